This design comes from an exercise in tuning for small area on the open sky130 flow, not from production work. RTL that was checked went through simulation tests only; none was proved equivalent to the original. Order is by start time. A run may have started before the one above it ended, and the first run may already hold edits. The series may have gaps, and a smaller design here may also do less where the tests do not look. Only the layout flow was run in runs 2 to 6 and 8; the RTL was not checked for function there. No activity file was given, so power comes from the tool's default toggle rates.

### config.mk
export PLATFORM = sky130hd
export DESIGN_NAME = Sobel
export DESIGN_NICKNAME = Sobel
export VERILOG_FILES = /design/flow/design.v
export SDC_FILE = /design/flow/constraint.sdc
export NUM_CORES = 4
export LEC_CHECK = 0
export CAP_MARGIN = 20
export CORE_MARGIN = 2
export CORE_UTILIZATION = 40
export SLEW_MARGIN = 20
### constraint.sdc
create_clock -name core_clock -period 7.0 [get_ports {clk}]
set_input_delay 1.4000 -clock core_clock [delete_from_list [all_inputs] [get_ports {clk}]]
set_output_delay 1.4000 -clock core_clock [all_outputs]
set_load 0.01 [all_outputs]
### design.v
`timescale 1ns / 1ps
module Sobel(
	clk, rst,
	valid_in,
	data_in,
	valid_sob,
	mor,
	the
    );
parameter  WIDE = 64,
					  HIGN = 64,
					  DW = 8,
					  CNT_DW = 16;
input clk, rst;
input valid_in;
input [DW-1:0] data_in;
output reg valid_sob;
output reg [DW-1:0] mor;
output reg [3:0] the;
reg valid_row[0:5];
reg [DW-1:0] data_row[0:5];
wire valid_cal[0:1];
wire [DW-1:0] data_cal[0:1];
reg [CNT_DW-1:0] cnt_w, cnt_h;
wire valid_xy;
reg valid_mor;
reg signed [DW-1:0] data_x, data_y;
Line_buff #(.NUM(WIDE), .DW(DW)) buff1(
 .clk(clk) ,
 .rst(rst),
 .valid_in(valid_in),
 .data_in(data_in),
 .valid_out(valid_cal[0]),
 .data_out(data_cal[0])
			 );
Line_buff #(.NUM(WIDE), .DW(DW)) buff2(
 .clk(clk) ,
 .rst(rst),
 .valid_in(valid_cal[0]),
 .data_in(data_cal[0]),
 .valid_out(valid_cal[1]),
 .data_out(data_cal[1])
			 );
generate
genvar j;
  for(j=0;j<6;j=j+1)
	  	begin
		  always@(posedge clk or negedge rst)
			if(!rst)
				begin
				data_row[j]<={DW{1'b0}};
				valid_row[j]<=1'b0;
				end
			else if(j==0)
				begin
				data_row[j]<=data_in;
				valid_row[j]<=valid_in;
				end		
			else if(j==2)
				begin
				data_row[j]<=data_cal[0];
				valid_row[j]<=valid_cal[0];
				end	
			else if(j==4)
				begin
				data_row[j]<=data_cal[1];
				valid_row[j]<=valid_cal[1];
				end			
			else 
				begin
				data_row[j]<=data_row[j-1];
				valid_row[j]<=valid_row[j-1];
				end									
			end
	endgenerate
	always @(posedge clk or negedge rst)
		if(!rst)
			begin
			cnt_h<={CNT_DW{1'b0}};
			cnt_w<={CNT_DW{1'b0}};
			end
		else if(!valid_row[2])
			begin
			cnt_h<={CNT_DW{1'b0}};
			cnt_w<={CNT_DW{1'b0}};
			end
		else if(cnt_h==(HIGN-1)&&cnt_w==(WIDE-1))
			begin
			cnt_h<={CNT_DW{1'b0}};
			cnt_w<={CNT_DW{1'b0}};
			end
		else if(cnt_w==(WIDE-1))
			begin
			cnt_h<=cnt_h+1'd1;
			cnt_w<={CNT_DW{1'b0}};
			end
		else 
			begin
			cnt_h<=cnt_h;
			cnt_w<=cnt_w+1;
			end
	assign valid_xy = (valid_row[2]&&(cnt_w>0)&&(cnt_h>0)&&(cnt_w<WIDE-1)&&(cnt_h<HIGN-1))?1:0;
	always@(posedge clk or negedge rst)
		if(!rst)
			valid_mor<=1'b0;
		else
			valid_mor<=valid_row[2];
	always@(posedge clk or negedge rst)
		if(!rst)
			begin
			data_x<=0;
			data_y<=0;
			end
		else if(valid_xy)
			begin
			data_x<=data_cal[0]-data_row[3];
			data_y<=data_row[4]-data_row[0];
			end
		else
			begin
			data_x<=0;
			data_y<=0;
			end
	wire signed [19:0] cor_the;
	wire signed [DW-1:0] cor_mor;
	wire valid_cor;
	Cordic_top #(.DW(DW)) cor(
		   .rst(rst), 
		   .clk(clk),
		   .in_x(data_x), 
		   .in_y(data_y), 
		   .in_z(20'b0),
		   .in_valid(valid_mor),
		   .out_x(cor_mor), 
		   .out_z(cor_the),
		   .out_valid(valid_cor)
			);	
	always@(posedge clk or negedge rst)
		if(!rst)
			begin
			mor<=20'b0;
			valid_sob<=1'b0;
			end
		else
			begin
			mor<=	cor_mor;
			valid_sob<=valid_cor;
			end
	always@(posedge clk or negedge rst)
		if(!rst)
			the<=4'd0;
		else if(cor_the>=20'h0&&cor_the<20'h8000)
			the<=4'd0;
		else if(cor_the>=20'h8000&&cor_the<20'h18000)
			the<=4'd1;			
		else if(cor_the>=20'h18000&&cor_the<20'h28000)
			the<=4'd2;    
		else if(cor_the>=20'h28000&&cor_the<20'h38000)	
			the<=4'd3;     
		else if(cor_the>=20'h38000&&cor_the<20'h48000)	
			the<=4'd4;     
		else if(cor_the>=20'h48000&&cor_the<20'h58000)	
			the<=4'd5;    
		else if(cor_the>=20'h58000&&cor_the<20'h68000)	
			the<=4'd6;     
		else if(cor_the>=20'h68000&&cor_the<20'h78000)	
			the<=4'd7;	
		else if(cor_the>=20'h78000&&cor_the<20'h88000)	
			the<=4'd8;     
		else if(cor_the>=20'h88000&&cor_the<20'h98000)	
			the<=4'd9;		
		else if(cor_the>=20'h98000&&cor_the<20'ha8000)	
			the<=4'd10;     
		else if(cor_the>=20'ha8000&&cor_the<20'hb8000)	
			the<=4'd11;		
		else if(cor_the>=20'hb8000&&cor_the<20'hc8000)	
			the<=4'd12;			
		else if(cor_the>=20'hc8000&&cor_the<20'hd8000)
			the<=4'd13;    
		else if(cor_the>=20'hd8000&&cor_the<20'he8000)	
			the<=4'd14;    
		else if(cor_the>=20'he8000&&cor_the<20'hf8000)	
			the<=4'd15;      
		else if(cor_the>=20'hf8000&&cor_the<=20'hfffff)	
			the<=4'd0; 			
		else
			the<=4'd0;		
endmodule
`timescale 1ns / 1ps
module Line_buff(
	clk ,rst,
	valid_in,
	data_in,
	valid_out,
	data_out
    );
    parameter NUM = 160,
                        DW = 16;
    input clk, rst;
    input valid_in;
    input [DW-1:0] data_in;
    output reg valid_out;
    output reg [DW-1:0] data_out;    
    reg [DW-1:0] data_tem[0:NUM-1];       
    reg valid_tem[0:NUM-1]; 
    generate
    genvar i;
    for(i=0;i<NUM-1;i=i+1)
    	begin
    	always@(posedge clk or negedge rst)
    		if(!rst)
    			begin
    			valid_tem[i]<=1'b0;
    			data_tem[i]<= {DW{1'b0}};
    			end
		   else if(i==0)
    			begin
				valid_tem[i]<=valid_in;
				data_tem[i]<=data_in;
			    end	
		   else 
    			begin
				valid_tem[i]<=valid_tem[i-1];
				data_tem[i]<=data_tem[i-1];
			    end	
		end
   endgenerate
   always@(posedge clk or negedge rst)
		if(!rst)
			begin
			valid_out<=1'b0;
			data_out<={DW{1'b0}};
			end
	   else 
			begin
			valid_out<=valid_tem[NUM-2];
			data_out<=data_tem[NUM-2];
			end	
endmodule
`timescale 1ns / 1ps
module Cordic_top(
   rst, clk,
   in_x, in_y, in_z,
   in_valid,
   out_x, out_z,
   out_valid
    );
    parameter DW = 16,
                         NORM = 20;
    input clk, rst;
    input signed [DW-1:0] in_x, in_y;
    input signed [NORM-1:0] in_z;
    input in_valid;
    output [DW-1:0] out_x;
    output [NORM-1:0] out_z;
    output out_valid;
    wire pre_out_valid;
    wire [DW-1:0] pre_out_x, pre_out_y;
    wire [NORM-1:0] core_out_x, core_out_z;
    wire [NORM-1:0] post_out_x, post_out_z;
    wire core_out_valid;
    wire [2:0] inf;
		   Coridc_pre #(.DW(DW)) pre(
		    .rst(rst), 
		    .clk(clk),
		    .in_valid(in_valid),
		    .in_x(in_x), 
		    .in_y(in_y),
		    .out_x(pre_out_x), 
		    .out_y(pre_out_y),
		    .inf(inf),
		    .out_valid(pre_out_valid)
		     );   
		    Cordic_core #(.DW(DW)) core(
		         .rst(rst),
		         .clk(clk),
		         .in_x(pre_out_x), 
		         .in_y(pre_out_y), 
		         .in_z(in_z),
		         .in_valid(pre_out_valid),
		         .out_x(core_out_x),
		         .out_z(core_out_z),
		         .out_valid(core_out_valid)
		         );
		 Cordic_post #(.DW(DW)) post(
				  .rst(rst), 
				  .clk(clk),
				  .in_x(core_out_x), 
				  .in_z(core_out_z),
				  .in_valid(core_out_valid),
				  .inf(inf),
				  .out_x(post_out_x), 
				  .out_z(post_out_z),
				  .out_valid(out_valid)
				 );      
		 assign out_z = post_out_z;
		 assign out_x = post_out_x[NORM-1:NORM-DW];
endmodule
`timescale 1ns / 1ps
module Coridc_pre(
    rst, clk,
    in_valid,
    in_x, in_y,
    out_x, out_y,
    inf,
    out_valid
    );
    parameter DW = 16;
    input rst, clk;
    input in_valid;
    input signed [DW-1:0] in_x, in_y;
    output signed [DW-1:0] out_x, out_y;
    output [2:0] inf;
    output reg out_valid;
    reg signed [DW-1:0] out_x_r, out_y_r;
    reg sign_x, sign_y;
    wire flag;
always @(posedge clk or negedge rst)
	if(!rst)
		 begin
		 sign_x<=0;
		 sign_y<=0;
		 end
	else if(!in_valid)
		 begin
		 sign_x<=0;
		 sign_y<=0;
		 end
	 else 
		 begin
		 sign_x<=in_x[DW-1]; 
		 sign_y<=in_y[DW-1];
		 end
always @(posedge clk or negedge rst)
	if(!rst)
		out_x_r<={DW{1'B0}};
	else if(!in_valid)
		out_x_r<={DW{1'B0}};
	else if(in_x[DW-1])
         out_x_r<=~in_x+1;
    else
    	 out_x_r<= in_x;
always @(posedge clk or negedge rst)
	if(!rst)
		out_y_r<={DW{1'B0}};
	else if(!in_valid)
		out_y_r<={DW{1'B0}};
	else if(in_y[DW-1])
         out_y_r<=~in_y+1;
    else
    	 out_y_r<= in_y;    	 
    always @(posedge clk or negedge rst)
       if(!rst)   
          out_valid<=1'b0;
       else
          out_valid<=in_valid;      
    assign out_x=(out_x_r>=out_y_r)?out_x_r:out_y_r;
    assign out_y=(out_x_r>=out_y_r)?out_y_r:out_x_r;  
    assign flag= (out_x_r>=out_y_r)?0:1;        
    assign inf={sign_x,sign_y,flag};      
endmodule
`timescale 1ns / 1ps
module Cordic_core(
    rst,clk,
    in_x, in_y, in_z,
    in_valid,
    out_x,
    out_z,
    out_valid
    );
     parameter    PIPELINE = 15, 
                            NORM = 20, 
                            DW = 16,
                            SUB = NORM - DW; 
     input rst, clk;
     input [DW-1:0] in_x, in_y;
     input [NORM-1:0] in_z;
     input in_valid;
     output reg signed [NORM-1:0] out_x, out_z;
     output reg out_valid;
     wire signed [NORM-1:0] in_x_r[PIPELINE:0], in_y_r[PIPELINE:0], in_z_r[PIPELINE:0];  
     wire in_valid_r[PIPELINE:1];
     wire out_valid_r;
     integer i;
     assign in_x_r[0] =(SUB>0)?{in_x, {SUB{1'b0}}}:in_x;    
     assign in_y_r[0] =(SUB>0)?{in_y, {SUB{1'b0}}}:in_y;
     assign in_z_r[0]=in_z; 
     assign in_x_r[1] =in_x_r[0]+in_y_r[0];    
     assign in_y_r[1] =in_y_r[0]-in_x_r[0];       
     assign in_z_r[1] = (in_y||in_x)?(in_z_r[0]+20'h20000):0;
     assign in_valid_r[1]=in_valid;
     assign out_valid_r=in_valid_r[PIPELINE];  
     always@(posedge clk or negedge rst)
        if(!rst)
           begin
           out_valid<=0;
		   out_x<=20'b0;
		   out_z<=20'b0;           
           end
        else if(!out_valid_r)
           begin
           out_valid<=0;
		   out_x<=20'b0;
		   out_z<=20'b0;           
           end
        else
           begin
		   out_valid<=out_valid_r;
           out_x<=in_x_r[PIPELINE];
           out_z<=in_z_r[PIPELINE];
			end       
        generate
        genvar n;
           begin
			   for(n=1;n<PIPELINE;n=n+1)
			   begin
				Cordic_ir_unit #(.DW(DW), .PIPENOW(n)) unit(
				  .rst(rst), 
				  .clk(clk),
				  .in_x(in_x_r[n]), 
				  .in_y(in_y_r[n]), 
				  .in_z(in_z_r[n]),
				  .in_valid(in_valid_r[n]),
				  .out_x(in_x_r[n+1]), 
				  .out_y(in_y_r[n+1]), 
				  .out_z(in_z_r[n+1]),
				  .out_valid(in_valid_r[n+1])
					 );
			 end 
		 end  
     endgenerate                                    
endmodule
`timescale 1ns / 1ps
module Cordic_ir_unit(
    rst, clk,
    in_x, in_y, in_z,
    in_valid,
    out_x, out_y, out_z,
    out_valid
    );
    parameter PIPELINE = 15, 
                         PIPENOW=1,
                         NORM = 20,
                         DW = 16, 
                         SUB = NORM - DW; 
   input clk, rst;
   input signed [NORM-1:0] in_z;
   input signed [NORM-1:0] in_x, in_y;
   input in_valid;
   output reg signed [NORM-1:0] out_x, out_y, out_z;
   output reg out_valid;
   reg signed [NORM-1:0] disp_x, disp_y, disp_z;
   always @(*)
 	   if(!rst)
 	   	    disp_x = {NORM{1'b0}};
 	   else if(in_x[NORM-1])
 	   	    disp_x = {{PIPENOW{1'b1}},in_x[NORM-1:PIPENOW]};
 	   else
 	   	    disp_x = {{PIPENOW{1'b0}},in_x[NORM-1:PIPENOW]};
   always @(*)
 	   if(!rst)
 	   	    disp_y = {NORM{1'b0}};
 	   else if(in_y[NORM-1])
 	   	    disp_y = {{PIPENOW{1'b1}},in_y[NORM-1:PIPENOW]};
 	   else
 	   	    disp_y = {{PIPENOW{1'b0}},in_y[NORM-1:PIPENOW]};
   always @(*)
 	   if(!rst)
 	   	    disp_z = {NORM{1'b0}};
 	   else if(in_y||in_x)
 	   	    disp_z = z_atan(PIPENOW);
 	   else
 	   	    disp_z = {NORM{1'b0}};
   function [NORM-1:0] z_atan;
   input [3:0] i;
   begin
      case(i)
      0: z_atan=20'h20000;
      1: z_atan=20'h12e40;
      2: z_atan=20'h9fb4;
      3: z_atan=20'h5111;
      4: z_atan=20'h28b1;
      5: z_atan=20'h145d;
      6: z_atan=20'ha2f;
      7: z_atan=20'h518;
      8: z_atan=20'h28c;
      9: z_atan=20'h146;
      10: z_atan=20'ha3;
      11: z_atan=20'h51;
      12: z_atan=20'h29;
      13: z_atan=20'h14;
      14: z_atan=20'ha;
      15: z_atan=20'h5;
      16: z_atan=20'h3;
      17: z_atan=20'h1;
      default:z_atan=0;
      endcase
   end
   endfunction
 always @(posedge clk or negedge rst)
    if(!rst)
         begin
         out_x<={NORM{1'b0}};
         out_y<={NORM{1'b0}};
         out_z<={NORM{1'b0}};
         out_valid<=1'b0;
         end
     else if(in_y[NORM-1])
         begin
         out_x<=(in_x-disp_y);
         out_y<=(in_y+disp_x);
         out_z<=(in_z-disp_z);
         out_valid<=in_valid;
         end
     else
         begin
         out_x<=(in_x+disp_y);
         out_y<=(in_y-disp_x);
         out_z<=(in_z+disp_z);
         out_valid<=in_valid;
         end     
endmodule
`timescale 1ns / 1ps
module Cordic_post(
     rst, clk,
     in_x, in_z,
     in_valid,
     inf,
     out_x, out_z,
     out_valid
    );
    parameter    PIPELINE = 15, 
                            NORM = 20,
                            DW = 16, 
                            SUB = NORM - DW; 
   parameter    NUM_90 = 20'h40000, 
                          NUM_180 = 20'h80000, 
                          NUM_360=20'h0;                      
   input rst, clk;
   input signed [NORM-1:0] in_x, in_z;
   input in_valid;
   input [2:0] inf;
   output reg signed [NORM-1:0] out_x;
   output reg signed [NORM-1:0] out_z;
   output reg out_valid;
   reg [2:0] inf_r[0:PIPELINE-1];
   wire signed [NORM-1:0] in_x1, in_x2, in_x3, in_x4;
   reg signed [NORM-1:0] out_x_r;
   wire signed [NORM-1:0] in_z1, in_z2, in_z3;
   assign in_x1 = (in_x[NORM-1]==0)?({1'b0,{in_x[NORM-1:1]}}+{3'b0,{in_x[NORM-1:3]}}):({1'b1,{in_x[NORM-1:1]}}+{3'b1,{in_x[NORM-1:3]}});
   assign in_x2 = (in_x[NORM-1]==0)?({6'b0,{in_x[NORM-1:6]}}+{9'b0,{in_x[NORM-1:9]}}):({6'b1,{in_x[NORM-1:6]}}+{9'b1,{in_x[NORM-1:9]}}); 
   assign in_x3 = in_x1-in_x2;
   assign in_x4 = (in_x3[NORM-1]==0)?{12'b0,{in_x3[NORM-1:12]}}:{12'b1,{in_x3[NORM-1:12]}};
   assign in_z1 = (inf_r[PIPELINE-1][0])?(NUM_90-in_z):in_z;             
   assign in_z2 = (inf_r[PIPELINE-1][2])?(NUM_180-in_z1):in_z1; 
   assign in_z3 = (inf_r[PIPELINE-1][1])?(NUM_360-in_z2):in_z2;  
   always @(posedge clk or negedge rst)
      if(!rst)
         begin
         out_x<=0; 
		 out_z<=0;  
		 out_valid<=0;        
         end     
      else if(!in_valid)
         begin
         out_x<=0; 
		 out_z<=0;  
		 out_valid<=0;        
         end     
      else
         begin
		 out_x<=(in_x3-in_x4); 
         out_z<=in_z3;  
         out_valid<=in_valid; 
         end
   generate
   genvar i;
   	  for(i=0;i<PIPELINE;i=i+1)  
   	  	  begin
   	  	  always @(posedge clk or negedge rst)  
			  if(!rst)   
				  inf_r[i]<=0;  
			  else if(i==0)
				  inf_r[i]<=inf;   
			  else
			  	  inf_r[i]<=inf_r[i-1];   
		  end
	endgenerate
      endmodule
### run.sh
#!/bin/bash
# synth_recipe.tcl (not shown) runs the flow's synth.tcl, then flattens the netlist and writes it again
# the make line also repeats each setting of config.mk as NAME=value (left out here)
make -C /OpenROAD-flow-scripts/flow DESIGN_CONFIG=/design/flow/config.mk WORK_HOME=/design/flow/orfs CLKGATE_MAP_FILE= SYNTH_SCRIPT=/design/flow/synth_recipe.tcl finish
==> run_results.csv, run 1 <==
group,metric,value,unit
routing,drtIter0Drc,3987,
synth,avgSynthCellArea,11.0,µm²
critical_path,r2r_slack,0.58,ns
cts,cts_htree_levels,4,
layout,fin_nets,9550,
synth,async_flop_share,1.00,
layout,regArea,51000,µm²
timing,finalClockSkew,0.0884,ns
timing,max_slew.worst_pin.slew,0.953,ns
synth,netlist-cell-type-count,88,
synth,yosysWarnings,26,
cts,cts.sinks,2038,
critical_path,cp_max_fo,5,
critical_path,crit_path_max_incr_delay,0.49,ns
synth,synth_seq_area_share,0.540,
critical_path,ff2ff_path_depth,30,
layout,fillers,21460,
floorplanning,rows,178,
critical_path,crit_path_start_kind,"register",
floorplanning,die_area,240000,µm²
global_routing,grt_pass1_vias,61915,
global_routing,grt_use_total,0.164,
outcome,outcome,"no timing/DRC/antenna violations",
timing,max_freq,156,MHz
layout,drive_gt1_frac,0.0585,
timing,setup_tns,0,ns
floorplanning,fp.dieW,490,µm
synth,syn-cell-area,94500,µm²
global_routing,grt.overflow.total,0,
critical_path,r2r-end,"cor.post.out_x[14]",
timing,setup_viol,0,
critical_path,crit_path_end,"cor.post.out_x[14]",
cts,ctsHoldBuffers,0,
hold_path,min_from,"buff1.data_tem[17][2]",
floorplanning,io_pins,24,
synth,synth_fp_nets,9400,
synth,synth_ff_type,"dfrtp_1",
run,maxCapViolCount,0,
cts,cts-root-buf,"clkbuf_16",
synth,synthCells,8554,
critical_path,end_kind,"register",
global_routing,antenna_found_initial,6,
layout,area_growth,12.1,%
timing,slew_headroom,0.364,
layout,design_area,106000,µm²
timing,hold_viol_final,0,
place,post-place-ws,0.305,ns
cts,clk_latency,0.87,ns
layout,fin_cells,12030,
cts,clock_path_buffers,3,
critical_path,crit_start,"cor.core.out_x[6]",
power,cellLeakagePower,51.9,nW
routing,vias,61692,
synth,synth_edf_count,0,
critical_path,required,7.72,ns
global_routing,grt_pass1_wl,325000,µm
critical_path,worstReg2RegStart,"cor.core.out_x[6]",
timing,rsz0062_at_grt,"no",
global_routing,grt_max_degree,143,
hold_path,hp-class,"reg -> reg",
power,total_power,23.6,mW
timing,period_share,0.917,
place,place_area,98700,µm²
place,placed_cells,11645,
synth,post-synth-top-count-cell,"dfrtp_1",
critical_path,critPathKind,"reg -> reg",
cts,cts_setup_buffers,0,
layout,multi_input_area,41400,µm²
power,power.density,223,nW/µm²
critical_path,slowest_stage,"or4_1",
power,vdd_drop_max,0.238,mV
synth,synth_seq_cells,2038,
timing,slew_viol_final,0,
routing,vias_per_cell,5.13,
place,place_congestion,0.915,
cts,clkTransAtPathRegs,0.06,ns
routing,wirelength,197000,µm
synth,yosys.area.top_type,"dfrtp_1",
routing,ant_nets,0,
cts,cts_resized,0,
synth,ys_top_cells_by_area,"dfrtp_1, ha_1, xnor2_1",
synth,synth_common_cells,"dfrtp_1, ha_1, nor2_1, a21oi_1, nand2_1",
routing,firstDrtPassIters,6,
cts,cts_made_buffers,207,
floorplanning,start_util,0.402,
routing,wl_per_cell,16.4,µm
critical_path,worst_ep_arrival_time,7.14,ns
cts,cts_tree,"yes",
place,portBuffers,23,
floorplanning,die_y,490,µm
timing,period_needed,6.42,ns
routing,drc,0,
place,dpl.hpwl,143000,µm
timing,setup_slack,0.584,ns
synth,synth_top_area_frac,0.540,
floorplanning,core,235000,µm²
==> cell type report <==
type | count | area share
Sequential cell | 2038 | 0.481
Multi-Input combinational cell | 5959 | 0.391
Clock buffer | 296 | 0.0559
Tap cell | 3150 | 0.0372
Inverter | 397 | 0.0141
Clock inverter | 87 | 0.0124
Timing Repair Buffer | 101 | 0.00836
Antenna cell | 2 | 0.0000472
==> worst min path at each step <==
stage / end / slack (ns) / depth (start not counted)
2_1_floorplan: buff1.data_out[0] / 0.33 / 0
3_3_place_gp: buff1.data_tem[13][3] / 0.33 / 0
3_5_place_dp: buff1.data_tem[11][3] / 0.33 / 0
4_1_cts: buff1.data_tem[18][2] / 0.28 / 0
5_1_grt: buff1.data_tem[18][2] / 0.29 / 0
6_report: buff1.data_tem[18][2] / 0.28 / 0
==> cell families after synthesis <==
| group | count (synthesis) | synth area share |
|---|---|---|
| flip-flops | 2038 | 0.540 |
| AO/OA/AOI/OAI | 1872 | 0.127 |
| multiplexers | 30 | 0.00321 |
| XOR/XNOR | 798 | 0.0743 |
| buffers and inverters | 557 | 0.0224 |
| AND/OR/NAND/NOR | 2422 | 0.120 |
| adder cells (fa/ha/maj) | 837 | 0.114 |
==> state kept, by name, indices dropped and copies added, names as in the netlist, 14 cells and up <==
| signal | flops |
|---|---|
| cor.core.out_x | 19 |
| cnt_h | 16 |
| cor.post.inf_r | 45 |
| buff2.data_tem | 504 |
| cor.core.out_z | 20 |
| cnt_w | 16 |
| cor.core.genblk0.genblk1.unit.out_valid | 14 |
| buff1.valid_tem | 63 |
| cor.core.genblk0.genblk1.unit.out_y | 232 |
| buff1.data_tem | 504 |
| cor.core.genblk0.genblk1.unit.out_z | 264 |
| cor.core.genblk0.genblk1.unit.out_x | 251 |
==> through the flow <==
stage | utilization | hold WS, ns
after floorplan | - | 0.331
after global placement | 0.420 | 0.331
after detailed placement | 0.420 | 0.335
after CTS | 0.451 | 0.281
after global routing | 0.451 | 0.287
final | 0.451 | 0.280
==> placed cells by master, fill, tap and decap left out, drive strengths merged, types with 268 or more instances in the layout <==
cell / synthesis / layout
nor3: 307 / 307
clkbuf: 134 / 296
a21oi: 591 / 591
xnor2: 528 / 528
xor2: 268 / 268
dfrtp: 2038 / 2038
o21ai: 377 / 377
nor2: 750 / 750
inv: 396 / 401
ha: 798 / 798
nand2: 577 / 577
==> worst max-delay path: cells and delay by family (launching register included) <==
kind	cells	cell delay, ns
and+or+nand+nor	4	0.97
buffers and inverters	2	0.20
AOI/OAI and AO/OA	17	2.73
DFF	1	0.40
adders and majority gates	6	1.89
xor gates and xnor gates	1	0.13
==> metal layers <==
layer / vias to the layer above / GRT usage / routed length [µm]
met4: 0 / 0.0529 / 6000
met3: 356 / 0.0226 / 6960
met2: 1136 / 0.274 / 93900
li1: 30101 / - / -
met5: - / 0 / 0
met1: 30099 / 0.220 / 89900
==> report_power, final <==
group | switching (mW) | internal, mW | leakage [nW]
logic | 0.281 | 0.0364 | 21.0
registers | 0.0385 | 11.9 | 27.4
clock network | 4.69 | 6.62 | 3.49
total | 5.01 | 18.6 | 51.9
==> run 2, diff against run 1 <==
==> design.v (replaced) <==
`timescale 1ns / 1ps
module Sobel(
	clk, rst,
	valid_in,
	data_in,
	valid_sob,
	mor,
	the
    );
parameter WIDE = 64,
          HIGN = 64,
          DW = 8;
input clk, rst;
input valid_in;
input [DW-1:0] data_in;
output reg valid_sob;
output [DW-1:0] mor;
output [3:0] the;
localparam [15:0] REGS = 16'h5554;
localparam integer NREG = 0 + REGS[0]+REGS[1]+REGS[2]+REGS[3]+REGS[4]+REGS[5]+REGS[6]+REGS[7]
                + REGS[8]+REGS[9]+REGS[10]+REGS[11]+REGS[12]+REGS[13]+REGS[14]+REGS[15];
localparam LAT = WIDE + NREG - 1;
wire [DW-1:0] tap_r1, tap_r1m, tap_r2;
Line_buff #(.NUM(2*WIDE), .DW(DW)) lb(
	.clk(clk),
	.data_in(data_in),
	.tap_a(tap_r1),     
	.tap_b(tap_r1m),    
	.tap_c(tap_r2)      
	);
reg [5:0] col, row;
always @(posedge clk or negedge rst)
	if(!rst) begin
		col <= 6'd0;
		row <= 6'd0;
	end else if(valid_in) begin
		col <= col + 1'b1;
		if(col == WIDE-1)
			row <= row + 1'b1;
	end
wire inner = valid_in && (row >= 2) && (col != 0) && (col != WIDE-1);
wire [DW-1:0] gx = inner ? tap_r1 - tap_r1m : {DW{1'b0}};
wire [DW-1:0] gy = inner ? tap_r2 - data_in : {DW{1'b0}};
Cordic_top #(.REGS(REGS)) cor(
	.clk(clk),
	.gx(gx),
	.gy(gy),
	.mag(mor),
	.bin(the)
	);
reg [6:0] since_end;
wire frame_end = valid_in && (row == HIGN-1) && (col == WIDE-1);
always @(posedge clk or negedge rst)
	if(!rst)
		since_end <= 7'h7f;
	else if(frame_end)
		since_end <= 7'd1;
	else if(since_end != 7'h7f)
		since_end <= since_end + 1'b1;
wire valid_lat = (valid_in && ({row, col} >= LAT)) || (since_end <= LAT);
always @(posedge clk or negedge rst)
	if(!rst)
		valid_sob <= 1'b0;
	else
		valid_sob <= valid_lat;
endmodule
`timescale 1ns / 1ps
module Line_buff(
	clk,
	data_in,
	tap_a,
	tap_b,
	tap_c
    );
parameter NUM = 128,
          DW = 8;
input clk;
input [DW-1:0] data_in;
output [DW-1:0] tap_a, tap_b, tap_c;
reg [DW-1:0] sr[1:NUM];
integer i;
always @(posedge clk) begin
	sr[1] <= data_in;
	for(i = 2; i <= NUM; i = i + 1)
		sr[i] <= sr[i-1];
end
assign tap_a = sr[NUM/2-1];
assign tap_b = sr[NUM/2+1];
assign tap_c = sr[NUM];
endmodule
`timescale 1ns / 1ps
module Cordic_top(
	clk,
	gx, gy,
	mag, bin
    );
parameter [15:0] REGS = 16'hffff;
input clk;
input [7:0] gx, gy;
output [7:0] mag;
output [3:0] bin;
wire sx = gx[7], sy = gy[7];
wire [7:0] ax = sx ? 8'd0 - gx : gx;
wire [7:0] ay = sy ? 8'd0 - gy : gy;
wire fl = ax < ay;
wire [7:0] ox = fl ? ay : ax;
wire [7:0] oy = fl ? ax : ay;
wire [7:0] x0 = ox + oy;
wire [7:0] y0 = oy - ox;
wire z00  = ~|{ax, ay};
wire b128 = ax[7] & ay[7];
wire [19:0] xw[0:14], yw[0:14];
wire [8:0]  sw[0:14];
wire [4:0]  fw[0:14];    
Cordic_pipe #(.W(54), .EN(REGS[0])) p0(.clk(clk),
	.d({{x0, 12'b0}, {y0, 12'b0}, 9'b0, fl, sx, sy, z00, b128}),
	.q({xw[0], yw[0], sw[0], fw[0]}));
genvar n;
generate
for(n = 1; n <= 14; n = n + 1) begin : step
	wire [19:0] xo, yo;
	wire [8:0] so;
	wire [4:0] fo;
	Cordic_ir_unit #(.N(n)) u(
		.in_x(xw[n-1]), .in_y(yw[n-1]),
		.out_x(xo), .out_y(yo));
	if(n <= 9)
		assign so = {sw[n-1][7:0], ~yw[n-1][19]};
	else
		assign so = sw[n-1];
	if(n == 9) begin : binning
		wire [3:0] b;
		Cordic_post bp(.sig(so), .flags(fw[n-1]), .bin(b));
		assign fo = {b, 1'b0};
	end else begin : keep
		assign fo = fw[n-1];
	end
	Cordic_pipe #(.W(54), .EN(REGS[n])) p(.clk(clk),
		.d({xo, yo, so, fo}), .q({xw[n], yw[n], sw[n], fw[n]}));
end
endgenerate
wire [7:0] m;
Coridc_pre sc(.x(xw[14]), .mag(m));
Cordic_pipe #(.W(12), .EN(REGS[15])) po(.clk(clk),
	.d({m, fw[14][4:1]}), .q({mag, bin}));
endmodule
module Cordic_pipe(clk, d, q);
parameter W = 1, EN = 1;
input clk;
input [W-1:0] d;
output [W-1:0] q;
generate
if(EN) begin : r
	reg [W-1:0] q_r;
	always @(posedge clk)
		q_r <= d;
	assign q = q_r;
end else begin : w
	assign q = d;
end
endgenerate
endmodule
`timescale 1ns / 1ps
module Coridc_pre(x, mag);
input [19:0] x;
output [7:0] mag;
wire s = x[19];
wire [19:0] x1 = {s, x[19:1]} + {2'b00, s, x[19:3]};
wire [19:0] x2 = {5'b0, s, x[19:6]} + {8'b0, s, x[19:9]};
wire [19:0] x3 = x1 - x2;
wire [19:0] x4 = {11'b0, x3[19], x3[19:12]};
wire [19:0] x5 = x3 - x4;
assign mag = x5[19:12];
endmodule
`timescale 1ns / 1ps
`timescale 1ns / 1ps
module Cordic_ir_unit(
	in_x, in_y,
	out_x, out_y
    );
parameter N = 1;
input [19:0] in_x, in_y;
output [19:0] out_x, out_y;
wire neg = in_y[19];
wire [19:0] dx = $signed(in_x) >>> N;
wire [19:0] dy = $signed(in_y) >>> N;
assign out_x = add_c(in_x, dy ^ {20{neg}}, neg);
assign out_y = add_c(in_y, dx ^ {20{~neg}}, ~neg);
function [19:0] add_c;
	input [19:0] a, b;
	input ci;
	integer i;
	reg c;
	begin
		c = ci;
		for(i = 0; i < 20; i = i + 1) begin
			add_c[i] = a[i] ^ b[i] ^ c;
			c = (a[i] & b[i]) | (a[i] & c) | (b[i] & c);
		end
	end
endfunction
endmodule
`timescale 1ns / 1ps
module Cordic_post(sig, flags, bin);
input [8:0] sig;
input [4:0] flags;       
output [3:0] bin;
wire fl = flags[4], sx = flags[3], sy = flags[2], z00 = flags[1], b128 = flags[0];
wire [2:0] base =
	z00          ? 3'd0 :
	b128         ? 3'd2 :
	(sig[8] & sig[7]) ? 3'd4 :
	(sig >= 9'b011000110) ? 3'd2 :
	(sig >= 9'b001011111) ? 3'd1 : 3'd0;
wire [3:0] v1 = fl ? 4'd4 - base : {1'b0, base};
wire [3:0] v2 = sx ? 4'd8 - v1 : v1;
assign bin = sy ? 4'd0 - v2 : v2;
endmodule
==> flow/run.sh (new file) <==
#!/bin/bash
# The standard layout (standard.sh), with one change: Yosys does not
# extract full adders (ADDER_MAP_FILE empty), so ABC maps the adders.
set -euo pipefail
bash standard.sh ADDER_MAP_FILE= finish > standard.log 2>&1
==> standard.sh (new file) <==
#!/bin/bash
# synth_recipe.tcl (not shown) runs the flow's synth.tcl, then flattens the netlist and writes it again
# the make line also repeats each setting of config.mk as NAME=value (left out here)
make -C /OpenROAD-flow-scripts/flow DESIGN_CONFIG=/design/flow/config.mk WORK_HOME=/design/flow/orfs CLKGATE_MAP_FILE= SYNTH_SCRIPT=/design/flow/synth_recipe.tcl "${@:-finish}"
--- a/config.mk
+++ b/config.mk
@@ -6,4 +6,5 @@
 export NUM_CORES = 4
 export LEC_CHECK = 0
+export ABC_AREA = 1
 export CAP_MARGIN = 20
 export CORE_MARGIN = 2
removed: run.sh
==> run_results.csv, run 2 <==
group,metric,value,unit
outcome,outcome,"finished with violations",
outcome,so.violations,"negative setup slack",
critical_path,critPathKind,"reg -> out",
global_routing,grt.overflow.total,0,
layout,layout_commonest_cell,"nand2_1",
routing,ant_nets,0,
global_routing,grt_max_degree,24,
synth,avgSynthCellArea,9.18,µm²
layout,num_antenna_cells,0,
layout,fillers,10681,
place,place_congestion,0.797,
timing,rsz0062_at_grt,"yes",
timing,slew_viol_final,0,
critical_path,worst_ep_arrival_time,5.78,ns
routing,wl_met3,2230,µm
critical_path,cp_top_family,"simple AND/OR/NAND/NOR gates",
hold_path,min_from,"lb.sr[123][6]",
timing,setup_slack,-0.181,ns
floorplanning,start_util,0.403,
cts,ctsHoldBuffers,0,
place,placed_cells,6720,
floorplanning,rows,124,
hold_path,hp-class,"reg -> reg",
layout,fin_nets,5407,
run,maxCapViolCount,0,
floorplanning,core,115000,µm²
timing,hold_viol_final,0,
synth,synth_ff_type,"dfxtp_1",
layout,reg.largest.list,"lb.sr (1024), cor.step.p.r.q_r (288), since_end (7)",
synth,synth_top_area_frac,0.569,
routing,wirelength,77200,µm
cts,clk_latency,0.73,ns
routing,top_layer,"met4",
synth,synth_fp_nets,5044,
floorplanning,die_area,118000,µm²
synth,syn-cell-area,46200,µm²
cts,cts_htree_levels,3,
cts,clkTransAtPathRegs,0.07,ns
layout,multi_input_area,17500,µm²
synth,synth_common_cells,"nand2_1, dfxtp_1, inv_1, xor2_1, nor2_1",
timing,finalClockSkew,0.0514,ns
routing,vias_per_cell,4.13,
timing,setup_viol,4,
synth,post-synth-top-count-cell,"nand2_1",
global_routing,grt_pass1_vias,27382,
synth,synth_edf_count,0,
routing,vias,28963,
cts,clock_path_buffers,3,
global_routing,antenna_found_initial,0,
synth,synth_seq_area_share,0.580,
floorplanning,io_pins,24,
routing,drt-met1-wl,37500,µm
cts,cts_made_buffers,119,
routing,firstDrtPassIters,7,
synth,yosys.area.top_type,"dfxtp_1",
critical_path,crit_start,"cor.step[14].p.r.q_r[43]",
floorplanning,die_y,344,µm
place,dpl.hpwl,55800,µm
critical_path,slowest_stage,"dfxtp_4",
layout,largest_register_ffs,1024,
place,portBuffers,23,
critical_path,required,5.60,ns
routing,wl_per_cell,11.0,µm
floorplanning,fp.dieW,344,µm
timing,period_needed,7.18,ns
global_routing,grt_use_total,0.132,
routing,drtIter0Drc,763,
timing,max_slew.worst_pin.slew,0.895,ns
layout,largest-register,"lb.sr",
layout,area_growth,18.3,%
synth,netlist-cell-type-count,64,
critical_path,crit_buf_inv,11,
routing,wl_met2,35300,µm
cts,cts-root-buf,"clkbuf_16",
synth,ys_top_cells_by_area,"dfxtp_1, nand2_1, xor2_1",
routing,drc,0,
layout,regArea,26800,µm²
layout,fin_cells,7007,
timing,max_freq,139,MHz
critical_path,crit_path_start_kind,"register",
cts,cts.sinks,1332,
timing,slew_headroom,0.402,
critical_path,worstReg2RegStart,"col[0]",
timing,holdWs,0.285,ns
synth,synth_seq_cells,1332,
cts,cts_tree,"yes",
timing,period_share,1.03,
critical_path,cp_max_fo,4,
timing,setup_tns,-0.444,ns
layout,final_cell_mix,"nand2_1, dfxtp_1, inv_1",
layout,drive_gt1_frac,0.198,
layout,final_util,0.477,
critical_path,end_kind,"output pin",
global_routing,grt_pass1_wl,128000,µm
critical_path,crit_path_max_incr_delay,0.38,ns
synth,async_flop_share,0.0150,
synth,yosysWarnings,18,
synth,synthCells,5033,
## run 2: changes by cell type in the layout (fill, tap and decap cells not counted), moves of 138 or more
cell     change
buf_4      +183
a21o_1     -138
a21oi_1    -524
dfrtp_1   -2025
nor3_1     -294
dfxtp_1   +1302
or2_2      +176
xnor2_1    -279
o21ai_0    -297
ha_1       -798
nand2_1    +760
nor2_1     -499
nand2_2    +188
## run 2: repair_timing
item	4_1_cts	5_1_grt
buffers inserted	26	42
setup endpoints to repair	7	51
cloned	0	1
hold endpoints to repair	0	0
gates resized for setup	67	116
pin swaps	31	66
## run 2: cell families (layout without fill, tap and decap cells)
logic type | Yosys count | after routing | share of synthesized area
adders and majority gates | 3 | 3 | 0.000650
buffers and inverters | 593 | 1054 | 0.0519
AOI/OAI and AO/OA | 221 | 221 | 0.0272
xor gates and xnor gates | 654 | 654 | 0.126
and+or+nand+nor | 2230 | 2231 | 0.215
DFF | 1332 | 1332 | 0.580
## run 2: final timing paths
path / cells past startpoint / slack, ns / end
worst max-delay path: 38 / -0.18 / mor[4]
worst min-delay path: 0 / 0.29 / lb.sr[124][6]
worst max register to register: 55 / 0.71 / cor.step[2].p.r.q_r[52]
worst min register to register: 0 / 0.29 / lb.sr[124][6]
max in group asynchronous: 1 / 5.23 / row[5]
min in group asynchronous: 1 / 1.21 / valid_sob
## run 2: layer usage
layer | global-route usage | up-vias
li1 | - | 15893
met1 | 0.170 | 12713
met2 | 0.224 | 213
met3 | 0.0231 | 144
met4 | 0.0465 | 0
met5 | 0 | -
## run 2: layout make-up
class	count	share of cell area
Clock buffer	171	0.0627
Tap cell	1512	0.0346
Timing Repair Buffer	286	0.0413
Multi-Input combinational cell	3109	0.321
Inverter	548	0.0380
Sequential cell	1332	0.491
Clock inverter	49	0.0123
## run 2: through the flow
stage	setup WS, ns	area (µm²)
3_3_place_gp	-0.648	49500
3_5_place_dp	-0.738	49500
4_1_cts	-0.413	53900
5_1_grt	-0.591	54600
2_1_floorplan	0.399	46200
6_report	-0.181	54600
Power of run 2 is left out: the tool's default activity adds up to more than one toggle a clock period on the data nets, which glitch-free logic cannot reach.
==> run 3, diff against run 2 <==
--- a/design.v
+++ b/design.v
@@ -95,5 +95,6 @@
 	mag, bin
     );
-parameter [15:0] REGS = 16'hffff;
+parameter [15:0] REGS = 16'h5554;
+parameter KW = 5;
 input clk;
 input [7:0] gx, gy;
@@ -101,18 +102,16 @@
 output [3:0] bin;
 wire sx = gx[7], sy = gy[7];
-wire [7:0] ax = sx ? 8'd0 - gx : gx;
-wire [7:0] ay = sy ? 8'd0 - gy : gy;
-wire fl = ax < ay;
-wire [7:0] ox = fl ? ay : ax;
-wire [7:0] oy = fl ? ax : ay;
-wire [7:0] x0 = ox + oy;
-wire [7:0] y0 = oy - ox;
-wire z00  = ~|{ax, ay};
-wire b128 = ax[7] & ay[7];
+wire [7:0] ax = add8(gx ^ {8{sx}}, 8'd0, sx);
+wire [7:0] ay = add8(gy ^ {8{sy}}, 8'd0, sy);
+wire [8:0] dd = add9({1'b0, ax}, {1'b0, ~ay}, 1'b1);
+wire fl = ~dd[8];                      
+wire [7:0] x0 = add8(ax, ay, 1'b0);    
+wire [7:0] y0 = add8(dd[7:0] ^ {8{~fl}}, 8'd0, ~fl);
+wire xy0 = ~|{ax, ay} | (ax[7] & ay[7]);
 wire [19:0] xw[0:14], yw[0:14];
 wire [8:0]  sw[0:14];
-wire [4:0]  fw[0:14];    
-Cordic_pipe #(.W(54), .EN(REGS[0])) p0(.clk(clk),
-	.d({{x0, 12'b0}, {y0, 12'b0}, 9'b0, fl, sx, sy, z00, b128}),
+wire [3:0]  fw[0:14];    
+Cordic_pipe #(.W(53), .EN(REGS[0])) p0(.clk(clk),
+	.d({{x0, 12'b0}, {y0, 12'b0}, 9'b0, fl, sx, sy, xy0}),
 	.q({xw[0], yw[0], sw[0], fw[0]}));
 genvar n;
@@ -121,20 +120,32 @@
 	wire [19:0] xo, yo;
 	wire [8:0] so;
-	wire [4:0] fo;
-	Cordic_ir_unit #(.N(n)) u(
-		.in_x(xw[n-1]), .in_y(yw[n-1]),
-		.out_x(xo), .out_y(yo));
+	wire [3:0] fo;
+	wire sgn;    
+	if(n < KW) begin : std
+		Cordic_ir_unit #(.N(n)) u(
+			.in_x(xw[n-1]), .in_y(yw[n-1]),
+			.out_x(xo), .out_y(yo));
+		assign sgn = yw[n-1][19];
+	end else begin : mag
+		wire [19:0] v;
+		if(n == KW)
+			assign v = {yw[n-1][19], yw[n-1][18:0] ^ {19{yw[n-1][19]}}};
+		else
+			assign v = yw[n-1];
+		Cordic_core #(.N(n)) u(
+			.in_x(xw[n-1]), .in_v(v),
+			.out_x(xo), .out_v(yo));
+		assign sgn = v[19];
+	end
 	if(n <= 9)
-		assign so = {sw[n-1][7:0], ~yw[n-1][19]};
+		assign so = {sw[n-1][7:0], ~sgn};
 	else
 		assign so = sw[n-1];
 	if(n == 9) begin : binning
-		wire [3:0] b;
-		Cordic_post bp(.sig(so), .flags(fw[n-1]), .bin(b));
-		assign fo = {b, 1'b0};
+		Cordic_post bp(.sig(so), .flags(fw[n-1]), .bin(fo));
 	end else begin : keep
 		assign fo = fw[n-1];
 	end
-	Cordic_pipe #(.W(54), .EN(REGS[n])) p(.clk(clk),
+	Cordic_pipe #(.W(53), .EN(REGS[n])) p(.clk(clk),
 		.d({xo, yo, so, fo}), .q({xw[n], yw[n], sw[n], fw[n]}));
 end
@@ -143,5 +154,31 @@
 Coridc_pre sc(.x(xw[14]), .mag(m));
 Cordic_pipe #(.W(12), .EN(REGS[15])) po(.clk(clk),
-	.d({m, fw[14][4:1]}), .q({mag, bin}));
+	.d({m, fw[14]}), .q({mag, bin}));
+function [7:0] add8;
+	input [7:0] a, b;
+	input ci;
+	integer i;
+	reg c;
+	begin
+		c = ci;
+		for(i = 0; i < 8; i = i + 1) begin
+			add8[i] = a[i] ^ b[i] ^ c;
+			c = (a[i] & b[i]) | (a[i] & c) | (b[i] & c);
+		end
+	end
+endfunction
+function [8:0] add9;
+	input [8:0] a, b;
+	input ci;
+	integer i;
+	reg c;
+	begin
+		c = ci;
+		for(i = 0; i < 9; i = i + 1) begin
+			add9[i] = a[i] ^ b[i] ^ c;
+			c = (a[i] & b[i]) | (a[i] & c) | (b[i] & c);
+		end
+	end
+endfunction
 endmodule
 module Cordic_pipe(clk, d, q);
@@ -166,12 +203,73 @@
 output [7:0] mag;
 wire s = x[19];
-wire [19:0] x1 = {s, x[19:1]} + {2'b00, s, x[19:3]};
-wire [19:0] x2 = {5'b0, s, x[19:6]} + {8'b0, s, x[19:9]};
-wire [19:0] x3 = x1 - x2;
-wire [19:0] x4 = {11'b0, x3[19], x3[19:12]};
-wire [19:0] x5 = x3 - x4;
-assign mag = x5[19:12];
-endmodule
-`timescale 1ns / 1ps
+wire [19:0] t1 = x >> 1;
+wire [19:0] t2 = x >> 3;
+wire [19:0] t3 = ~(x >> 6);
+wire [19:0] t4 = ~(x >> 9);
+wire [19:0] k = (s ? 20'h9b800 : 20'h0) + 20'd2;
+wire [19:0] u = t1 ^ t2 ^ t3;
+wire [19:0] v = {(t1[18:0] & t2[18:0]) | (t1[18:0] & t3[18:0]) | (t2[18:0] & t3[18:0]), 1'b0};
+wire [19:0] p = u ^ v ^ t4;
+wire [19:0] q = {(u[18:0] & v[18:0]) | (u[18:0] & t4[18:0]) | (v[18:0] & t4[18:0]), 1'b0};
+wire [19:0] r = p ^ q ^ k;
+wire [19:0] c = {(p[18:0] & q[18:0]) | (p[18:0] & k[18:0]) | (q[18:0] & k[18:0]), 1'b0};
+wire [19:0] x3 = add20(r, c);
+wire [7:0] h = x3[19:12];
+wire lt = x3[11:0] < {3'b0, x3[19], h};
+assign mag = lt ? add8(h, 8'hff, 1'b0) : h;
+function [19:0] add20;
+	input [19:0] a, b;
+	integer i;
+	reg c;
+	begin
+		c = 1'b0;
+		for(i = 0; i < 20; i = i + 1) begin
+			add20[i] = a[i] ^ b[i] ^ c;
+			c = (a[i] & b[i]) | (a[i] & c) | (b[i] & c);
+		end
+	end
+endfunction
+function [7:0] add8;
+	input [7:0] a, b;
+	input ci;
+	integer i;
+	reg c;
+	begin
+		c = ci;
+		for(i = 0; i < 8; i = i + 1) begin
+			add8[i] = a[i] ^ b[i] ^ c;
+			c = (a[i] & b[i]) | (a[i] & c) | (b[i] & c);
+		end
+	end
+endfunction
+endmodule
+`timescale 1ns / 1ps
+module Cordic_core(
+	in_x, in_v,
+	out_x, out_v
+    );
+parameter N = 5;
+input [19:0] in_x, in_v;
+output [19:0] out_x, out_v;
+wire s = in_v[19];
+wire [19:0] w = {1'b0, in_v[18:0]};
+wire [19:0] dx = $signed(in_x) >>> N;
+assign out_x = add_c(in_x, w >> N, s);
+wire [19:0] d = add_c(w, ~dx, 1'b1);
+assign out_v = {s ^ d[19], d[18:0] ^ {19{d[19]}}};
+function [19:0] add_c;
+	input [19:0] a, b;
+	input ci;
+	integer i;
+	reg c;
+	begin
+		c = ci;
+		for(i = 0; i < 20; i = i + 1) begin
+			add_c[i] = a[i] ^ b[i] ^ c;
+			c = (a[i] & b[i]) | (a[i] & c) | (b[i] & c);
+		end
+	end
+endfunction
+endmodule
 `timescale 1ns / 1ps
 module Cordic_ir_unit(
@@ -204,10 +302,9 @@
 module Cordic_post(sig, flags, bin);
 input [8:0] sig;
-input [4:0] flags;       
+input [3:0] flags;       
 output [3:0] bin;
-wire fl = flags[4], sx = flags[3], sy = flags[2], z00 = flags[1], b128 = flags[0];
+wire fl = flags[3], sx = flags[2], sy = flags[1], xy0 = flags[0];
 wire [2:0] base =
-	z00          ? 3'd0 :
-	b128         ? 3'd2 :
+	xy0               ? {1'b0, sx, 1'b0} :
 	(sig[8] & sig[7]) ? 3'd4 :
 	(sig >= 9'b011000110) ? 3'd2 :
==> run_results.csv, run 3 <==
group,metric,value,unit
synth,async_flop_share,0.0151,
floorplanning,die_area,119000,µm²
critical_path,crit_path_start_kind,"register",
routing,ant_nets,0,
synth,post-synth-top-count-cell,"nand2_1",
cts,clkTransAtPathRegs,0.06,ns
hold_path,hold_path_depth,0,
layout,largest_register_ffs,1024,
cts,cts_made_buffers,119,
synth,synthSimpleGateAreaFrac,0.223,
cts,cts_tree,"yes",
synth,synth_fa_ha_area_frac,0.00150,
critical_path,r2r-end,"cor.step[6].p.r.q_r[21]",
hold_path,hp-class,"reg -> reg",
floorplanning,fp.dieW,345,µm
synth,yosysWarnings,20,
cts,cts_htree_levels,3,
outcome,so.violations,"negative setup slack",
global_routing,grt.overflow.total,0,
timing,holdWs,0.309,ns
layout,area_growth,24.1,%
layout,fin_nets,5620,
place,portBuffers,23,
timing,period_needed,7.07,ns
routing,vias,30712,
floorplanning,rows,125,
critical_path,required,5.60,ns
critical_path,crit_path_max_incr_delay,0.42,ns
routing,wirelength,83000,µm
place,place_congestion,0.819,
critical_path,critPathMostFrequentCell,"nand2_1",
timing,hold_viol_final,0,
floorplanning,start_util,0.402,
timing,finalClockSkew,0.0379,ns
run,maxCapViolCount,0,
global_routing,grt_pass1_vias,28593,
global_routing,met1_usage,0.174,
timing,setup_slack,-0.0717,ns
timing,setup_viol,3,
critical_path,crit_path_end,"mor[6]",
floorplanning,die_y,345,µm
global_routing,grt_max_degree,21,
floorplanning,core,116000,µm²
synth,synthMuxAreaShare,0,
critical_path,critPathKind,"reg -> out",
synth,synth_seq_area_share,0.573,
synth,synth_top_area_frac,0.562,
critical_path,slowest_stage,"or3_4",
timing,slew_viol_final,0,
layout,layout_commonest_cell,"dfxtp_1",
global_routing,grt_util_met2,0.226,
global_routing,antenna_found_initial,2,
global_routing,grt_use_total,0.134,
synth,synth_compound_area_frac,0.0417,
synth,synth_edf_count,0,
critical_path,worst_ep_arrival_time,5.67,ns
critical_path,cp_max_fo,3,
cts,cts.sinks,1328,
routing,drtIter0Drc,994,
synth,synthCells,5069,
synth,yosys.area.top_type,"dfxtp_1",
global_routing,grt_util_met3,0.0198,
critical_path,worstReg2RegStart,"cor.step[4].p.r.q_r[32]",
synth,synth_ff_type,"dfxtp_1",
synth,avgSynthCellArea,9.19,µm²
routing,firstDrtPassIters,5,
layout,num_antenna_cells,0,
routing,vias_per_cell,4.25,
layout,reg.largest.list,"lb.sr (1024), cor.step.p.r.q_r (284), since_end (7)",
timing,slew_headroom,0.359,
synth,netlist-cell-type-count,80,
timing,period_share,1.01,
synth,ys_top_cells_by_area,"dfxtp_1, nand2_1, xor2_1",
cts,clock_path_buffers,3,
synth,synth_common_cells,"nand2_1, dfxtp_1, inv_1, xor2_1, nor2_1",
critical_path,r2r_slack,0.10,ns
layout,final_cell_mix,"dfxtp_1, nand2_1, inv_1",
cts,cts-root-buf,"clkbuf_16",
global_routing,grt_pass1_wl,134000,µm
layout,largest-register,"lb.sr",
synth,synth_seq_cells,1328,
synth,synth_fp_nets,5080,
synth,synth_top_family_by_area,"simple AND/OR/NAND/NOR gates",
critical_path,ff2ff_path_depth,68,
timing,max_freq,141,MHz
timing,rsz0062_at_grt,"yes",
critical_path,crit_start,"cor.step[14].p.r.q_r[36]",
place,dpl.hpwl,58200,µm
layout,drive_gt1_frac,0.255,
cts,ctsHoldBuffers,0,
cts,clk_latency,0.71,ns
routing,drc,0,
floorplanning,io_pins,24,
synth,syn-cell-area,46600,µm²
global_routing,grt_busiest_layer,"met2",
routing,wl_per_cell,11.5,µm
outcome,outcome,"finished with violations",
synth,synth_xor_xnor_area_share,0.105,
critical_path,end_kind,"output pin",
timing,max_slew.worst_pin.slew,0.951,ns
run 3: changes by cell type after synthesis, sizes merged, moves of 17 or more:
| cell | before | now |
|---|---|---|
| nand4 | 10 | 27 |
| or2 | 256 | 162 |
| nand3b | 4 | 21 |
| inv | 543 | 570 |
| xor2 | 397 | 380 |
| a21oi | 84 | 111 |
| nand3 | 96 | 179 |
| o21ai | 104 | 136 |
| nor2 | 300 | 322 |
| xnor2 | 257 | 166 |
| nand2 | 1541 | 1511 |
run 3: metrics by stage:
stage | area [µm²] | utilization | instances | setup TNS [ns] | worst slack, ns
after global routing | 57800 | 0.499 | 7231 | -22.85 | -0.615
after global placement | 50500 | 0.435 | 6840 | -10.06 | -0.818
after floorplan | 46600 | - | 5069 | 0 | 0.0182
after detailed placement | 50500 | 0.435 | 6840 | -12.99 | -0.995
final | 57800 | 0.499 | 7231 | -0.116 | -0.0717
after CTS | 55000 | 0.475 | 7093 | -1.42 | -0.296
run 3: final cells by class:
cell class	count	area (µm²)
Inverter	577	2210
Timing Repair inverter	1	11.3
Timing Repair Buffer	463	3740
Multi-Input combinational cell	3119	19100
Clock buffer	167	3430
Sequential cell	1328	26700
Fill cell	10542	58100
Clock inverter	52	713
Tap cell	1524	1910
run 3: kinds of logic after synthesis:
logic type                 count (synthesis)
DFF                                     1328
AOI/OAI and AO/OA                        307
adders and majority gates                  7
xor gates and xnor gates                 546
buffers and inverters                    626
and+or+nand+nor                         2255
run 3: metal layers:
layer / wire length (µm) / share of wire
met1: 39400 / 0.47
met2: 39200 / 0.47
met3: 2050 / 0.025
met4: 2360 / 0.028
met5: 0 / 0
run 3: timing repair:
item                       in CTS  in global routing
cloned                          0                  8
pin swaps                      48                238
gates resized for setup        81                402
setup endpoints to repair      24                126
setup buffers                  35                133
run 3: how the worst min path moves through the flow:
| stage | start | to |
|---|---|---|
| floorplan | cor.step[10].p.r.q_r[0] | cor.step[12].p.r.q_r[0] |
| global placement | lb.sr[14][4] | lb.sr[15][4] |
| detailed placement | lb.sr[101][2] | lb.sr[102][2] |
| CTS | lb.sr[33][2] | lb.sr[34][2] |
| global route | lb.sr[118][1] | lb.sr[119][1] |
| finish | lb.sr[33][2] | lb.sr[34][2] |
run 3: critical path: cells and delay by family, from the launching register on:
family,cells,cell delay (ns)
flops,1,0.37
buf+inv,2,0.20
simple gates,22,2.36
compound gates,13,1.44
fa+ha+maj,2,0.34
xor+xnor,2,0.27
Power of run 3 is left out for the same reason.
==> run 4, diff against run 3 <==
--- a/config.mk
+++ b/config.mk
@@ -10,3 +10,4 @@
 export CORE_MARGIN = 2
 export CORE_UTILIZATION = 40
+export CTS_BUF_LIST = sky130_fd_sc_hd__clkbuf_4
 export SLEW_MARGIN = 20
==> run_results.csv, run 4 <==
group,metric,value,unit
global_routing,grt_use_total,0.138,
synth,netlist-cell-type-count,80,
synth,ys_top_cells_by_area,"dfxtp_1, nand2_1, xor2_1",
place,place_area,50500,µm²
timing,slew_headroom,0.350,
floorplanning,start_util,0.402,
global_routing,grt_pass1_vias,30300,
cts,clock_path_buffers,4,
cts,cts_made_buffers,327,
critical_path,crit_buf_inv,4,
timing,max_slew.worst_pin.slew,0.964,ns
floorplanning,core,116000,µm²
synth,synth_ff_type,"dfxtp_1",
critical_path,required,5.60,ns
run,maxCapViolCount,0,
critical_path,cp_top_family,"simple AND/OR/NAND/NOR gates",
synth,synth_seq_cells,1328,
place,placed_cells,6840,
place,dpl.hpwl,58200,µm
outcome,outcome,"finished with violations",
global_routing,grt.overflow.total,0,
layout,layout_commonest_cell,"dfxtp_1",
critical_path,critPathMostFrequentCell,"nand2_1",
timing,max_freq,134,MHz
routing,drtIter0Drc,907,
timing,setup_viol,7,
global_routing,antenna_found_initial,4,
cts,cts_tree,"yes",
routing,wl_per_cell,11.1,µm
layout,fillers,10786,
synth,synth_seq_area_share,0.573,
layout,largest-register,"lb.sr",
synth,avgSynthCellArea,9.19,µm²
timing,period_needed,7.45,ns
synth,yosysWarnings,20,
synth,async_flop_share,0.0151,
synth,synth_top_area_frac,0.562,
timing,slew_viol_final,0,
cts,clkTransAtPathRegs,0.07,ns
timing,hold_viol_final,0,
hold_path,hold_path_depth,0,
synth,post-synth-top-count-cell,"nand2_1",
global_routing,grt_max_degree,21,
layout,drive_gt1_frac,0.288,
synth,yosys.area.top_type,"dfxtp_1",
synth,synth_fa_ha_area_frac,0.00150,
floorplanning,fp.dieW,345,µm
floorplanning,die_y,345,µm
critical_path,crit_start,"cor.step[14].p.r.q_r[37]",
synth,synth_common_cells,"nand2_1, dfxtp_1, inv_1, xor2_1, nor2_1",
synth,synth_compound_area_frac,0.0417,
layout,fin_nets,5820,
timing,setup_slack,-0.448,ns
routing,firstDrtPassIters,4,
cts,cts-root-buf,"clkbuf_4",
synth,synth_xor_xnor_area_share,0.105,
critical_path,slowest_stage,"or3_4",
outcome,so.violations,"negative setup slack",
cts,clk_latency,1.11,ns
timing,period_share,1.06,
cts,cts_htree_levels,5,
timing,rsz0062_at_grt,"yes",
critical_path,crit_path_start_kind,"register",
synth,synthCells,5069,
layout,final_cell_mix,"dfxtp_1, nand2_1, inv_1",
critical_path,crit_path_max_incr_delay,0.42,ns
synth,synthMuxAreaShare,0,
layout,largest_register_ffs,1024,
synth,syn-cell-area,46600,µm²
routing,vias,31718,
floorplanning,rows,125,
hold_path,hp-class,"reg -> reg",
routing,drc,0,
synth,synthSimpleGateAreaFrac,0.223,
timing,finalClockSkew,0.0881,ns
synth,synth_top_family_by_area,"simple AND/OR/NAND/NOR gates",
critical_path,crit_cells,42,
routing,wirelength,84000,µm
routing,vias_per_cell,4.20,
critical_path,ff2ff_path_depth,67,
layout,design_area,57400,µm²
global_routing,grt_pass1_wl,138000,µm
floorplanning,die_area,119000,µm²
critical_path,worst_ep_arrival_time,6.05,ns
layout,fin_cells,7544,
synth,synth_edf_count,0,
critical_path,end_kind,"output pin",
cts,cts.sinks,1328,
synth,synth_fp_nets,5080,
layout,reg.largest.list,"lb.sr (1024), cor.step.p.r.q_r (284), since_end (7)",
floorplanning,io_pins,24,
cts,ctsHoldBuffers,0,
layout,area_growth,23.4,%
critical_path,critPathKind,"reg -> out",
critical_path,cp_max_fo,3,
hold_path,min_from,"lb.sr[97][5]",
critical_path,worstReg2RegStart,"cor.step[4].p.r.q_r[32]",
place,portBuffers,23,
place,place_congestion,0.819,
routing,ant_nets,0,
==> run 4: what timing repair did <==
item | 4_1_cts | 5_1_grt
buffers inserted | 20 | 142
gates cloned | 0 | 5
pin swaps | 30 | 208
resized for setup | 69 | 415
endpoints found under the setup margin | 23 | 118
==> run 4: cell type report <==
| cell class | instances | area, µm² | area share |
|---|---|---|---|
| sequential | 1328 | 26700 | 0.465 |
| multi-input combinational | 3118 | 19000 | 0.331 |
| timing repair buffer | 457 | 3670 | 0.0640 |
| clock buffer | 461 | 3460 | 0.0602 |
| inverter | 577 | 2210 | 0.0384 |
| tap | 1524 | 1910 | 0.0332 |
| clock inverter | 74 | 427 | 0.00743 |
| antenna | 5 | 12.5 | 0.000218 |
==> run 4: worst reg2reg max path, delay by kind of cell (launching register included) <==
family                 cells  cell delay, ns
buffers and inverters      4            0.45
AO/OA/AOI/OAI              2            0.33
XOR/XNOR                   1            0.28
AND/OR/NAND/NOR           60            5.43
flip-flops                 1            0.35
==> run 4: final timing paths <==
path / to / slack [ns]
hold reg to reg: lb.sr[98][5] / 0.26
setup reg to reg: cor.step[6].p.r.q_r[15] / 0.06
setup / recovery: mor[6] / -0.45
min in group asynchronous: col[2] / 0.84
hold / removal: lb.sr[98][5] / 0.26
max in group asynchronous: col[0] / 5.57
==> run 4: cell families (layout without fill, tap and decap cells) <==
logic type / count (synthesis) / after routing
simple gates: 2255 / 2258
flops: 1328 / 1328
buf+inv: 626 / 1569
xor+xnor: 546 / 546
compound gates: 307 / 307
fa+ha+maj: 7 / 7
other cells: 0 / 5
==> run 4: per-layer routing <==
layer,vias to the layer above,wire length [µm],share of wire,track usage
met1,14156,39900,0.48,0.172
met4,0,1870,0.022,0.0648
li1,17140,-,-,-
met2,300,40200,0.48,0.227
met3,122,2060,0.024,0.0297
met5,-,0,0,0
==> run 4: metrics by stage <==
| stage | util | hold WS (ns) | TNS (ns) | setup slack [ns] |
|---|---|---|---|---|
| 2_1_floorplan | - | 0.310 | 0 | 0.0182 |
| 3_3_place_gp | 0.435 | 0.310 | -10.06 | -0.818 |
| 3_5_place_dp | 0.435 | 0.312 | -12.99 | -0.995 |
| 4_1_cts | 0.471 | 0.231 | -4.66 | -0.758 |
| 5_1_grt | 0.496 | 0.249 | -26.83 | -1.07 |
| 6_report | 0.496 | 0.255 | -2.34 | -0.448 |
Power of run 4 is left out for the same reason.
==> run 5, diff against run 4 <==
--- a/design.v
+++ b/design.v
@@ -17,5 +17,5 @@
 output [DW-1:0] mor;
 output [3:0] the;
-localparam [15:0] REGS = 16'h5554;
+localparam [15:0] REGS = 16'hd554;
 localparam integer NREG = 0 + REGS[0]+REGS[1]+REGS[2]+REGS[3]+REGS[4]+REGS[5]+REGS[6]+REGS[7]
                 + REGS[8]+REGS[9]+REGS[10]+REGS[11]+REGS[12]+REGS[13]+REGS[14]+REGS[15];
@@ -95,6 +95,6 @@
 	mag, bin
     );
-parameter [15:0] REGS = 16'h5554;
-parameter KW = 5;
+parameter [15:0] REGS = 16'hd554;
+parameter KW = 15;
 input clk;
 input [7:0] gx, gy;
--- a/config.mk
+++ b/config.mk
@@ -9,5 +9,4 @@
 export CAP_MARGIN = 20
 export CORE_MARGIN = 2
-export CORE_UTILIZATION = 40
-export CTS_BUF_LIST = sky130_fd_sc_hd__clkbuf_4
+export CORE_UTILIZATION = 70
 export SLEW_MARGIN = 20
==> run_results.csv, run 5 <==
group,metric,value,unit
layout,drive_gt1_frac,0.177,
synth,synth_seq_area_share,0.581,
synth,synth_seq_cells,1340,
place,place_congestion,0.864,
synth,yosys.area.top_type,"dfxtp_1",
timing,period_needed,7.35,ns
timing,setup_slack,-0.353,ns
synth,synth_edf_count,0,
timing,max_freq,136,MHz
timing,period_share,1.05,
critical_path,worst_ep_arrival_time,7.94,ns
layout,largest-register,"lb.sr",
floorplanning,core,65600,µm²
synth,avgSynthCellArea,9.30,µm²
layout,fin_nets,5230,
layout,final_util,0.807,
cts,cts_htree_levels,3,
timing,max_slew.worst_pin.slew,1.13,ns
synth,post-synth-top-count-cell,"nand2_1",
layout,fillers,3784,
layout,reg.largest.list,"lb.sr (1024), cor.step.p.r.q_r (284), cor.po.r.q_r (12)",
cts,cts_tree,"yes",
layout,layout_commonest_cell,"nand2_1",
global_routing,grt.overflow.total,0,
layout,final_cell_mix,"nand2_1, dfxtp_1, inv_1",
floorplanning,die_area,68300,µm²
routing,firstDrtPassIters,9,
routing,wl_per_cell,16.9,µm
synth,synth_fp_nets,4995,
layout,largest_register_ffs,1024,
layout,multi_input_area,17500,µm²
place,portBuffers,23,
synth,synth_top_area_frac,0.570,
floorplanning,rows,94,
hold_path,hp-class,"reg -> reg",
critical_path,crit_path_max_incr_delay,0.61,ns
layout,regArea,26900,µm²
cts,cts_made_buffers,118,
critical_path,cp_max_fo,13,
place,dpl.hpwl,60000,µm
global_routing,grt_pass1_vias,30650,
critical_path,crit_path_start_kind,"register",
cts,clk_latency,0.74,ns
critical_path,required,7.59,ns
run,maxCapViolCount,0,
cts,cts-root-buf,"clkbuf_16",
cts,clock_path_buffers,3,
layout,design_area,53000,µm²
synth,async_flop_share,0.0149,
routing,ant_nets,0,
cts,ctsHoldBuffers,0,
timing,slew_viol_final,0,
routing,drc,0,
global_routing,grt_pass1_wl,155000,µm
floorplanning,die_y,261,µm
synth,synth_ff_type,"dfxtp_1",
timing,finalClockSkew,0.121,ns
critical_path,critPathMostFrequentCell,"nand2_1",
timing,slew_headroom,0.240,
global_routing,antenna_found_initial,4,
timing,setup_viol,3,
cts,clkTransAtPathRegs,0.08,ns
synth,ys_top_cells_by_area,"dfxtp_1, nand2_1, xor2_1",
floorplanning,fp.dieW,261,µm
synth,synthCells,4984,
critical_path,critPathKind,"reg -> reg",
routing,vias,31488,
timing,hold_viol_final,0,
floorplanning,start_util,0.706,
global_routing,grt_max_degree,22,
routing,wirelength,105000,µm
synth,syn-cell-area,46300,µm²
synth,netlist-cell-type-count,75,
routing,drtIter0Drc,2471,
place,place_area,48100,µm²
critical_path,r2r_slack,-0.35,ns
floorplanning,io_pins,24,
cts,cts.sinks,1340,
synth,synth_common_cells,"nand2_1, dfxtp_1, inv_1, xor2_1, xnor2_1",
critical_path,slowest_stage,"dfxtp_1",
synth,yosysWarnings,21,
outcome,so.violations,"negative setup slack",
layout,area_growth,14.3,%
routing,vias_per_cell,5.09,
timing,setup_tns,-0.787,ns
global_routing,grt_use_total,0.288,
critical_path,end_kind,"register",
outcome,outcome,"finished with violations",
run 5: changes by cell type in the layout (fill, tap and decap cells not counted), sizes merged, moves of 52 or more:
cell	previous run	this run
clkbuf	464	153
nand2	1513	1565
buf	438	137
nor2	322	253
nand3	180	118
xnor2	166	272
inv	573	501
or2	162	238
run 5: cell families after synthesis:
group,Yosys count,synth area share
buffers and inverters,543,0.0481
and+or+nand+nor,2217,0.215
adders and majority gates,2,0.000432
DFF,1340,0.581
AOI/OAI and AO/OA,223,0.0292
xor gates and xnor gates,659,0.126
run 5: worst max-delay path, delay by kind of cell (launching register included):
kind	cells	cell delay, ns
buf+inv	5	0.96
xor+xnor	3	0.77
compound gates	5	1.36
simple gates	27	3.53
flops	1	0.61
run 5: timing repair:
action,4_1_cts,5_1_grt
gates resized for setup,7,91
endpoints found under the setup margin,7,41
setup buffers,5,23
pin swaps,2,19
run 5: layout make-up:
class                      instances  area share
sequential                      1340       0.509
tap                              864      0.0204
inverter                         498      0.0357
timing repair buffer             160      0.0250
clock buffer                     153      0.0618
antenna                            3    0.000142
clock inverter                    70      0.0180
multi-input combinational       3101       0.330
run 5: path summary, 6_finish.rpt:
check / start / to / cells past startpoint
worst max-delay path: cor.step[2].p.r.q_r[32] / cor.step[4].p.r.q_r[32] / 40
worst min-delay path: lb.sr[36][6] / lb.sr[37][6] / 0
worst max register to register: cor.step[2].p.r.q_r[32] / cor.step[4].p.r.q_r[32] / 40
worst min register to register: lb.sr[36][6] / lb.sr[37][6] / 0
max in group asynchronous: rst / col[4] / 1
min in group asynchronous: rst / valid_sob / 1
run 5: stage by stage:
step / hold WS (ns) / instances / setup slack [ns]
floorplan: 0.310 / 4984 / 0.543
global placement: 0.309 / 5935 / -0.164
detailed placement: 0.312 / 5935 / -0.415
CTS: 0.283 / 6163 / 0.00334
global route: 0.289 / 6186 / -0.448
finish: 0.282 / 6189 / -0.353
run 5: metal layers:
metal  wire length (µm)  GRT usage
met3               6820     0.0532
met2              51600      0.514
met1              40200      0.334
met4               6030      0.139
met5                 22          0
Power of run 5 is left out for the same reason.
==> run 6, diff against run 5 <==
--- a/config.mk
+++ b/config.mk
@@ -10,3 +10,7 @@
 export CORE_MARGIN = 2
 export CORE_UTILIZATION = 70
+export CTS_BUF_LIST = sky130_fd_sc_hd__clkbuf_8
+export CTS_CLUSTER_DIAMETER = 60
+export CTS_CLUSTER_SIZE = 18
+export GPL_TIMING_DRIVEN = 0
 export SLEW_MARGIN = 20
==> run_results.csv, run 6 <==
group,metric,value,unit
synth,netlist-cell-type-count,75,
critical_path,worstReg2RegStart,"cor.step[2].p.r.q_r[32]",
critical_path,end_kind,"register",
layout,reg.largest.list,"lb.sr (1024), cor.step.p.r.q_r (284), cor.po.r.q_r (12)",
floorplanning,rows,94,
critical_path,crit_start,"data_in[1]",
synth,post-synth-top-count-cell,"nand2_1",
floorplanning,die_area,68300,µm²
global_routing,grt.overflow.total,0,
synth,async_flop_share,0.0149,
cts,clk_latency,0.76,ns
cts,clkTransAtPathRegs,0.11,ns
timing,hold_viol_final,0,
cts,cts_htree_levels,3,
synth,yosysWarnings,21,
critical_path,worst_ep_arrival_time,7.28,ns
place,dpl.hpwl,58000,µm
synth,avgSynthCellArea,9.30,µm²
layout,layout_commonest_cell,"nand2_1",
floorplanning,start_util,0.706,
timing,setup_viol,0,
place,portBuffers,23,
hold_path,hold_path_depth,0,
synth,ys_top_cells_by_area,"dfxtp_1, nand2_1, xor2_1",
routing,wirelength,78900,µm
place,place_area,47700,µm²
global_routing,grt_pass1_wl,128000,µm
routing,ant_nets,0,
synth,syn-cell-area,46300,µm²
layout,largest-register,"lb.sr",
cts,cts.sinks,1340,
routing,vias,28885,
cts,clock_path_buffers,3,
timing,max_slew.worst_pin.slew,0.938,ns
synth,synth_fp_nets,4995,
critical_path,crit_path_start_kind,"input pin",
critical_path,cp_max_fo,6,
timing,finalClockSkew,0.0504,ns
critical_path,crit_path_max_incr_delay,0.28,ns
timing,period_needed,6.66,ns
timing,slew_headroom,0.373,
layout,area_growth,7.23,%
synth,synthCells,4984,
synth,synth_seq_cells,1340,
synth,yosys.area.top_type,"dfxtp_1",
critical_path,critPathMostFrequentCell,"nand2_2",
layout,design_area,49700,µm²
floorplanning,die_y,261,µm
synth,synth_seq_area_share,0.581,
floorplanning,core,65600,µm²
cts,cts-root-buf,"clkbuf_8",
place,place_congestion,0.837,
global_routing,grt_use_total,0.233,
critical_path,ff2ff_path_depth,35,
timing,period_share,0.951,
critical_path,critPathKind,"in -> reg",
synth,synth_common_cells,"nand2_1, dfxtp_1, inv_1, xor2_1, xnor2_1",
routing,firstDrtPassIters,5,
synth,synth_ff_type,"dfxtp_1",
layout,fin_nets,5139,
critical_path,required,7.62,ns
layout,final_cell_mix,"nand2_1, dfxtp_1, inv_1",
hold_path,hp-class,"reg -> reg",
global_routing,antenna_found_initial,4,
layout,largest_register_ffs,1024,
cts,ctsHoldBuffers,0,
routing,wl_per_cell,13.1,µm
floorplanning,fp.dieW,261,µm
floorplanning,io_pins,24,
run,maxCapViolCount,0,
routing,drtIter0Drc,1361,
timing,max_freq,150,MHz
global_routing,grt_max_degree,21,
hold_path,min_from,"lb.sr[61][6]",
layout,drive_gt1_frac,0.144,
cts,cts_tree,"yes",
routing,drc,0,
synth,synth_top_area_frac,0.570,
timing,slew_viol_final,0,
cts,cts_made_buffers,94,
synth,synth_edf_count,0,
routing,vias_per_cell,4.79,
outcome,outcome,"no timing/DRC/antenna violations",
global_routing,grt_pass1_vias,26942,
critical_path,slowest_stage,"or2_4",
-- run 6: routing by layer --
metal / up-vias / wire [µm] / GRT usage
li1: 15304 / - / -
met1: 13065 / 37000 / 0.305
met2: 387 / 37300 / 0.401
met3: 129 / 2690 / 0.0346
met4: 0 / 1900 / 0.0701
met5: - / 0 / 0
-- run 6: logic make-up after synthesis --
family          Yosys count  share of synthesized area
simple gates           2217                      0.215
flops                  1340                      0.581
xor+xnor                659                      0.126
buf+inv                 543                     0.0481
compound gates          223                     0.0292
fa+ha+maj                 2                   0.000432
-- run 6: timing repair --
action,4_1_cts,5_1_grt
gates resized for setup,2,47
buffers inserted,0,24
cloned,0,1
pin swaps,0,18
setup endpoints to repair,2,20
-- run 6: final timing paths --
kind                                                 to  slack (ns)
worst max-delay path            cor.step[2].p.r.q_r[51]        0.34
worst min-delay path                       lb.sr[62][6]        0.31
max in group asynchronous                        row[4]        5.25
worst min register to register             lb.sr[62][6]        0.31
min in group asynchronous                        col[1]        1.18
worst max register to register  cor.step[4].p.r.q_r[52]        0.59
-- run 6: critical path: cells and delay by family --
kind	cells	cell delay, ns
AND/OR/NAND/NOR	48	4.09
XOR/XNOR	2	0.36
buffers and inverters	5	0.56
AO/OA/AOI/OAI	5	0.81
-- run 6: through the flow --
stage | setup TNS [ns] | hold slack [ns] | util | instances | setup WS, ns
floorplan | 0 | 0.310 | - | 4984 | 0.543
global placement | -5.40 | 0.310 | 0.726 | 5871 | -0.648
detailed placement | -7.49 | 0.312 | 0.726 | 5871 | -0.802
CTS | 0 | 0.298 | 0.752 | 6000 | 0.112
global route | -0.294 | 0.303 | 0.757 | 6027 | -0.0944
finish | 0 | 0.306 | 0.757 | 6027 | 0.341
-- run 6: area by class of cell --
type	instances	area, µm²
repair buffers	47	410
fillers	4531	15900
diodes	2	5.00
flip-flops and latches	1340	26900
plain buffers	45	352
multi-input cells	3102	17300
clock inverters	34	372
well taps	864	1080
clock buffers	95	1310
inverters	498	1890
Power of run 6 is left out for the same reason.
==> run 7, diff against run 6 <==
--- a/design.v
+++ b/design.v
@@ -96,5 +96,4 @@
     );
 parameter [15:0] REGS = 16'hd554;
-parameter KW = 15;
 input clk;
 input [7:0] gx, gy;
@@ -121,21 +120,8 @@
 	wire [8:0] so;
 	wire [3:0] fo;
-	wire sgn;    
-	if(n < KW) begin : std
-		Cordic_ir_unit #(.N(n)) u(
-			.in_x(xw[n-1]), .in_y(yw[n-1]),
-			.out_x(xo), .out_y(yo));
-		assign sgn = yw[n-1][19];
-	end else begin : mag
-		wire [19:0] v;
-		if(n == KW)
-			assign v = {yw[n-1][19], yw[n-1][18:0] ^ {19{yw[n-1][19]}}};
-		else
-			assign v = yw[n-1];
-		Cordic_core #(.N(n)) u(
-			.in_x(xw[n-1]), .in_v(v),
-			.out_x(xo), .out_v(yo));
-		assign sgn = v[19];
-	end
+	Cordic_ir_unit #(.N(n)) u(
+		.in_x(xw[n-1]), .in_y(yw[n-1]),
+		.out_x(xo), .out_y(yo));
+	wire sgn = yw[n-1][19];    
 	if(n <= 9)
 		assign so = {sw[n-1][7:0], ~sgn};
@@ -245,31 +231,4 @@
 endmodule
 `timescale 1ns / 1ps
-module Cordic_core(
-	in_x, in_v,
-	out_x, out_v
-    );
-parameter N = 5;
-input [19:0] in_x, in_v;
-output [19:0] out_x, out_v;
-wire s = in_v[19];
-wire [19:0] w = {1'b0, in_v[18:0]};
-wire [19:0] dx = $signed(in_x) >>> N;
-assign out_x = add_c(in_x, w >> N, s);
-wire [19:0] d = add_c(w, ~dx, 1'b1);
-assign out_v = {s ^ d[19], d[18:0] ^ {19{d[19]}}};
-function [19:0] add_c;
-	input [19:0] a, b;
-	input ci;
-	integer i;
-	reg c;
-	begin
-		c = ci;
-		for(i = 0; i < 20; i = i + 1) begin
-			add_c[i] = a[i] ^ b[i] ^ c;
-			c = (a[i] & b[i]) | (a[i] & c) | (b[i] & c);
-		end
-	end
-endfunction
-endmodule
 `timescale 1ns / 1ps
 module Cordic_ir_unit(
@@ -281,6 +240,6 @@
 output [19:0] out_x, out_y;
 wire neg = in_y[19];
-wire [19:0] dx = $signed(in_x) >>> N;
-wire [19:0] dy = $signed(in_y) >>> N;
+wire [19:0] dx = {{N{in_x[19]}}, in_x[19:N]};
+wire [19:0] dy = {{N{in_y[19]}}, in_y[19:N]};
 assign out_x = add_c(in_x, dy ^ {20{neg}}, neg);
 assign out_y = add_c(in_y, dx ^ {20{~neg}}, ~neg);
==> run_results.csv, run 7 <==
group,metric,value,unit
outcome,outcome,"no timing/DRC/antenna violations",
place,dpl.hpwl,58300,µm
timing,period_share,0.933,
floorplanning,start_util,0.710,
place,post-place-ws,-0.711,ns
timing,slew_headroom,0.382,
synth,synth_common_cells,"dfxtp_1, nand2_1, inv_1, xor2_1, nand2_2",
synth,synth_top_family_by_area,"simple AND/OR/NAND/NOR gates",
routing,vias_per_cell,4.74,
critical_path,slowest_stage,"clkdlybuf4s50_1",
cts,cts.sinks,1340,
synth,synth_xor_xnor_area_share,0.122,
critical_path,cp_top_family,"simple AND/OR/NAND/NOR gates",
timing,setup_viol,0,
synth,synth_seq_cells,1340,
cts,cts_htree_levels,3,
layout,area_growth,6.45,%
critical_path,critPathKind,"in -> reg",
hold_path,min_from,"lb.sr[118][3]",
cts,cts-root-buf,"clkbuf_8",
routing,ant_nets,0,
synth,synthMuxAreaShare,0,
floorplanning,die_y,263,µm
layout,largest_register_ffs,1024,
critical_path,crit_buf_inv,4,
routing,vias,28602,
floorplanning,die_area,69100,µm²
layout,drive_gt1_frac,0.163,
critical_path,r2r_slack,0.55,ns
cts,cts_made_buffers,92,
synth,ys_top_cells_by_area,"dfxtp_1, nand2_1, xor2_1",
cts,clock_path_buffers,3,
global_routing,grt.overflow.total,0,
critical_path,critPathMostFrequentCell,"nand2_2",
floorplanning,core,66100,µm²
critical_path,cp_max_fo,10,
critical_path,worstReg2RegStart,"cor.step[2].p.r.q_r[32]",
synth,yosys.area.top_type,"dfxtp_1",
timing,period_needed,6.53,ns
layout,regArea,26900,µm²
timing,holdWs,0.305,ns
routing,wirelength,78500,µm
synth,async_flop_share,0.0149,
timing,finalClockSkew,0.0708,ns
critical_path,ff2ff_path_depth,38,
synth,synth_seq_area_share,0.574,
synth,synth_ff_type,"dfxtp_1",
global_routing,antenna_found_initial,2,
timing,slew_viol_final,0,
synth,syn-cell-area,46900,µm²
critical_path,required,7.62,ns
layout,multi_input_area,17700,µm²
global_routing,grt_max_degree,21,
hold_path,hold_path_depth,0,
layout,reg.largest.list,"lb.sr (1024), cor.step.p.r.q_r (284), cor.po.r.q_r (12)",
synth,synth_fp_nets,5028,
cts,clk_latency,0.76,ns
synth,synth_top_area_frac,0.563,
place,place_congestion,0.859,
layout,final_cell_mix,"dfxtp_1, nand2_1, inv_1",
routing,firstDrtPassIters,7,
synth,synth_edf_count,0,
synth,synthSimpleGateAreaFrac,0.224,
timing,hold_viol_final,0,
cts,clkTransAtPathRegs,0.11,ns
floorplanning,rows,94,
synth,netlist-cell-type-count,70,
place,portBuffers,23,
layout,fillers,4561,
routing,wl_per_cell,13.0,µm
synth,post-synth-top-count-cell,"dfxtp_1",
synth,avgSynthCellArea,9.35,µm²
critical_path,crit_path_start_kind,"input pin",
layout,fin_nets,5151,
routing,drtIter0Drc,1166,
critical_path,end_kind,"register",
layout,final_util,0.756,
hold_path,hold_end,"lb.sr[119][3]",
synth,synth_compound_area_frac,0.0267,
critical_path,r2r-end,"cor.step[4].p.r.q_r[32]",
routing,drc,0,
run,maxCapViolCount,0,
global_routing,grt_use_total,0.231,
critical_path,crit_path_max_incr_delay,0.58,ns
synth,yosysWarnings,21,
timing,max_freq,153,MHz
floorplanning,fp.dieW,263,µm
timing,setup_slack,0.467,ns
synth,synthCells,5017,
global_routing,grt_pass1_vias,27231,
synth,synth_fa_ha_area_frac,0.00224,
hold_path,hp-class,"reg -> reg",
layout,layout_commonest_cell,"dfxtp_1",
timing,max_slew.worst_pin.slew,0.924,ns
global_routing,grt_pass1_wl,130000,µm
cts,cts_tree,"yes",
layout,largest-register,"lb.sr",
critical_path,worst_ep_arrival_time,7.15,ns
floorplanning,io_pins,24,
[run 7: cell types whose count changed in the layout (fill, tap and decap cells not counted), sizes merged, moves of 6 or more]
cell / delta
xnor2: -23
clkbuf: -6
xor2: +15
buf: -15
or2: +7
maj3: +8
o21ai: -10
inv: +29
[run 7: cell families after synthesis]
group,Yosys count
and+or+nand+nor,2234
adders and majority gates,10
buffers and inverters,576
AOI/OAI and AO/OA,206
DFF,1340
xor gates and xnor gates,651
[run 7: worst reg2reg max path, delay by kind of cell, from the launching register on]
| family | cells | cell delay (ns) |
|---|---|---|
| simple gates | 28 | 3.33 |
| compound gates | 5 | 1.28 |
| buf+inv | 2 | 0.71 |
| xor+xnor | 3 | 0.63 |
| flops | 1 | 0.41 |
[run 7: cell type report]
cell class | count | area share
flip-flops and latches | 1340 | 0.539
plain buffers | 46 | 0.00744
clock buffers | 92 | 0.0253
multi-input cells | 3101 | 0.354
inverters | 530 | 0.0400
repair buffers | 29 | 0.00556
well taps | 864 | 0.0216
diodes | 2 | 0.000100
clock inverters | 31 | 0.00679
[run 7: how the worst max path moves through the flow]
stage	start	end	slack (ns)	cells after the start
floorplan	data_in[0]	cor.step[2].p.r.q_r[32]	0.67	53
global placement	data_in[0]	cor.step[2].p.r.q_r[32]	-0.64	54
detailed placement	data_in[0]	cor.step[2].p.r.q_r[31]	-0.71	56
CTS	data_in[0]	cor.step[2].p.r.q_r[31]	0.04	56
global route	data_in[1]	cor.step[2].p.r.q_r[31]	-0.08	57
finish	data_in[4]	cor.step[2].p.r.q_r[31]	0.47	54
[run 7: repair_timing]
action                                 in CTS  in global routing
setup endpoints to repair                   0                 13
resized for setup                           0                 17
setup buffers                               0                  6
hold buffers                                0                  0
endpoints found under the hold margin       0                  0
[run 7: metal layers]
metal | up-vias | wire length (µm) | GRT usage
met2 | 380 | 37200 | 0.402
li1 | 15304 | - | -
met5 | - | 0 | 0
met1 | 12772 | 37000 | 0.303
met3 | 146 | 2140 | 0.0279
met4 | 0 | 2090 | 0.0700
[run 7: metrics by stage]
step,std cells,cell area [µm²],setup TNS (ns)
global placement,5904,48200,-4.88
global route,6034,50000,-0.140
floorplan,5017,46900,0
finish,6035,50000,0
detailed placement,5904,48200,-5.45
CTS,6027,49800,0
Power of run 7 is left out for the same reason.
==> run 8, diff against run 7 <==
--- a/design.v
+++ b/design.v
@@ -20,12 +20,13 @@
 localparam integer NREG = 0 + REGS[0]+REGS[1]+REGS[2]+REGS[3]+REGS[4]+REGS[5]+REGS[6]+REGS[7]
                 + REGS[8]+REGS[9]+REGS[10]+REGS[11]+REGS[12]+REGS[13]+REGS[14]+REGS[15];
-localparam LAT = WIDE + NREG - 1;
-wire [DW-1:0] tap_r1, tap_r1m, tap_r2;
-Line_buff #(.NUM(2*WIDE), .DW(DW)) lb(
+localparam LAT = WIDE + NREG;
+wire [DW-1:0] tap_r1, tap_r1m, tap_r2, tap_r0;
+Line_buff #(.NUM(2*WIDE+1), .DW(DW)) lb(
 	.clk(clk),
 	.data_in(data_in),
 	.tap_a(tap_r1),     
 	.tap_b(tap_r1m),    
-	.tap_c(tap_r2)      
+	.tap_c(tap_r2),     
+	.tap_d(tap_r0)      
 	);
 reg [5:0] col, row;
@@ -39,7 +40,24 @@
 			row <= row + 1'b1;
 	end
-wire inner = valid_in && (row >= 2) && (col != 0) && (col != WIDE-1);
-wire [DW-1:0] gx = inner ? tap_r1 - tap_r1m : {DW{1'b0}};
-wire [DW-1:0] gy = inner ? tap_r2 - data_in : {DW{1'b0}};
+reg inner;
+always @(posedge clk or negedge rst)
+	if(!rst)
+		inner <= 1'b0;
+	else
+		inner <= valid_in && (row >= 2) && (col != 0) && (col != WIDE-1);
+wire [DW-1:0] gx = inner ? sub8(tap_r1, tap_r1m) : {DW{1'b0}};
+wire [DW-1:0] gy = inner ? sub8(tap_r2, tap_r0) : {DW{1'b0}};
+function [7:0] sub8;
+	input [7:0] a, b;
+	integer i;
+	reg c;
+	begin
+		c = 1'b1;
+		for(i = 0; i < 8; i = i + 1) begin
+			sub8[i] = a[i] ^ ~b[i] ^ c;
+			c = (a[i] & ~b[i]) | (a[i] & c) | (~b[i] & c);
+		end
+	end
+endfunction
 Cordic_top #(.REGS(REGS)) cor(
 	.clk(clk),
@@ -71,11 +89,12 @@
 	tap_a,
 	tap_b,
-	tap_c
+	tap_c,
+	tap_d
     );
-parameter NUM = 128,
+parameter NUM = 129,
           DW = 8;
 input clk;
 input [DW-1:0] data_in;
-output [DW-1:0] tap_a, tap_b, tap_c;
+output [DW-1:0] tap_a, tap_b, tap_c, tap_d;
 reg [DW-1:0] sr[1:NUM];
 integer i;
@@ -85,7 +104,8 @@
 		sr[i] <= sr[i-1];
 end
-assign tap_a = sr[NUM/2-1];
-assign tap_b = sr[NUM/2+1];
+assign tap_a = sr[(NUM+1)/2-1];
+assign tap_b = sr[(NUM+1)/2+1];
 assign tap_c = sr[NUM];
+assign tap_d = sr[1];
 endmodule
 `timescale 1ns / 1ps
@@ -109,8 +129,8 @@
 wire xy0 = ~|{ax, ay} | (ax[7] & ay[7]);
 wire [19:0] xw[0:14], yw[0:14];
-wire [8:0]  sw[0:14];
+wire [2:0]  sw[0:14];    
 wire [3:0]  fw[0:14];    
-Cordic_pipe #(.W(53), .EN(REGS[0])) p0(.clk(clk),
-	.d({{x0, 12'b0}, {y0, 12'b0}, 9'b0, fl, sx, sy, xy0}),
+Cordic_pipe #(.W(47), .EN(REGS[0])) p0(.clk(clk),
+	.d({{x0, 12'b0}, {y0, 12'b0}, 3'b0, fl, sx, sy, xy0}),
 	.q({xw[0], yw[0], sw[0], fw[0]}));
 genvar n;
@@ -118,20 +138,28 @@
 for(n = 1; n <= 14; n = n + 1) begin : step
 	wire [19:0] xo, yo;
-	wire [8:0] so;
+	wire [2:0] so;
 	wire [3:0] fo;
 	Cordic_ir_unit #(.N(n)) u(
 		.in_x(xw[n-1]), .in_y(yw[n-1]),
 		.out_x(xo), .out_y(yo));
-	wire sgn = yw[n-1][19];    
-	if(n <= 9)
-		assign so = {sw[n-1][7:0], ~sgn};
+	wire sgn;
+	if(n == 1 && !REGS[0])
+		assign sgn = ~(ax == ay);
+	else
+		assign sgn = yw[n-1][19];
+	if(n <= 3)
+		assign so = {sw[n-1][1:0], ~sgn};
+	else if(n == 4)
+		assign so = cls_init({sw[n-1], ~sgn});
+	else if(n <= 9)
+		assign so = cls_step(sw[n-1], ~sgn, T1[9-n], T2[9-n]);
 	else
 		assign so = sw[n-1];
 	if(n == 9) begin : binning
-		Cordic_post bp(.sig(so), .flags(fw[n-1]), .bin(fo));
+		Cordic_post bp(.cls(so), .flags(fw[n-1]), .bin(fo));
 	end else begin : keep
 		assign fo = fw[n-1];
 	end
-	Cordic_pipe #(.W(53), .EN(REGS[n])) p(.clk(clk),
+	Cordic_pipe #(.W(47), .EN(REGS[n])) p(.clk(clk),
 		.d({xo, yo, so, fo}), .q({xw[n], yw[n], sw[n], fw[n]}));
 end
@@ -141,4 +169,28 @@
 Cordic_pipe #(.W(12), .EN(REGS[15])) po(.clk(clk),
 	.d({m, fw[14]}), .q({mag, bin}));
+localparam [8:0] T1 = 9'b001011111, T2 = 9'b011000110;
+function [2:0] cls_init;      
+	input [3:0] p;
+	begin
+		if(p[3] & p[2])            cls_init = 3'd5;
+		else if(p > T2[8:5])       cls_init = 3'd4;
+		else if(p == T2[8:5])      cls_init = 3'd3;
+		else if(p > T1[8:5])       cls_init = 3'd2;
+		else if(p == T1[8:5])      cls_init = 3'd1;
+		else                       cls_init = 3'd0;
+	end
+endfunction
+function [2:0] cls_step;
+	input [2:0] c;
+	input b, t1, t2;
+	begin
+		if(c == 3'd1)
+			cls_step = (b == t1) ? 3'd1 : (b ? 3'd2 : 3'd0);
+		else if(c == 3'd3)
+			cls_step = (b == t2) ? 3'd3 : (b ? 3'd4 : 3'd2);
+		else
+			cls_step = c;
+	end
+endfunction
 function [7:0] add8;
 	input [7:0] a, b;
@@ -259,14 +311,14 @@
 endmodule
 `timescale 1ns / 1ps
-module Cordic_post(sig, flags, bin);
-input [8:0] sig;
+module Cordic_post(cls, flags, bin);
+input [2:0] cls;
 input [3:0] flags;       
 output [3:0] bin;
 wire fl = flags[3], sx = flags[2], sy = flags[1], xy0 = flags[0];
 wire [2:0] base =
-	xy0               ? {1'b0, sx, 1'b0} :
-	(sig[8] & sig[7]) ? 3'd4 :
-	(sig >= 9'b011000110) ? 3'd2 :
-	(sig >= 9'b001011111) ? 3'd1 : 3'd0;
+	xy0          ? {1'b0, sx, 1'b0} :
+	(cls == 3'd5) ? 3'd4 :
+	(cls >= 3'd3) ? 3'd2 :
+	(cls >= 3'd1) ? 3'd1 : 3'd0;
 wire [3:0] v1 = fl ? 4'd4 - base : {1'b0, base};
 wire [3:0] v2 = sx ? 4'd8 - v1 : v1;
==> run_results.csv, run 8 <==
group,metric,value,unit
synth,netlist-cell-type-count,61,
synth,synth_seq_cells,1340,
cts,clkTransAtPathRegs,0.10,ns
place,place_area,47200,µm²
layout,area_growth,8.96,%
layout,largest_register_ffs,1032,
outcome,outcome,"no timing/DRC/antenna violations",
place,place_congestion,0.794,
critical_path,r2r-end,"cor.step[2].p.r.q_r[45]",
synth,synth_top_area_frac,0.575,
timing,slew_viol_final,0,
critical_path,cp_max_fo,6,
timing,period_needed,6.60,ns
critical_path,ff2ff_path_depth,57,
critical_path,crit_start,"lb.sr[64][0]",
timing,setup_tns,0,ns
timing,slew_headroom,0.369,
synth,synth_edf_count,0,
routing,wl_per_cell,12.7,µm
synth,syn-cell-area,45900,µm²
critical_path,crit_path_start_kind,"register",
critical_path,worstReg2RegStart,"lb.sr[64][0]",
floorplanning,io_pins,24,
routing,drc,0,
critical_path,critPathKind,"reg -> reg",
synth,synth_common_cells,"nand2_1, dfxtp_1, inv_1, xor2_1, xnor2_1",
floorplanning,core,64600,µm²
routing,firstDrtPassIters,6,
hold_path,hp-class,"reg -> reg",
layout,layout_commonest_cell,"nand2_1",
floorplanning,die_y,260,µm
timing,hold_viol_final,0,
place,post-place-ws,0.0491,ns
floorplanning,rows,93,
cts,cts.sinks,1340,
cts,clk_latency,0.76,ns
timing,max_freq,151,MHz
synth,synth_fp_nets,5039,
routing,vias_per_cell,4.74,
critical_path,crit_path_end,"cor.step[2].p.r.q_r[45]",
floorplanning,start_util,0.711,
cts,clock_path_buffers,3,
critical_path,r2r_slack,0.40,ns
run,maxCapViolCount,0,
timing,rsz0062_at_grt,"yes",
place,dpl.hpwl,56900,µm
global_routing,grt.overflow.total,0,
routing,ant_nets,0,
cts,cts-root-buf,"clkbuf_8",
global_routing,grt_pass1_vias,27157,
layout,drive_gt1_frac,0.138,
layout,final_cell_mix,"nand2_1, dfxtp_1, inv_1",
global_routing,grt_max_degree,22,
layout,largest-register,"lb.sr",
routing,drtIter0Drc,1140,
critical_path,end_kind,"register",
timing,max_slew.worst_pin.slew,0.944,ns
cts,ctsHoldBuffers,0,
synth,post-synth-top-count-cell,"nand2_1",
timing,finalClockSkew,0.0784,ns
synth,async_flop_share,0.0157,
layout,fin_nets,5221,
critical_path,crit_path_max_incr_delay,0.38,ns
floorplanning,die_area,67600,µm²
cts,cts_tree,"yes",
timing,setup_viol,0,
global_routing,grt_pass1_wl,125000,µm
critical_path,required,7.58,ns
synth,synthCells,5028,
layout,design_area,50000,µm²
critical_path,worst_ep_arrival_time,7.18,ns
routing,wirelength,77100,µm
global_routing,grt_use_total,0.227,
routing,vias,28904,
synth,ys_top_cells_by_area,"dfxtp_1, nand2_1, xor2_1",
synth,yosysWarnings,21,
synth,synth_ff_type,"dfxtp_1",
layout,reg.largest.list,"lb.sr (1032), cor.step.p.r.q_r (275), cor.po.r.q_r (12)",
critical_path,critPathMostFrequentCell,"nand2_2",
layout,final_util,0.774,
cts,cts_htree_levels,3,
timing,period_share,0.943,
timing,setup_slack,0.396,ns
floorplanning,fp.dieW,260,µm
critical_path,slowest_stage,"dfxtp_4",
place,portBuffers,23,
layout,fillers,4452,
cts,cts_made_buffers,89,
synth,yosys.area.top_type,"dfxtp_1",
synth,avgSynthCellArea,9.13,µm²
global_routing,antenna_found_initial,2,
synth,synth_seq_area_share,0.587,
run 8: cell types whose count changed after synthesis, moves of 10 or more:
| cell | change |
|---|---|
| nand2_4 | -10 |
| nor2_4 | -12 |
| nor2_1 | +23 |
| o21ai_0 | +28 |
| nand2_1 | +218 |
| nand2_2 | -196 |
| xnor2_1 | +26 |
| xor2_1 | -14 |
| nand3_2 | -19 |
| clkbuf_1 | +11 |
| inv_2 | -11 |
run 8: what timing repair did:
item,in CTS,in global routing
gates cloned,0,2
gates resized for setup,1,185
endpoints found under the setup margin,4,59
pin swaps,0,55
buffers inserted,0,68
run 8: area by class of cell:
class	instances	area, µm²	share of cell area
Antenna cell	2	5.00	0.000100
Buffer	44	290	0.00581
Clock buffer	92	1270	0.0253
Clock inverter	25	324	0.00648
Inverter	521	1980	0.0395
Multi-Input combinational cell	3122	17300	0.347
Sequential cell	1340	27000	0.539
Tap cell	855	1070	0.0214
Timing Repair Buffer	92	762	0.0152
run 8: worst max-delay path: cells and delay by family (launching register included):
kind	cells	cell delay [ns]
flip-flops	1	0.38
buffers and inverters	8	0.51
AND/OR/NAND/NOR	45	4.94
XOR/XNOR	3	0.52
AO/OA/AOI/OAI	1	0.06
run 8: cell families after synthesis:
| logic type | synth area share |
|---|---|
| buffers and inverters | 0.0487 |
| AO/OA/AOI/OAI | 0.0269 |
| AND/OR/NAND/NOR | 0.211 |
| flip-flops | 0.587 |
| XOR/XNOR | 0.126 |
run 8: worst min-delay path by stage:
stage | from | to | slack [ns] | cells after the start
after floorplan | cor.step[14].p.r.q_r[0] | cor.po.r.q_r[0] | 0.31 | 0
after global placement | lb.sr[86][6] | lb.sr[87][6] | 0.31 | 0
after detailed placement | lb.sr[114][0] | lb.sr[115][0] | 0.31 | 0
after CTS | lb.sr[71][4] | lb.sr[72][4] | 0.27 | 0
after global routing | lb.sr[2][6] | lb.sr[3][6] | 0.28 | 0
final | lb.sr[6][6] | lb.sr[7][6] | 0.28 | 0
run 8: routing by layer:
metal  global-route usage  up-vias  wire length (µm)
met4               0.0707        0              1880
li1                     -    15445                 -
met2                0.391      373             36800
met1                0.297    12952             35900
met3               0.0293      134              2630
met5                    0        -                 0
run 8: metrics by stage:
step	instances	hold slack [ns]
2_1_floorplan	5028	0.310
3_3_place_gp	5906	0.310
3_5_place_dp	5906	0.312
4_1_cts	6023	0.272
5_1_grt	6092	0.283
6_report	6093	0.278
Power of run 8 is left out for the same reason.
==> run 9, diff against run 8 <==
--- a/design.v
+++ b/design.v
@@ -20,13 +20,12 @@
 localparam integer NREG = 0 + REGS[0]+REGS[1]+REGS[2]+REGS[3]+REGS[4]+REGS[5]+REGS[6]+REGS[7]
                 + REGS[8]+REGS[9]+REGS[10]+REGS[11]+REGS[12]+REGS[13]+REGS[14]+REGS[15];
-localparam LAT = WIDE + NREG;
-wire [DW-1:0] tap_r1, tap_r1m, tap_r2, tap_r0;
-Line_buff #(.NUM(2*WIDE+1), .DW(DW)) lb(
+localparam LAT = WIDE + NREG - 1;
+wire [DW-1:0] tap_r1, tap_r1m, tap_r2;
+Line_buff #(.NUM(2*WIDE), .DW(DW)) lb(
 	.clk(clk),
 	.data_in(data_in),
 	.tap_a(tap_r1),     
 	.tap_b(tap_r1m),    
-	.tap_c(tap_r2),     
-	.tap_d(tap_r0)      
+	.tap_c(tap_r2)      
 	);
 reg [5:0] col, row;
@@ -40,12 +39,7 @@
 			row <= row + 1'b1;
 	end
-reg inner;
-always @(posedge clk or negedge rst)
-	if(!rst)
-		inner <= 1'b0;
-	else
-		inner <= valid_in && (row >= 2) && (col != 0) && (col != WIDE-1);
+wire inner = valid_in && (row >= 2) && (col != 0) && (col != WIDE-1);
 wire [DW-1:0] gx = inner ? sub8(tap_r1, tap_r1m) : {DW{1'b0}};
-wire [DW-1:0] gy = inner ? sub8(tap_r2, tap_r0) : {DW{1'b0}};
+wire [DW-1:0] gy = inner ? sub8(tap_r2, data_in) : {DW{1'b0}};
 function [7:0] sub8;
 	input [7:0] a, b;
@@ -89,12 +83,11 @@
 	tap_a,
 	tap_b,
-	tap_c,
-	tap_d
+	tap_c
     );
-parameter NUM = 129,
+parameter NUM = 128,
           DW = 8;
 input clk;
 input [DW-1:0] data_in;
-output [DW-1:0] tap_a, tap_b, tap_c, tap_d;
+output [DW-1:0] tap_a, tap_b, tap_c;
 reg [DW-1:0] sr[1:NUM];
 integer i;
@@ -104,8 +97,7 @@
 		sr[i] <= sr[i-1];
 end
-assign tap_a = sr[(NUM+1)/2-1];
-assign tap_b = sr[(NUM+1)/2+1];
+assign tap_a = sr[NUM/2-1];
+assign tap_b = sr[NUM/2+1];
 assign tap_c = sr[NUM];
-assign tap_d = sr[1];
 endmodule
 `timescale 1ns / 1ps
@@ -143,9 +135,5 @@
 		.in_x(xw[n-1]), .in_y(yw[n-1]),
 		.out_x(xo), .out_y(yo));
-	wire sgn;
-	if(n == 1 && !REGS[0])
-		assign sgn = ~(ax == ay);
-	else
-		assign sgn = yw[n-1][19];
+	wire sgn = yw[n-1][19];    
 	if(n <= 3)
 		assign so = {sw[n-1][1:0], ~sgn};
--- a/config.mk
+++ b/config.mk
@@ -9,5 +9,5 @@
 export CAP_MARGIN = 20
 export CORE_MARGIN = 2
-export CORE_UTILIZATION = 70
+export CORE_UTILIZATION = 80
 export CTS_BUF_LIST = sky130_fd_sc_hd__clkbuf_8
 export CTS_CLUSTER_DIAMETER = 60
==> run_results.csv, run 9 <==
group,metric,value,unit
synth,synth_top_area_frac,0.571,
synth,synth_top_family_by_area,"simple AND/OR/NAND/NOR gates",
outcome,failing_step,"global routing",
synth,synth_fp_nets,5027,
floorplanning,io_pins,24,
synth,syn-cell-area,46000,µm²
floorplanning,rows,87,
cts,cts_htree_levels,3,
synth,yosysWarnings,21,
synth,async_flop_share,0.0150,
global_routing,antenna_found_initial,31,
cts,cts-root-buf,"clkbuf_8",
synth,synth_fa_ha_area_frac,0.00177,
synth,synth_xor_xnor_area_share,0.128,
place,place_congestion,0.861,
cts,clock_path_buffers,3,
synth,netlist-cell-type-count,60,
outcome,outcome,"aborted with a tool error",
synth,synthCells,5016,
synth,post-synth-top-count-cell,"nand2_1",
synth,synth_ff_type,"dfxtp_1",
outcome,error_line,"[ERROR GRT-0232] Routing congestion too high. Check the congestion heatmap in the GUI.",
synth,synthSimpleGateAreaFrac,0.215,
synth,synthMuxAreaShare,0.000218,
place,portBuffers,23,
cts,cts_made_buffers,87,
synth,synth_compound_area_frac,0.0241,
synth,synth_seq_area_share,0.582,
synth,avgSynthCellArea,9.17,µm²
global_routing,grt.overflow.total,5,
floorplanning,fp.dieW,244,µm
place,placed_cells,5795,
synth,ys_top_cells_by_area,"dfxtp_1, nand2_1, xor2_1",
place,place_area,47200,µm²
place,dpl.hpwl,70100,µm
synth,yosys.area.top_type,"dfxtp_1",
floorplanning,start_util,0.812,
synth,synth_seq_cells,1331,
global_routing,grt_use_total,0.536,
timing,repair-timing-grt-worst-ep,"cor.step[2].p.r.q_r[45]$_DFF_P_/D",
timing,worst_path_end_type,"register data pin",
synth,synth_common_cells,"nand2_1, dfxtp_1, inv_1, xor2_1, xnor2_1",
floorplanning,die_y,244,µm
synth,synth_edf_count,0,
global_routing,grt_max_degree,21,
cts,cts.sinks,1331,
[run 9: worst max-delay path by stage]
| stage | start | end | slack (ns) | cells after the start |
|---|---|---|---|---|
| floorplan | data_in[0] | cor.step[2].p.r.q_r[45] | 0.40 | 53 |
| global placement | data_in[1] | cor.step[2].p.r.q_r[25] | -0.87 | 48 |
| detailed placement | data_in[1] | cor.step[2].p.r.q_r[46] | -1.35 | 54 |
| CTS | data_in[0] | cor.step[2].p.r.q_r[45] | 0.006 | 62 |
[run 9: per-stage QoR]
stage	util	hold WS (ns)	setup slack [ns]	TNS [ns]
after global placement	0.833	0.310	-0.872	-8.89
after detailed placement	0.833	0.312	-1.35	-16.12
after CTS	0.861	0.322	0.00596	0
after floorplan	-	0.310	0.399	0
[run 9: logic make-up after synthesis]
| logic type | Yosys count |
|---|---|
| simple gates | 2245 |
| buf+inv | 567 |
| mux | 1 |
| xor+xnor | 666 |
| flops | 1331 |
| compound gates | 198 |
| fa+ha+maj | 8 |
[run 9: per-layer routing]
metal / global-route usage / GRT overflow
met5: 0.257 / 0
met4: 0.435 / 2
met2: 0.729 / 2
met1: 0.545 / 0
met3: 0.369 / 1
[run 9: timing repair]
item / 4_1_cts
hold buffers: 0
setup endpoints to repair: 19
pin swaps: 5
endpoints found under the hold margin: 0
resized for setup: 24
setup buffers: 14
==> run 10, diff against run 9 <==
--- a/config.mk
+++ b/config.mk
@@ -9,5 +9,5 @@
 export CAP_MARGIN = 20
 export CORE_MARGIN = 2
-export CORE_UTILIZATION = 80
+export CORE_UTILIZATION = 70
 export CTS_BUF_LIST = sky130_fd_sc_hd__clkbuf_8
 export CTS_CLUSTER_DIAMETER = 60
==> run_results.csv, run 10 <==
group,metric,value,unit
timing,period_needed,6.80,ns
timing,max_freq,147,MHz
synth,synthCells,5016,
synth,ys_top_cells_by_area,"dfxtp_1, nand2_1, xor2_1",
layout,reg.largest.list,"lb.sr (1024), cor.step.p.r.q_r (275), cor.po.r.q_r (12)",
place,dpl.hpwl,57200,µm
global_routing,grt_use_total,0.229,
global_routing,grt_max_degree,21,
global_routing,grt_pass1_vias,26928,
global_routing,grt_util_met2,0.393,
cts,cts_made_buffers,88,
cts,cts-root-buf,"clkbuf_8",
global_routing,grt.overflow.total,0,
floorplanning,rows,93,
timing,max_slew.worst_pin.slew,0.945,ns
critical_path,required,7.61,ns
timing,holdWs,0.288,ns
place,portBuffers,23,
timing,setup_viol,0,
run,maxCapViolCount,0,
floorplanning,start_util,0.711,
floorplanning,fp.dieW,260,µm
routing,firstDrtPassIters,6,
synth,synth_common_cells,"nand2_1, dfxtp_1, inv_1, xor2_1, xnor2_1",
synth,async_flop_share,0.0150,
timing,slew_viol_final,0,
synth,avgSynthCellArea,9.17,µm²
routing,wirelength,78300,µm
synth,synth_top_area_frac,0.571,
timing,period_share,0.971,
synth,yosysWarnings,21,
layout,largest-register,"lb.sr",
synth,synthSimpleGateAreaFrac,0.215,
synth,synth_xor_xnor_area_share,0.128,
floorplanning,core,64700,µm²
layout,fillers,4443,
critical_path,crit_path_max_incr_delay,0.41,ns
place,placed_cells,5894,
synth,synth_seq_cells,1331,
synth,synth_ff_type,"dfxtp_1",
floorplanning,io_pins,24,
layout,fin_nets,5203,
cts,clock_path_buffers,3,
synth,synth_fp_nets,5027,
synth,syn-cell-area,46000,µm²
layout,layout_commonest_cell,"nand2_1",
global_routing,met1_usage,0.296,
global_routing,grt_util_met3,0.0312,
critical_path,cp_max_fo,7,
cts,clk_latency,0.76,ns
synth,synth_edf_count,0,
layout,final_cell_mix,"nand2_1, dfxtp_1, inv_1",
routing,vias,28844,
critical_path,cp_top_family,"simple AND/OR/NAND/NOR gates",
layout,largest_register_ffs,1024,
layout,drive_gt1_frac,0.139,
global_routing,grt_pass1_wl,125000,µm
synth,post-synth-top-count-cell,"nand2_1",
routing,drtIter0Drc,1189,
timing,finalClockSkew,0.0658,ns
cts,clkTransAtPathRegs,0.11,ns
synth,synth_compound_area_frac,0.0241,
cts,cts_htree_levels,3,
timing,slew_headroom,0.368,
global_routing,antenna_found_initial,3,
critical_path,critPathKind,"in -> reg",
routing,drc,0,
outcome,outcome,"no timing/DRC/antenna violations",
place,place_area,47300,µm²
hold_path,hp-class,"reg -> reg",
layout,area_growth,8.48,%
layout,fin_cells,6078,
routing,vias_per_cell,4.75,
synth,synth_fa_ha_area_frac,0.00177,
place,place_congestion,0.848,
synth,synthMuxAreaShare,0.000218,
synth,synth_seq_area_share,0.582,
routing,ant_nets,0,
floorplanning,die_area,67800,µm²
synth,netlist-cell-type-count,60,
critical_path,worst_ep_arrival_time,7.40,ns
critical_path,crit_path_start_kind,"input pin",
routing,wl_per_cell,12.9,µm
critical_path,slowest_stage,"xnor2_1",
critical_path,end_kind,"register",
critical_path,critPathMostFrequentCell,"nand2_2",
cts,cts_tree,"yes",
layout,design_area,49900,µm²
cts,cts.sinks,1331,
floorplanning,die_y,260,µm
timing,hold_viol_final,0,
synth,synth_top_family_by_area,"simple AND/OR/NAND/NOR gates",
global_routing,grt_busiest_layer,"met2",
synth,yosys.area.top_type,"dfxtp_1",
critical_path,crit_buf_inv,6,
[run 10: worst paths after layout]
| path | slack (ns) | cells past startpoint | end | startpoint |
|---|---|---|---|---|
| worst max-delay path | 0.20 | 53 | cor.step[2].p.r.q_r[45] | data_in[1] |
| worst min-delay path | 0.29 | 0 | lb.sr[47][2] | lb.sr[46][2] |
| worst max register to register | 0.45 | 53 | cor.step[2].p.r.q_r[45] | lb.sr[63][2] |
| worst min register to register | 0.29 | 0 | lb.sr[47][2] | lb.sr[46][2] |
| max in group asynchronous | 5.26 | 1 | col[4] | rst |
| min in group asynchronous | 1.16 | 1 | col[0] | rst |
[run 10: cell families after synthesis]
| kind of cell | count (synthesis) |
|---|---|
| xor+xnor | 666 |
| buf+inv | 567 |
| compound gates | 198 |
| flops | 1331 |
| simple gates | 2245 |
| mux | 1 |
| fa+ha+maj | 8 |
[run 10: stage by stage]
step                      worst slack (ns)   util  setup TNS (ns)
after floorplan                      0.399      -               0
after global placement              -0.796  0.731           -7.50
after detailed placement             -1.04  0.731          -11.24
after CTS                           0.0900  0.756               0
after global routing                -0.182  0.771          -0.844
final                                0.202  0.771               0
[run 10: metal layers]
metal | wire length, µm | up-vias
li1 | - | 15411
met1 | 36100 | 12908
met2 | 37100 | 384
met3 | 2740 | 141
met4 | 2290 | 0
met5 | 0 | -
[run 10: what timing repair did]
| item | CTS | global route |
|---|---|---|
| hold buffers | 0 | 0 |
| gates resized for setup | 10 | 124 |
| setup endpoints to repair | 7 | 32 |
| pin swaps | 5 | 60 |
| gates cloned | 0 | 2 |
| setup buffers | 6 | 55 |
| endpoints found under the hold margin | 0 | 0 |
[run 10: cell type report]
class | count | area (µm²) | share of cell area
Timing Repair Buffer | 85 | 721 | 0.0144
Antenna cell | 1 | 2.50 | 0.0000502
Inverter | 521 | 1970 | 0.0395
Clock buffer | 91 | 1250 | 0.0251
Tap cell | 855 | 1070 | 0.0214
Clock inverter | 29 | 320 | 0.00642
Buffer | 46 | 294 | 0.00589
Multi-Input combinational cell | 3119 | 17500 | 0.351
Sequential cell | 1331 | 26800 | 0.536
Power of run 10 is left out for the same reason.

==> port drivers added, routing unchanged <==
The results above use ideal ports. As a check the final layouts listed here were re-extracted and re-timed, cells and wires unchanged.
Step 1 (the two cells are an assumption about what drives the block):
set clk [get_ports {clk}]
set_driving_cell -lib_cell sky130_fd_sc_hd__clkbuf_16 $clk
set_driving_cell -lib_cell sky130_fd_sc_hd__buf_2 [delete_from_list [all_inputs] $clk]
Step 2 moves the port delays by t, midway between the first and last clock arrival at a register: inputs arrive t later, outputs are due t later. That takes back most of the time a late clock gives input paths.
Slacks: ideal / step 1 / step 2; pairs: ideal / step 1.
| run | shift t [ns] | setup slack, ns | clock arrival spread, ns | slew at the worst register clock pin (ns) | cell pins on the clock port's net |
|---|---|---|---|---|---|
| run 1 | 0.919 | 0.584 / 0.584 / 0.584 | 0.118 / 0.118 | 0.07 / 0.07 | 1 |
| run 2 | 0.771 | -0.181 / -0.249 / -0.222 | 0.054 / 0.054 | 0.07 / 0.07 | 1 |
| run 3 | 0.758 | -0.072 / -0.140 / -0.516 | 0.039 / 0.039 | 0.07 / 0.07 | 1 |
| run 4 | 1.122 | -0.448 / -0.513 / -0.669 | 0.104 / 0.103 | 0.08 / 0.08 | 1 |
| run 5 | 0.752 | -0.353 / -0.353 / -0.436 | 0.130 / 0.130 | 0.08 / 0.08 | 1 |
| run 6 | 0.785 | 0.341 / 0.381 / -0.404 | 0.063 / 0.062 | 0.11 / 0.11 | 1 |
| run 7 | 0.787 | 0.467 / 0.504 / -0.283 | 0.071 / 0.071 | 0.11 / 0.11 | 1 |
| run 8 | 0.784 | 0.396 / 0.396 / 0.396 | 0.079 / 0.078 | 0.11 / 0.11 | 1 |
| run 10 | 0.785 | 0.202 / 0.239 / -0.547 | 0.067 / 0.067 | 0.11 / 0.11 | 1 |
With both steps, setup timing fails in run 6, run 7 and run 10, where it was met with ideal ports. For run 7, which loses most, drivers alone change the setup slack by +0.037 ns; drivers and shift together by -0.750 ns.
